This is an optimization exercise on Yosys and OpenROAD, whose aim is small area, not a production implementation.
At most, simulation tests tie the RTL to the original design; equivalence was not proved.
Order is by start time. A run may have started before the one above it ended, and the first run may already hold edits.
Some runs may be left out. An edit can pass the tests and still lose a function that they never use.
No functional check of the RTL was part of runs 5 to 11.
In runs 12 to 18 the design's own scripts or RTL, not TritonCTS, make the clock network.
No driver is modelled on the clock port, so clock power and skew are understated where the tree is cut down; a real chip needs a root buffer or a tree.
Power figures rest on the tool's default switching activity, not on a simulated workload.

<file path="flow/constraint.sdc">
create_clock -name core_clock -period 20.0 [get_ports {clk}]
set_input_delay 4.0000 -clock core_clock [delete_from_list [all_inputs] [get_ports {clk}]]
set_output_delay 4.0000 -clock core_clock [all_outputs]
set_load 0.01 [all_outputs]
</file>
<file path="flow/design.v">
module mod_m_counter
  #(
    parameter N=4,  
              M=10  
    )
    (
     input wire clk, reset,
     output wire max_tick,
     output wire [N-1:0] q
    );
    reg [N-1:0] r_reg;
    wire [N-1:0] r_next;
    always@(posedge clk, posedge reset)
      if (reset)
        r_reg <= 0;
      else
        r_reg <= r_next;
    assign r_next = (r_reg==(M-1)) ? 0 : r_reg + 1;
    assign q = r_reg;
    assign max_tick = (r_reg==(M-1)) ? 1'b1 : 1'b0;
endmodule 
module visualizer
  (input wire clk,reset,
   input wire [7:0] d,
   output wire [7:0] leds
  );
reg [7:0] s_reg;
always@(posedge clk, posedge reset)
  if (reset)
    s_reg <= 0;
  else
    s_reg <= d;
assign leds[0] = (s_reg >= 8'h1f ) ? 1'b1 : 1'b0;
assign leds[1] = (s_reg >= 8'h3f ) ? 1'b1 : 1'b0;
assign leds[2] = (s_reg >= 8'h5f ) ? 1'b1 : 1'b0;
assign leds[3] = (s_reg >= 8'h7f ) ? 1'b1 : 1'b0;
assign leds[4] = (s_reg >= 8'h9f ) ? 1'b1 : 1'b0;
assign leds[5] = (s_reg >= 8'hbf ) ? 1'b1 : 1'b0;
assign leds[6] = (s_reg >= 8'hdf ) ? 1'b1 : 1'b0;
assign leds[7] = (s_reg >= 8'hff ) ? 1'b1 : 1'b0;
endmodule
module processing_unit
  #(
    parameter k=50,      
              k_th=3,    
              th_val=8'd75  
  )
  (
  input wire clk, reset,
  input wire sample_tick,  
  input wire [7:0] d,      
  output wire ctrl, wr
  );
  localparam [1:0]
    idle = 2'b00,
    read = 2'b01,
    compare = 2'b10;
  reg [1:0] state_reg, state_next;
  reg [5:0] cmp_succ_reg, cmp_succ_next;
  reg [5:0] n_reg, n_next;
  reg [7:0] s_reg;
  reg ctrl_reg, ctrl_next;
  reg wr_reg, wr_next;
  always@(posedge clk, posedge reset)
    if (reset)
      begin
        state_reg <= idle;
        cmp_succ_reg <= 0;
        n_reg <= 0;
        s_reg <= 8'b0;
        ctrl_reg <= 0;
        wr_reg <= 0;
      end
    else
      begin
        state_reg <= state_next;
        ctrl_reg <= ctrl_next;
		  s_reg <= d;
        wr_reg <= wr_next;
        cmp_succ_reg <= cmp_succ_next;
        n_reg <= n_next;
      end
  always@*
    begin
      state_next = state_reg;
      cmp_succ_next = cmp_succ_reg;
      n_next = n_reg;
      ctrl_next = ctrl_reg;
      wr_next = 0;
      case(state_reg)
        idle:
          begin
            cmp_succ_next = 0;
            n_next = 0;
            if(sample_tick)
              begin
                wr_next = 0;
                state_next = read;
              end
          end
        read:
          if(sample_tick)
            if(n_reg==k)
              state_next = compare;
            else 
              begin
                n_next = n_reg + 1;
                if(s_reg > th_val)
                  cmp_succ_next = cmp_succ_reg + 1;
              end
        compare:
          if(sample_tick)
            if(cmp_succ_reg >= k_th)
            begin
              ctrl_next = 1;
              wr_next = 1;
              state_next =idle;
            end
            else
            begin
              ctrl_next = 0;
              wr_next = 1;
              state_next =idle;
            end
      endcase
    end
  assign ctrl = ctrl_reg;
  assign wr = wr_reg;
endmodule 
module fifo
  #(
   parameter B=8,
             W=4
  )
  (
   input wire clk,reset,
   input wire rd, wr,
   input wire [B-1:0] w_data,
   output wire empty, full,
   output wire [B-1:0] r_data
  );
  reg [B-1:0] array_reg [2**W-1:0];  
  reg [W-1:0] w_ptr_reg, w_ptr_next ;
  reg [W-1:0] r_ptr_reg, r_ptr_next ;
  reg full_reg, empty_reg, full_next, empty_next;
  wire [W-1:0] w_ptr_succ, r_ptr_succ;
  wire wr_en;
  always@(posedge clk)
    if (wr_en)
        array_reg[w_ptr_reg] <= w_data ;
  assign r_data = array_reg[r_ptr_reg];
  assign wr_en = wr & ~full_reg;
always@(posedge clk, posedge reset)
  if (reset)
    begin 
      w_ptr_reg <= 0;
      r_ptr_reg <= 0;
      full_reg <= 1'b0;
      empty_reg <= 1'b1;
    end
  else
    begin
      w_ptr_reg <= w_ptr_next;
      r_ptr_reg <= r_ptr_next;
      full_reg <= full_next;
      empty_reg <= empty_next;
    end
  always@*
    begin
      w_ptr_next = w_ptr_reg;
      r_ptr_next = r_ptr_reg;
      full_next = full_reg;
      empty_next = empty_reg;
      case ({wr, rd})
        2'b01:  
          if(~empty_reg)
            begin
              r_ptr_next = r_ptr_succ;
              full_next = 1'b0;
              if (r_ptr_succ == w_ptr_reg)
                empty_next = 1'b1;
            end
        2'b10:  
          if (~full_reg)
            begin
              w_ptr_next = w_ptr_succ;
              empty_next = 1'b0;
              if (w_ptr_succ == r_ptr_reg)
                full_next = 1'b1;
            end
        2'b11:
          begin
            w_ptr_next = w_ptr_succ;
            r_ptr_next = r_ptr_succ;
          end
      endcase
    end
    assign w_ptr_succ = w_ptr_reg + 1;
    assign r_ptr_succ = r_ptr_reg + 1;
    assign full = full_reg;
    assign empty =empty_reg;
endmodule
module pwm_generator
	#(
		parameter period = 20'd1000000,		 
					 pbit = 20,			 
					 dbit = 20			 
	  )
  (
	input wire clk, reset,
	input wire en,	big_tick,					 
	input wire [dbit-1:0] duty,    
	output wire pwm_out            
   );
	localparam [1:0]
		start = 2'b00,
		idle = 2'b01,
		one  = 2'b10,
		zero = 2'b11;
	reg pwm_next, pwm_reg;
	reg [1:0] state_next, state_reg;
	reg [dbit-1:0] dut_next, dut_reg;
	reg [pbit-1:0] per_next, per_reg;
	always @(posedge clk, posedge reset)
		if (reset)
			begin
				state_reg <= start;
				dut_reg <= 0;
				per_reg <= 0;
				pwm_reg <= 0;
			end
		else
			begin
				state_reg <= state_next;
				dut_reg <= dut_next;
				per_reg <= per_next;
				pwm_reg <= pwm_next;
			end
	always @*
	begin
		state_next = state_reg;
		dut_next = dut_reg;
		per_next = per_reg;
		pwm_next = pwm_reg;
		case (state_reg)
			start:
				if (big_tick)
					state_next = idle;
			idle:
				if (en)
					begin
						state_next = one;
						dut_next = duty;
						per_next = period;
					end
			one:
				begin
					pwm_next = 1'b1;
					if (dut_reg == 0)
						state_next = zero;
					else
						begin
							dut_next = dut_reg - 1;
							per_next = per_reg - 1;
						end
				end
			zero:
				begin
					pwm_next = 1'b0;
					if (per_reg == 0)
						state_next = idle;
					else
						per_next = per_reg - 1;
				end
			default: state_next = idle;
		endcase
	end
	assign pwm_out = pwm_reg;
endmodule
module top_level
  #(
    parameter DVSR = 50,    
              DVSR_BIT = 8,
              DBIT = 1,
              FIFO_W = 2         
  )
  (input wire clk,reset,
   input wire [7:0] d,
   output wire servo, pwm,
	output wire [7:0] leds
  );
reg [19:0] duty;
reg en;
wire tick, big_tick, ctrl, wr, empty ;
wire r_data;
reg led_reg, led_next, rd;
mod_m_counter #(.M(24'd10000000), .N(24)) sample_tick_gen1
  (.clk(clk), .reset(reset), .q(), .max_tick(big_tick));
mod_m_counter #(.M(DVSR), .N(DVSR_BIT)) sample_tick_gen
  (.clk(clk), .reset(reset), .q(), .max_tick(tick));
visualizer visual_unit
  (.clk(clk), .reset(reset), .d(d), .leds(leds));
processing_unit proc_unit 
  (.clk(clk), .reset(reset), .d(d), .sample_tick(tick),
   .wr(wr), .ctrl(ctrl));
fifo #(.B(DBIT), .W(FIFO_W)) fifo_unit
  (.clk(clk), .reset(reset), .w_data(ctrl), .wr(wr), .full(), .rd(rd),
   .empty(empty) , .r_data(r_data));
pwm_generator pwm_gen_unit  
	(.clk(clk), .reset(reset), .en(en), .duty(duty), .pwm_out(pwm), .big_tick(big_tick));
always@(posedge clk, posedge reset)
  if(reset)
    led_reg <= 0;
  else
    led_reg <= led_next;
always@*
  begin
	 duty = 0;
	 en = 0;
    rd = 0;
    led_next = led_reg;
    if(~empty)
      begin
       rd = 1;
		 en = 1;
       led_next = r_data;		 
		 if (led_reg)
			duty = 20'd88000;                
		 else
			duty = 20'd60000;						 
     end
  end
assign servo = led_reg;
endmodule
</file>
<file path="flow/config.mk">
export PLATFORM = sky130hd
export DESIGN_NAME = top_level
export DESIGN_NICKNAME = top_level
export VERILOG_FILES = /design/flow/design.v
export SDC_FILE = /design/flow/constraint.sdc
export NUM_CORES = 4
export LEC_CHECK = 0
export CAP_MARGIN = 20
export CORE_MARGIN = 2
export CORE_UTILIZATION = 40
export SLEW_MARGIN = 20
</file>
<file path="flow/run.sh">
#!/bin/bash
# synth_recipe.tcl (not shown) runs the flow's synth.tcl, then flattens the netlist and writes it again
# the make line also repeats each setting of config.mk as NAME=value (left out here)
make -C /OpenROAD-flow-scripts/flow DESIGN_CONFIG=/design/flow/config.mk WORK_HOME=/design/flow/orfs CLKGATE_MAP_FILE= SYNTH_SCRIPT=/design/flow/synth_recipe.tcl finish
</file>
==> results.yml, run 1 <==
cts:
  ctsResizeCount: 0
  clock_path_buffers: 2
  hold_buffers: 0
  clock_latency_ns: 0.36
  htree_levels: 3
  cts_sinks: 110
  root_buffer: "clkbuf_16"
  cts.reportedPaths.clkPinSlew_ns: 0.07
  cts_made_buffers: 9
  tritoncts: "yes"
  cts_setup_buffers: 0
detailed_routing:
  wl_met1_mm: 5.95
  met3_length_um: 401
  wl_per_cell_um: 14.9
  first_iter_violations: 287
  vias_per_cell: 5.59
  antenna_left: 0
  routed_wl_mm: 12.2
  vias: 4547
  top_layer: "met4"
  dr.pass1.iters: 5
  wl_met2_mm: 5.67
  drc: 0
pwr:
  combPwrFrac_pct: 2.3
  swShare_pct: 23.5
  ir_drop_mv: 0.0474
  p_leak_nw: 2.93
  p_total_mw: 0.413
  power.density_nw_per_um2: 62.3
  p_int_mw: 0.316
  clkPwrFrac_pct: 43.3
  switchingPower_mw: 0.0969
  p_seq_share_pct: 54.4
sta:
  tightest_slew_ns: 1.04
  fmax_ghz: 0.172
  setup_viol: 0
  clock_skew_ns: 0.0157
  fin_tns_setup_ns: 0
  hold_ws_ns: 0.481
  slew_headroom_pct: 30.5
  layout_min_cycle_time_ns: 5.83
  maxSlewViolCount: 0
  min_period_over_period_pct: 29.1
  timing.final.hold_violations: 0
  rsz0062_at_grt: "no"
finish:
  final_nets: 661
  final-seq-area_sq_um: 2770
  synthToLayoutAreaGrowth_pct: 11.0
  diodes: 0
  instances_no_fill: 814
  drive_above_1_share_pct: 6.67
  num-fill-cells: 1335
  multi_input_area_sq_um: 3030
  largest_reg_flops: 24
  fin_area_sq_um: 6640
synth:
  synth_async_sr_flop_share_pct: 96.4
  synth_nets: 647
  synth-seq-cells: 110
  synth_area_leaders: "dfrtp_1 (44%), ha_1 (5.4%), nor2_1 (4.6%)"
  synth_top_cell_by_area: "dfrtp_1"
  syn-cell-area_sq_um: 5980
  syn_inst: 611
  yosysSeqAreaShare_pct: 46.4
  synthDominantCellAreaShare_pct: 44.0
  syn_area_per_cell_sq_um: 9.78
  synth.most_common_cell: "dfrtp_1"
  synth-edff-count: 4
  yosysUniqueCellTypes: 67
  yosysWarnings: 7
  ys_dominant_reg_cell: "dfrtp_1"
  synthTopCellsByCount: "dfrtp_1 (105), nor2_1 (74), nand2_1 (41)"
floorplan:
  die_h_um: 126
  start_util_pct: 41.0
  ios: 20
  coreArea_sq_um: 14600
  die_w_um: 126
  num_rows: 44
  fp.dieArea_sq_um: 15900
critical_path:
  path_max_fanout: 4
  rr_worst_depth: 5
  path_class: "reg2out"
  endpoint_kind: "primary output"
  critPathArrivalTime_ns: 1.83
  crit_required_ns: 16.00
  worstSetupStartpointType: "flip-flop"
hold_path:
  holdCritPathClass: "reg2reg"
  hold_path_depth: 1
status:
  status: "no timing/DRC/antenna violations"
place:
  io_buffer_count: 19
  dpl-instance-area_sq_um: 6330
  place_congestion: 0.807
  dp.cells: 798
  dpl.hpwl_mm: 8.46
grt:
  grt_pass1_wl_mm: 21.0
  grt_usage_pct: 15.9
  overflow: 0
  grt_max_degree: 87
  grt_pass1_vias: 4466
  antenna_found_initial: 0
job:
  cap_viol_max_count: 0
[path summary, 6_finish.rpt]
kind / from / endpoint / slack (ns)
max: proc_unit.s_reg[3] / leds[2] / 14.17
min: sample_tick_gen1.r_reg[0] / sample_tick_gen1.r_reg[0] / 0.48
max reg2reg: pwm_gen_unit.per_reg[9] / pwm_gen_unit.per_reg[3] / 17.01
min reg2reg: sample_tick_gen1.r_reg[0] / sample_tick_gen1.r_reg[0] / 0.48
max in group asynchronous: reset / pwm_gen_unit.dut_reg[10] / 15.01
min in group asynchronous: reset / proc_unit.s_reg[2] / 3.92
[per-stage QoR]
step / util [%] / setup slack (ns)
2_1_floorplan: - / 13.21
3_3_place_gp: 43.4 / 14.25
3_5_place_dp: 43.4 / 14.21
4_1_cts: 45.5 / 14.15
5_1_grt: 45.5 / 14.01
6_report: 45.5 / 14.17
[area by class of cell]
| cell class | count | area share, % |
|---|---|---|
| clock buffer | 9 | 3.39 |
| inverter | 23 | 1.34 |
| multi-input combinational | 459 | 45.6 |
| timing repair buffer | 22 | 3.26 |
| tap | 184 | 3.47 |
| clock inverter | 7 | 1.11 |
| sequential | 110 | 41.8 |
[critical path: stages, from the launching register on]
cell and delay (ns):
dfrtp_1 0.38, nand3_1 0.08, nor2_1 0.07, or2_2 0.29, a21o_1 0.18, clkdlybuf4s50_1 0.47
[kinds of logic (layout without fill, tap and decap cells)]
kind of cell | after synthesis | in the layout | synth area share (%)
multiplexers | 13 | 13 | 2.45
AO/OA/AOI/OAI | 111 | 111 | 12.8
XOR/XNOR | 40 | 40 | 5.86
flip-flops | 110 | 110 | 46.4
adder cells (fa/ha/maj) | 26 | 26 | 5.44
AND/OR/NAND/NOR | 269 | 269 | 24.1
buffers and inverters | 42 | 61 | 2.97
[cell usage in the layout (no fill, tap or decap), drive strengths merged, types with 9 or more instances in the layout]
cell type / count
dfrtp: 105
or3: 11
xnor2: 25
o31ai: 13
nand3: 24
o21ai: 28
ha: 26
and2: 10
xor2: 15
o22a: 14
nor4: 11
inv: 26
a31oi: 10
nand2: 41
clkbuf: 9
clkdlybuf4s50: 19
a21oi: 19
nand4: 22
mux2i: 9
nor3: 29
nor2: 74
[power groups by stage]
| stage | clock (mW) | sequential (mW) | combinational, mW |
|---|---|---|---|
| after floorplan | 0 | 0.229 | 0.00473 |
| after global placement | 0 | 0.229 | 0.00956 |
| after detailed placement | 0 | 0.229 | 0.00972 |
| after CTS | 0.185 | 0.225 | 0.00978 |
| after global routing | 0.193 | 0.225 | 0.0108 |
| final | 0.179 | 0.225 | 0.00935 |
[layer usage]
layer / up-vias / track usage [%]
met4: 0 / 4.85
met1: 2226 / 21.6
met2: 65 / 25.8
met5: - / 0
met3: 9 / 3.44
li1: 2247 / -
==> run 2: changes to the inputs <==
==> flow/design.v (replaced) <==
module top_level
  (input wire clk, reset,
   input wire [7:0] d,
   output wire servo, pwm,
   output wire [7:0] leds
  );
  reg [2:0] s_hi;
  reg       s_lo31;    
  reg       s_lo12;    
  always @(posedge clk, posedge reset)
    if (reset) begin
      s_hi   <= 3'd0;
      s_lo31 <= 1'b0;
      s_lo12 <= 1'b0;
    end else begin
      s_hi   <= d[7:5];
      s_lo31 <= &d[4:0];
      s_lo12 <= d[4] | (d[3] & d[2]);
    end
  genvar i;
  generate
    for (i = 0; i < 8; i = i + 1) begin : g_leds
      assign leds[i] = (s_hi > i) || ((s_hi == i) && s_lo31);
    end
  endgenerate
  wire hit = (s_hi > 3'd2) || ((s_hi == 3'd2) && s_lo12);
  reg [5:0]  c;
  reg [5:0]  p;
  reg [11:0] r;
  wire tick = (c == 6'd49);
  wire rt   = (p == 6'd0) && (c == 6'd1);    
  always @(posedge clk, posedge reset)
    if (reset)
      c <= 6'd0;
    else
      c <= tick ? 6'd0 : c + 6'd1;
  always @(posedge clk, posedge reset)
    if (reset)
      p <= 6'd0;
    else if (tick)
      p <= (p == 6'd52) ? 6'd0 : p + 6'd1;
  reg [1:0] succ;
  reg       servo_reg;
  always @(posedge clk, posedge reset)
    if (reset) begin
      succ      <= 2'd0;
      servo_reg <= 1'b0;
    end else if (rt) begin
      succ      <= 2'd0;
      servo_reg <= &succ;
    end else if (tick && (p != 6'd0) && (p < 6'd51) && hit && !(&succ))
      succ <= succ + 2'd1;
  assign servo = servo_reg;
  localparam [11:0] R_FIRE  = 12'd3774;           
  localparam [11:0] R_WRAP  = R_FIRE - 12'd377;   
  localparam [11:0] R_END1  = R_WRAP + 12'd33;    
  localparam [11:0] R_END0  = R_WRAP + 12'd22;    
  reg started;
  reg dsel;
  reg pwm_reg;
  wire fire = rt && (r == R_FIRE);
  always @(posedge clk, posedge reset)
    if (reset) begin
      r       <= 12'd0;
      started <= 1'b0;
    end else if (rt) begin
      if (r == R_FIRE) begin
        r       <= R_WRAP;
        started <= 1'b1;
      end else
        r <= r + 12'd1;
    end
  always @(posedge clk)
    if (fire)
      dsel <= servo_reg;
  wire pwm_on  = started && (r == R_WRAP) && (p == 6'd0) && (c == 6'd2);
  wire pwm_off = started && (c == 6'd3) &&
                 (dsel ? ((r == R_END1) && (p == 6'd11))
                       : ((r == R_END0) && (p == 6'd34)));
  always @(posedge clk, posedge reset)
    if (reset)
      pwm_reg <= 1'b0;
    else if (pwm_on)
      pwm_reg <= 1'b1;
    else if (pwm_off)
      pwm_reg <= 1'b0;
  assign pwm = pwm_reg;
endmodule
==> results.yml, run 2 <==
grt:
  grt_usage_pct: 16.0
  overflow: 0
  grt_max_degree: 35
  grt_pass1_wl_mm: 6.73
  antenna_found_initial: 0
  grt_pass1_vias: 1444
place:
  dpl-instance-area_sq_um: 2250
  io_buffer_count: 19
  dp.cells: 286
  place_congestion: 0.745
  pre_cts_ws_ns: 14.81
  dpl.hpwl_mm: 2.75
finish:
  diodes: 0
  instances_no_fill: 294
  largest_reg_flops: 12
  num-fill-cells: 446
  drive_above_1_share_pct: 9.69
  final_nets: 246
  fin_util_pct: 49.4
  synthToLayoutAreaGrowth_pct: 18.1
  layout.cells.most_common: "dfrtp_1"
  fin_area_sq_um: 2360
  final_cell_mix: "dfrtp_1 (34), nand2_1 (25), nor2_1 (19), clkdlybuf4s50_1 (19), nand3_1 (13)"
cts:
  cts.reportedPaths.clkPinSlew_ns: 0.07
  cts_made_buffers: 5
  hold_buffers: 0
  ctsResizeCount: 0
  clock_path_buffers: 2
  tritoncts: "yes"
  htree_levels: 2
  cts_setup_buffers: 0
  clock_latency_ns: 0.29
  root_buffer: "clkbuf_8"
  cts_sinks: 35
floorplan:
  num_rows: 25
  ios: 20
  die_h_um: 74.7
  start_util_pct: 41.8
  die_w_um: 74.7
  fp.dieArea_sq_um: 5590
  coreArea_sq_um: 4790
critical_path:
  path_max_fanout: 7
  path_cells: "o31a_1 > clkdlybuf4s50_1"
  cp_slowest_cell: "clkdlybuf4s50_1"
  critPathBufInv: 1
  rrSetupSlack_ns: 17.87
  endpoint_kind: "primary output"
  critPathMaxStageDelay_ns: 0.47
  worstSetupStartpointType: "flip-flop"
  path_class: "reg2out"
  crit_required_ns: 16.00
  path_delay_family: "buffers and inverters"
  critPathArrivalTime_ns: 1.51
synth:
  synth_top_cell_by_area: "dfrtp_1"
  syn_area_per_cell_sq_um: 9.72
  synth.most_common_cell: "dfrtp_1"
  syn-cell-area_sq_um: 2000
  syn_inst: 206
  synth-seq-cells: 35
  yosysUniqueCellTypes: 51
  yosysWarnings: 1
  synthDominantCellAreaShare_pct: 42.5
  synth_async_sr_flop_share_pct: 97.1
  synth-edff-count: 1
  yosysSeqAreaShare_pct: 44.0
  synth_nets: 226
  synth_area_leaders: "dfrtp_1 (43%), ha_1 (6.3%), nand2_1 (4.7%)"
  ys_dominant_reg_cell: "dfrtp_1"
  synthTopCellsByCount: "dfrtp_1 (34), nand2_1 (25), nor2_1 (19)"
sta:
  hold_ws_ns: 0.490
  min_period_over_period_pct: 27.5
  fmax_ghz: 0.182
  slew_headroom_pct: 71.7
  clock_skew_ns: 0.00591
  layout_min_cycle_time_ns: 5.51
  setup_viol: 0
  fin_tns_setup_ns: 0
  tightest_slew_ns: 0.425
  timing.final.hold_violations: 0
  maxSlewViolCount: 0
  rsz0062_at_grt: "no"
  worst_slack_ns: 14.49
job:
  cap_viol_max_count: 0
pwr:
  ir_drop_mv: 0.0439
  p_leak_nw: 1.02
  power.density_nw_per_um2: 61.4
  p_total_mw: 0.145
detailed_routing:
  vias: 1517
  dr.pass1.iters: 4
  first_iter_violations: 113
  drc: 0
  antenna_left: 0
  routed_wl_mm: 3.85
  vias_per_cell: 5.16
  wl_per_cell_um: 13.1
status:
  status: "no timing/DRC/antenna violations"
hold_path:
  holdCritPathClass: "reg2reg"
==> run 2: kinds of logic (layout without fill, tap and decap cells) <==
logic type | count (synthesis) | in the layout | synth area share (%)
DFF | 35 | 35 | 44.0
buffers and inverters | 16 | 37 | 3.75
adders and majority gates | 10 | 10 | 6.25
muxes | 7 | 7 | 3.69
and+or+nand+nor | 101 | 101 | 30.1
AOI/OAI and AO/OA | 33 | 33 | 10.5
xor gates and xnor gates | 4 | 4 | 1.75
==> run 2: path summary, 6_finish.rpt <==
check,start,to,depth (start not counted)
setup / recovery,s_hi[1],leds[4],2
hold / removal,servo_reg,dsel,0
setup reg to reg,p[0],dsel,6
hold reg to reg,servo_reg,dsel,0
max in group asynchronous,reset,c[0],3
min in group asynchronous,reset,r[4],3
==> run 2: routing by layer <==
layer | track usage (%) | part of all wire (%) | vias to the layer above
li1 | - | - | 777
met1 | 21.8 | 53 | 708
met2 | 23.4 | 41 | 25
met3 | 4.55 | 3.6 | 7
met4 | 7.74 | 2.0 | 0
met5 | 0 | 0 | -
==> run 2: report_power, final <==
part	total (mW)	internal, mW	switching (mW)	leakage (nW)
Clock	0.0667	0.0403	0.0264	0.0612
Sequential	0.0720	0.0714	0.000555	0.453
Combinational	0.00635	0.00360	0.00275	0.506
==> run 2: final cells by class <==
| cell class | count | area (sq um) | share of cell area (%) |
|---|---|---|---|
| clock buffers | 6 | 82.6 | 3.49 |
| repair buffers | 21 | 205 | 8.68 |
| inverters | 8 | 30.0 | 1.27 |
| clock inverters | 2 | 35.0 | 1.48 |
| well taps | 67 | 83.8 | 3.55 |
| flip-flops and latches | 35 | 881 | 37.3 |
| multi-input cells | 155 | 1050 | 44.3 |
==> run 2: worst reg2reg max path, delay by kind of cell, from the launching register on <==
family | cells | cell delay, ns
flip-flops | 1 | 0.41
AND/OR/NAND/NOR | 3 | 0.99
buffers and inverters | 2 | 0.24
adder cells (fa/ha/maj) | 1 | 0.20
==> run 3: changes to the inputs <==
==> flow/design.v (replaced) <==
module top_level
  (input wire clk, reset,
   input wire [7:0] d,
   output wire servo, pwm,
   output wire [7:0] leds
  );
  reg [2:0] s_hi;
  reg       s_lo31;
  always @(posedge clk, posedge reset)
    if (reset) begin
      s_hi   <= 3'd0;
      s_lo31 <= 1'b0;
    end else begin
      s_hi   <= d[7:5];
      s_lo31 <= &d[4:0];
    end
  genvar i;
  generate
    for (i = 0; i < 8; i = i + 1) begin : g_leds
      assign leds[i] = (s_hi > i) || ((s_hi == i) && s_lo31);
    end
  endgenerate
  reg [5:0] c;
  reg [5:0] q;
  reg [6:0] a;
  reg [4:0] b;
  wire [11:0] ab = {b, a};
  wire c1  = (~c[0] & c[2] & ~c[3] & c[5]);
  wire c2  = (c[0] & ~c[1] & c[3] & ~c[4]);
  wire c3  = (c[1] & ~c[2] & c[4] & ~c[5]);
  wire c48 = (~c[0] & ~c[1] & c[2] & ~c[4] & c[5]);
  wire q1  = (q[0] & ~q[1] & ~q[2] & ~q[4] & q[5]);
  wire q2  = (~q[0] & q[1] & ~q[2] & ~q[3] & ~q[5]);
  wire q7  = (~q[0] & q[2] & ~q[4] & ~q[5]);
  wire q23 = (~q[0] & ~q[1] & ~q[2] & q[3] & ~q[4]);
  wire qx  = (q[0] & ~q[1] & q[3] & ~q[4] & q[5]) | (q[0] & ~q[1] & q[2] & q[3] & q[4] & ~q[5]);
  wire rt   = c1 & q1;                         
  wire fire = rt & (ab[0] & ab[1] & ab[2] & ~ab[3] & ~ab[4] & ab[5] & ab[6] & ab[7] & ab[8] & ab[9] & ab[10] & ~ab[11]);   
  always @(posedge clk, posedge reset)
    if (reset)
      c <= 6'd51;
    else
      c <= {c[4:0], c[5] ^ c[0]} ^ {3'd0, c1, 2'd0};
  always @(posedge clk, posedge reset)
    if (reset)
      q <= 6'd52;
    else
      q <= {q[4:0], q[5] ^ q[0]} ^ {5'd0, q23};
  always @(posedge clk, posedge reset)
    if (reset) begin
      a <= 7'd105;
      b <= 5'd5;
    end else begin
      a <= {a[5], a[4], a[3], a[2], a[1], a[0], (~(a[6] ^ a[5]) & ~fire)};
      b <= {b[3], (b[2] & ~fire), b[1], b[0], ~(b[4] ^ b[2])};
    end
  reg [1:0] succ;
  reg       servo_reg;
  always @(posedge clk, posedge reset)
    if (reset) begin
      succ      <= 2'd0;
      servo_reg <= 1'b0;
    end else if (rt) begin
      succ      <= 2'd0;
      servo_reg <= &succ;
    end else if (c48 && !qx && (d > 8'd75) && !(&succ))
      succ <= succ + 2'd1;
  assign servo = servo_reg;
  reg dsel;         
  reg pwm_reg;      
  always @(posedge clk)
    if (fire)
      dsel <= servo_reg;
  wire off1 = c3 & q23 & (~ab[2] & ~ab[3] & ab[6]);
  wire off0 = c3 & q7 & (ab[1] & ~ab[5] & ab[10]);
  always @(posedge clk, posedge reset)
    if (reset)
      pwm_reg <= 1'b0;
    else if (fire)
      pwm_reg <= 1'b1;
    else if (dsel ? off1 : off0)
      pwm_reg <= 1'b0;
  wire first = c2 & q2 & (ab[2] & ~ab[5] & ab[8]);
  assign pwm = pwm_reg & ~first;
endmodule
==> results.yml, run 3 <==
critical_path:
  crit_required_ns: 16.00
  endpoint_kind: "primary output"
  path_cells: "or3_1 > nor3_1 > a21boi_0 > clkdlybuf4s50_1"
  critPathArrivalTime_ns: 1.94
  cp_slowest_cell: "clkdlybuf4s50_1"
  rrSetupSlack_ns: 18.27
  critPathMaxStageDelay_ns: 0.49
  path_delay_family: "simple AND/OR/NAND/NOR gates"
  worstSetupStartpointType: "flip-flop"
  path_max_fanout: 6
  path_class: "reg2out"
  critPathBufInv: 1
finish:
  largest_reg_flops: 7
  final_nets: 134
  diodes: 0
  final_cell_mix: "dfrtp_1 (19), clkdlybuf4s50_1 (19), dfstp_2 (13)"
  drive_above_1_share_pct: 20.2
  synthToLayoutAreaGrowth_pct: 24.1
  final-seq-area_sq_um: 847
  fin_area_sq_um: 1600
  num-fill-cells: 292
  multi_input_area_sq_um: 442
  fin_util_pct: 52.5
synth:
  synth_area_leaders: "dfrtp_1 (37%), dfstp_2 (26%), nand2_1 (2.9%)"
  syn-cell-area_sq_um: 1290
  yosysUniqueCellTypes: 33
  syn_area_per_cell_sq_um: 13.5
  synth_nets: 107
  synth_top_cell_by_area: "dfrtp_1"
  synthDominantCellAreaShare_pct: 36.8
  ys_dominant_reg_cell: "dfrtp_1"
  synth.most_common_cell: "dfrtp_1"
  yosysWarnings: 1
  synth-edff-count: 1
  synth_async_sr_flop_share_pct: 97.0
  syn_inst: 96
  synthTopCellsByCount: "dfrtp_1 (19), dfstp_2 (13), nand2_1 (10)"
  yosysSeqAreaShare_pct: 65.5
  synth-seq-cells: 33
sta:
  rsz0062_at_grt: "no"
  maxSlewViolCount: 0
  hold_ws_ns: 0.388
  timing.final.hold_violations: 0
  tightest_slew_ns: 0.383
  fin_tns_setup_ns: 0
  fmax_ghz: 0.168
  layout_min_cycle_time_ns: 5.94
  slew_headroom_pct: 74.5
  clock_skew_ns: 0.0129
  min_period_over_period_pct: 29.7
  setup_viol: 0
detailed_routing:
  drc: 0
  wl_per_cell_um: 13.4
  vias_per_cell: 4.85
  routed_wl_mm: 2.26
  dr.pass1.iters: 4
  vias: 815
  antenna_left: 0
  first_iter_violations: 29
grt:
  grt_pass1_vias: 802
  grt_max_degree: 33
  antenna_found_initial: 0
  grt_usage_pct: 15.0
  grt_pass1_wl_mm: 3.80
  overflow: 0
floorplan:
  start_util_pct: 42.3
  ios: 20
  fp.dieArea_sq_um: 3700
  die_w_um: 60.8
  num_rows: 20
  coreArea_sq_um: 3050
  die_h_um: 60.8
status:
  status: "no timing/DRC/antenna violations"
cts:
  cts_sinks: 33
  htree_levels: 2
  cts_made_buffers: 5
  clock_latency_ns: 0.33
  cts.reportedPaths.clkPinSlew_ns: 0.10
  ctsResizeCount: 0
  cts_setup_buffers: 0
  root_buffer: "clkbuf_4"
  clock_path_buffers: 2
  hold_buffers: 0
  tritoncts: "yes"
pwr:
  power.density_nw_per_um2: 70.0
  p_leak_nw: 0.692
  ir_drop_mv: 0.0461
  p_total_mw: 0.112
job:
  cap_viol_max_count: 0
place:
  place_congestion: 0.757
  dpl.hpwl_mm: 1.64
  io_buffer_count: 19
  dpl-instance-area_sq_um: 1550
hold_path:
  holdCritPathClass: "reg2reg"
run 3: layout make-up:
type / count / share of cell area [%]
timing repair buffer: 20 / 12.3
inverter: 1 / 0.234
sequential: 33 / 52.8
tap: 44 / 3.43
multi-input combinational: 62 / 27.5
clock buffer: 8 / 3.67
run 3: report_power, final:
group	switching, mW	leakage, nW	internal, mW
clock network	0.0207	0.0326	0.0173
logic	0.00272	0.288	0.00356
registers	0.000514	0.371	0.0674
total	0.0239	0.692	0.0883
run 3: final timing paths:
check | from | cells after the start | to
max in group asynchronous | reset | 3 | q[2]
min reg2reg | q[4] | 0 | q[5]
min | q[4] | 0 | q[5]
max | q[0] | 4 | pwm
max reg2reg | c[5] | 3 | dsel
min in group asynchronous | reset | 3 | a[1]
run 3: routing by layer:
| metal | track usage (%) | vias to the layer above | wire length (um) |
|---|---|---|---|
| met2 | 20.6 | 17 | 1040 |
| met3 | 7.04 | 5 | 112 |
| li1 | - | 396 | - |
| met1 | 20.1 | 397 | 1060 |
| met5 | 0 | - | 0 |
| met4 | 7.45 | 0 | 45 |
run 3: cells by family (layout without fill, tap and decap cells):
kind of cell | Yosys count | in the layout | synth area share (%)
flops | 33 | 33 | 65.5
fa+ha+maj | 1 | 1 | 0.968
compound gates | 11 | 11 | 6.20
mux | 4 | 4 | 3.19
buf+inv | 1 | 29 | 0.290
simple gates | 41 | 41 | 20.4
xor+xnor | 5 | 5 | 3.39
run 3: per-stage QoR:
stage	instances	setup slack (ns)
2_1_floorplan	96	14.92
3_3_place_gp	160	14.44
3_5_place_dp	160	14.41
4_1_cts	168	14.03
5_1_grt	168	13.93
6_report	168	14.06
run 3: worst reg2reg max path, stage by stage (launching register included):
cell,delay (ns)
dfstp_2,0.57
and4bb_2,0.29
nand4_4,0.17
nor4_4,0.40
==> run 4: changes to the inputs <==
--- a/flow/config.mk
+++ b/flow/config.mk
@@ -7,5 +7,6 @@
 export LEC_CHECK = 0
 export CAP_MARGIN = 20
 export CORE_MARGIN = 2
-export CORE_UTILIZATION = 40
+export CORE_UTILIZATION = 70
+export CTS_BUF_LIST = sky130_fd_sc_hd__clkbuf_4
 export SLEW_MARGIN = 20
==> results.yml, run 4 <==
sta:
  min_period_over_period_pct: 30.1
  tightest_slew_ns: 0.651
  fmax_ghz: 0.166
  rsz0062_at_grt: "no"
  maxSlewViolCount: 0
  layout_min_cycle_time_ns: 6.02
  slew_headroom_pct: 56.5
  fin_tns_setup_ns: 0
  timing.final.hold_violations: 0
  clock_skew_ns: 0.0143
  setup_viol: 0
grt:
  grt_pass1_vias: 931
  grt_pass1_wl_mm: 5.11
  antenna_found_initial: 0
  grt_usage_pct: 36.5
  overflow: 0
  grt_max_degree: 18
synth:
  synth.most_common_cell: "dfrtp_1"
  yosysSeqAreaShare_pct: 65.5
  synth_top_cell_by_area: "dfrtp_1"
  synth-edff-count: 1
  ys_dominant_reg_cell: "dfrtp_1"
  synth-seq-cells: 33
  synthDominantCellAreaShare_pct: 36.8
  syn_inst: 96
  synthTopCellsByCount: "dfrtp_1 (19), dfstp_2 (13), nand2_1 (10)"
  yosysUniqueCellTypes: 33
  synth_nets: 107
  syn_area_per_cell_sq_um: 13.5
  yosysWarnings: 1
  syn-cell-area_sq_um: 1290
  synth_area_leaders: "dfrtp_1 (37%), dfstp_2 (26%), nand2_1 (2.9%)"
  synth_async_sr_flop_share_pct: 97.0
floorplan:
  num_rows: 15
  die_w_um: 47.0
  ios: 20
  coreArea_sq_um: 1730
  start_util_pct: 74.9
  die_h_um: 47.0
  fp.dieArea_sq_um: 2210
critical_path:
  critPathBufInv: 1
  path_delay_family: "simple AND/OR/NAND/NOR gates"
  crit_required_ns: 16.00
  path_max_fanout: 6
  cp_slowest_cell: "clkdlybuf4s50_1"
  critPathArrivalTime_ns: 2.02
  path_cells: "or3_1 > nor3_1 > a21boi_0 > clkdlybuf4s50_1"
  endpoint_kind: "primary output"
  worstSetupStartpointType: "flip-flop"
  path_class: "reg2out"
  critPathMaxStageDelay_ns: 0.50
detailed_routing:
  first_iter_violations: 45
  vias_per_cell: 6.40
  antenna_left: 0
  routed_wl_mm: 3.24
  vias: 953
  dr.pass1.iters: 4
  wl_per_cell_um: 21.8
  drc: 0
place:
  place_congestion: 0.781
  dpl-instance-area_sq_um: 1530
  dpl.hpwl_mm: 2.25
  dp.cells: 141
  io_buffer_count: 19
cts:
  cts_made_buffers: 5
  hold_buffers: 0
  root_buffer: "clkbuf_4"
  clock_path_buffers: 2
  cts.reportedPaths.clkPinSlew_ns: 0.10
  ctsResizeCount: 0
  htree_levels: 2
  cts_sinks: 33
  clock_latency_ns: 0.34
  tritoncts: "yes"
  cts_setup_buffers: 0
job:
  cap_viol_max_count: 0
finish:
  largest_reg_flops: 7
  drive_above_1_share_pct: 21.0
  instances_no_fill: 149
  synthToLayoutAreaGrowth_pct: 22.7
  diodes: 0
  final_nets: 134
  final_cell_mix: "dfrtp_1 (19), clkdlybuf4s50_1 (19), dfstp_2 (13)"
  fin_area_sq_um: 1590
pwr:
  power.density_nw_per_um2: 70.5
  ir_drop_mv: 0.0591
  p_leak_nw: 0.695
status:
  status: "no timing/DRC/antenna violations"
hold_path:
  holdCritPathClass: "reg2reg"
run 4: cell type report:
cell class | instances | area, sq um
Sequential cell | 33 | 847
Multi-Input combinational cell | 62 | 442
Timing Repair Buffer | 20 | 205
Fill cell | 66 | 141
Clock buffer | 7 | 52.6
Tap cell | 25 | 31.3
Clock inverter | 1 | 3.75
Inverter | 1 | 3.75
run 4: path summary, 6_finish.rpt:
| path | from | end | slack (ns) | cells after the start |
|---|---|---|---|---|
| worst min register to register | a[5] | a[6] | 0.38 | 0 |
| worst max register to register | c[5] | dsel | 18.15 | 3 |
| worst min-delay path | a[5] | a[6] | 0.38 | 0 |
| min in group asynchronous | reset | succ[0] | 4.05 | 2 |
| worst max-delay path | q[0] | pwm | 13.98 | 4 |
| max in group asynchronous | reset | q[2] | 15.33 | 3 |
run 4: logic make-up (layout without fill, tap and decap cells):
family / Yosys count / after routing / synth area share [%]
simple gates: 41 / 41 / 20.4
buf+inv: 1 / 29 / 0.290
flops: 33 / 33 / 65.5
compound gates: 11 / 11 / 6.20
mux: 4 / 4 / 3.19
fa+ha+maj: 1 / 1 / 0.968
xor+xnor: 5 / 5 / 3.39
run 4: metal layers:
metal	GRT usage [%]	routed length (um)
met1	43.2	1170
met5	0	0
met3	12.7	257
met2	60.5	1650
met4	16.1	162
run 4: power breakdown:
| part | internal [mW] | switching [mW] | total [mW] |
|---|---|---|---|
| registers | 0.0674 | 0.000540 | 0.0679 |
| clock network | 0.0162 | 0.0208 | 0.0370 |
| logic | 0.00370 | 0.00305 | 0.00676 |
| total | 0.0873 | 0.0244 | 0.112 |
run 4: metrics by stage:
stage	power [mW]	setup WS [ns]	hold WS, ns	util [%]
after floorplan	0.0714	14.92	0.348	-
after global placement	0.0751	14.45	0.374	87.7
after detailed placement	0.0759	14.43	0.380	88.6
after CTS	0.111	14.05	0.386	91.8
after global routing	0.116	13.94	0.402	91.8
final	0.112	13.98	0.378	91.8
==> run 5: changes to the inputs <==
--- a/flow/design.v
+++ b/flow/design.v
@@ -40,12 +40,12 @@
     if (reset)
       c <= 6'd51;
     else
-      c <= {c[4:0], c[5] ^ c[0]} ^ {3'd0, c1, 2'd0};
+      c <= {c[4], c[3], c[2], (c[1] & ~c1), c[0], (c[5] ^ c[0])};
   always @(posedge clk, posedge reset)
     if (reset)
       q <= 6'd52;
     else
-      q <= {q[4:0], q[5] ^ q[0]} ^ {5'd0, q23};
+      q <= {q[4], q[3], q[2], q[1], q[0], ((q[5] ^ q[0]) & ~q23)};
   always @(posedge clk, posedge reset)
     if (reset) begin
       a <= 7'd105;
@@ -56,15 +56,16 @@
     end
   reg [1:0] succ;
   reg       servo_reg;
+  wire      hit = c48 & ~qx & (d > 8'd75);
   always @(posedge clk, posedge reset)
     if (reset) begin
       succ      <= 2'd0;
       servo_reg <= 1'b0;
     end else if (rt) begin
       succ      <= 2'd0;
-      servo_reg <= &succ;
-    end else if (c48 && !qx && (d > 8'd75) && !(&succ))
-      succ <= succ + 2'd1;
+      servo_reg <= succ[1] & ~succ[0];
+    end else if (hit)
+      succ <= {succ[1] | succ[0], ~succ[1]};
   assign servo = servo_reg;
   reg dsel;         
   reg pwm_reg;      
==> flow/config.mk (replaced) <==
export PLATFORM = sky130hd
export DESIGN_NAME = top_level
export DESIGN_NICKNAME = top_level
export VERILOG_FILES = /design/flow/design.v
export SDC_FILE = /design/flow/constraint.sdc
export NUM_CORES = 4
export LEC_CHECK = 0
export CAP_MARGIN = 0
export CORE_MARGIN = 2
export CORE_UTILIZATION = 70
export CTS_BUF_LIST = sky130_fd_sc_hd__clkbuf_8
export CTS_CLUSTER_DIAMETER = 100
export CTS_CLUSTER_SIZE = 40
export SLEW_MARGIN = 0
==> results.yml, run 5 <==
grt:
  grt_pass1_wl_mm: 4.00
  grt_max_degree: 33
  overflow: 0
  antenna_found_initial: 0
  grt_pass1_vias: 850
  grt_usage_pct: 28.1
critical_path:
  rrSetupSlack_ns: 18.15
  path_max_fanout: 7
  path_class: "reg2out"
  critPathArrivalTime_ns: 2.02
  crit_start: "q[0]"
  crit_required_ns: 16.00
  rr_startpoint: "c[5]"
  crit_end: "pwm"
  endpoint_kind: "primary output"
  timing.rr.end: "dsel"
  rr_worst_depth: 3
  worstSetupStartpointType: "flip-flop"
floorplan:
  start_util_pct: 74.3
  die_h_um: 46.6
  die_w_um: 46.6
  ios: 20
  fp.dieArea_sq_um: 2170
  coreArea_sq_um: 1710
  num_rows: 15
sta:
  min_period_over_period_pct: 30.1
  fin_tns_setup_ns: 0
  timing.final.hold_violations: 0
  fmax_ghz: 0.166
  rsz0062_at_grt: "no"
  slew_headroom_pct: 25.3
  clock_skew_ns: 0.00714
  tightest_slew_ns: 1.12
  maxSlewViolCount: 0
  layout_min_cycle_time_ns: 6.02
  hold_ws_ns: 0.384
  setup_viol: 0
pwr:
  ir_drop_mv: 0.0563
  combPwrFrac_pct: 5.1
  clkPwrFrac_pct: 39.6
  switchingPower_mw: 0.0253
  p_int_mw: 0.0979
  p_seq_share_pct: 55.2
  p_leak_nw: 0.652
  swShare_pct: 20.5
  power.density_nw_per_um2: 78.0
place:
  place_congestion: 0.841
  io_buffer_count: 19
  dpl.hpwl_mm: 1.71
  dpl-instance-area_sq_um: 1490
finish:
  final-seq-area_sq_um: 847
  diodes: 0
  multi_input_area_sq_um: 407
  num-fill-cells: 62
  drive_above_1_share_pct: 18.3
  synthToLayoutAreaGrowth_pct: 24.6
  largest_reg_flops: 7
  final_nets: 135
  fin_area_sq_um: 1580
  final_cell_mix: "dfrtp_1 (19), clkdlybuf4s50_1 (19), dfstp_2 (13)"
cts:
  ctsResizeCount: 0
  htree_levels: 2
  hold_buffers: 0
  cts_sinks: 33
  cts_made_buffers: 5
  cts.reportedPaths.clkPinSlew_ns: 0.07
  clock_latency_ns: 0.28
  root_buffer: "clkbuf_8"
  tritoncts: "yes"
  cts_setup_buffers: 0
  clock_path_buffers: 2
detailed_routing:
  wl_met2_mm: 1.34
  met3_length_um: 140
  antenna_left: 0
  dr.pass1.iters: 4
  routed_wl_mm: 2.64
  top_layer: "met4"
  vias_per_cell: 5.93
  wl_per_cell_um: 17.5
  first_iter_violations: 24
  wl_met1_mm: 1.11
  drc: 0
  vias: 895
synth:
  synth-edff-count: 1
  synth.most_common_cell: "dfrtp_1"
  synth-seq-cells: 33
  syn-cell-area_sq_um: 1270
  synthDominantCellAreaShare_pct: 37.5
  synth_area_leaders: "dfrtp_1 (37%), dfstp_2 (27%), nand2_1 (3.0%)"
  synth_async_sr_flop_share_pct: 97.0
  syn_area_per_cell_sq_um: 12.8
  yosysWarnings: 1
  synth_top_cell_by_area: "dfrtp_1"
  synthTopCellsByCount: "dfrtp_1 (19), dfstp_2 (13), nand2_1 (10)"
  synth_nets: 109
  syn_inst: 99
  ys_dominant_reg_cell: "dfrtp_1"
  yosysSeqAreaShare_pct: 66.8
  yosysUniqueCellTypes: 35
hold_path:
  hold_path_depth: 0
  holdCritPathClass: "reg2reg"
job:
  cap_viol_max_count: 0
status:
  status: "no timing/DRC/antenna violations"
==> run 5: cell count changes in the layout (fill, tap and decap cells not counted), moves of 3 or more <==
cell | previous run | this run
clkbuf_4 | 7 | 0
clkbuf_8 | 0 | 6
inv_1 | 1 | 6
nand2b_1 | 2 | 5
nand4b_1 | 4 | 0
nor3_1 | 4 | 0
nor4_1 | 0 | 4
==> run 5: power by group through the flow <==
stage,Combinational (mW),Clock (mW),Sequential [mW]
after floorplan,0.00250,0,0.0690
after global placement,0.00616,0,0.0690
after detailed placement,0.00636,0,0.0691
after CTS,0.00647,0.0491,0.0681
after global routing,0.00702,0.0522,0.0681
final,0.00634,0.0488,0.0681
==> run 5: critical path, cell delays in order, from the launching register on <==
cell	delay [ns]
dfrtp_1	0.44
or3_1	0.43
o41a_1	0.41
clkdlybuf4s50_1	0.48
==> run 5: metal layers <==
| layer | track usage, % | up-vias |
|---|---|---|
| li1 | - | 400 |
| met2 | 43.3 | 38 |
| met1 | 37.5 | 452 |
| met4 | 12.6 | 0 |
| met3 | 7.06 | 5 |
| met5 | 0 | - |
==> run 5: stage by stage <==
step           setup slack, ns  utilization (%)  total power, mW  cells
3_5_place_dp             14.29             87.3           0.0755    143
3_3_place_gp             14.29             87.3           0.0752    143
2_1_floorplan            14.75                -           0.0715     99
5_1_grt                  13.91             92.5            0.127    151
6_report                 13.98             92.5            0.123    151
4_1_cts                  13.97             92.5            0.124    151
==> run 5: cells by family after synthesis <==
logic type / Yosys count / share of synthesized area [%]
compound gates: 13 / 7.50
xor+xnor: 4 / 2.76
buf+inv: 4 / 1.18
flops: 33 / 66.8
mux: 1 / 0.789
simple gates: 44 / 21.0
==> run 5: how the worst min path moves through the flow <==
stage                end  from  slack [ns]
floorplan           b[4]  b[3]        0.35
global route        c[5]  c[4]        0.39
CTS                 a[2]  a[1]        0.39
detailed placement  b[4]  b[3]        0.37
finish              a[2]  a[1]        0.38
global placement    b[4]  b[3]        0.36
==> run 5: area by class of cell <==
cell class / count / area share, %
clock buffers: 6 / 5.23
well taps: 25 / 1.98
clock inverters: 2 / 0.475
inverters: 4 / 0.950
repair buffers: 19 / 12.0
flip-flops and latches: 33 / 53.6
multi-input cells: 62 / 25.7
==> run 6: changes to the inputs <==
==> flow/flow/run.sh (new file) <==
#!/bin/bash
# The standard layout, with one-size-smaller port buffers: every input and
# output port still gets its own buffer, of cell sky130_fd_sc_hd__buf_1.
set -euo pipefail
export BUFFER_PORTS_ARGS="-buffer_cell sky130_fd_sc_hd__buf_1"
bash standard.sh finish > standard_flow.log 2>&1
==> flow/standard.sh (new file) <==
#!/bin/bash
# synth_recipe.tcl (not shown) runs the flow's synth.tcl, then flattens the netlist and writes it again
# the make line also repeats each setting of config.mk as NAME=value (left out here)
make -C /OpenROAD-flow-scripts/flow DESIGN_CONFIG=/design/flow/config.mk WORK_HOME=/design/flow/orfs CLKGATE_MAP_FILE= SYNTH_SCRIPT=/design/flow/synth_recipe.tcl "${@:-finish}"
removed: flow/run.sh
==> results.yml, run 6 <==
hold_path:
  holdCritPathClass: "reg2reg"
finish:
  drive_above_1_share_pct: 20.5
  num-fill-cells: 79
  synthToLayoutAreaGrowth_pct: 16.7
  diodes: 0
  instances_no_fill: 152
  largest_reg_flops: 7
  final-seq-area_sq_um: 847
  fin_util_pct: 86.7
  multi_input_area_sq_um: 407
  final_cell_mix: "dfrtp_1 (19), buf_1 (19), dfstp_2 (13)"
  final_nets: 136
cts:
  cts_sinks: 33
  cts.reportedPaths.clkPinSlew_ns: 0.07
  hold_buffers: 0
  clock_latency_ns: 0.28
  htree_levels: 2
  clock_path_buffers: 2
  cts_made_buffers: 5
  root_buffer: "clkbuf_8"
  cts_setup_buffers: 0
  tritoncts: "yes"
  ctsResizeCount: 0
sta:
  layout_min_cycle_time_ns: 5.67
  setup_viol: 0
  tightest_slew_ns: 0.461
  clock_skew_ns: 0.00812
  hold_ws_ns: 0.385
  rsz0062_at_grt: "no"
  fin_tns_setup_ns: 0
  maxSlewViolCount: 0
  slew_headroom_pct: 69.2
  min_period_over_period_pct: 28.4
  timing.final.hold_violations: 0
  fmax_ghz: 0.176
place:
  dp.cells: 144
  io_buffer_count: 19
  dpl.hpwl_mm: 1.71
  place_congestion: 0.917
grt:
  grt_pass1_wl_mm: 3.91
  top_usage_layer: "met2"
  grt_use_met1_pct: 34.6
  antenna_found_initial: 0
  grt_max_degree: 21
  grt_util_met2_pct: 44.7
  grt_usage_pct: 28.5
  overflow: 0
  met3_usage_pct: 10.6
  grt_pass1_vias: 803
floorplan:
  fp.dieArea_sq_um: 2170
  coreArea_sq_um: 1710
  num_rows: 15
  start_util_pct: 74.3
  die_h_um: 46.6
  die_w_um: 46.6
  ios: 20
critical_path:
  critPathArrivalTime_ns: 1.67
  endpoint_kind: "primary output"
  crit_end: "pwm"
  crit_required_ns: 16.00
  worstSetupStartpointType: "flip-flop"
  timing.rr.end: "dsel"
  crit_start: "q[0]"
  path_max_fanout: 7
  path_class: "reg2out"
  rr_startpoint: "c[5]"
  rr_worst_depth: 3
  rrSetupSlack_ns: 18.15
synth:
  synthTopCellsByCount: "dfrtp_1 (19), dfstp_2 (13), nand2_1 (10)"
  ys_dominant_reg_cell: "dfrtp_1"
  syn_inst: 99
  synth.most_common_cell: "dfrtp_1"
  synth-edff-count: 1
  syn_area_per_cell_sq_um: 12.8
  synth_top_cell_by_area: "dfrtp_1"
  synth_async_sr_flop_share_pct: 97.0
  synth_nets: 109
  synth-seq-cells: 33
  synthDominantCellAreaShare_pct: 37.5
  synth_area_leaders: "dfrtp_1 (37%), dfstp_2 (27%), nand2_1 (3.0%)"
  yosysUniqueCellTypes: 35
  syn-cell-area_sq_um: 1270
  yosysWarnings: 1
  yosysSeqAreaShare_pct: 66.8
detailed_routing:
  routed_wl_mm: 2.52
  vias_per_cell: 5.72
  antenna_left: 0
  vias: 870
  first_iter_violations: 28
  dr.pass1.iters: 4
  drc: 0
  wl_per_cell_um: 16.6
pwr:
  p_leak_nw: 0.606
  ir_drop_mv: 0.0759
  power.density_nw_per_um2: 85.6
job:
  cap_viol_max_count: 0
status:
  status: "no timing/DRC/antenna violations"
==> run 6: cell counts after synthesis <==
Identical to the previous run, type by type.
==> run 6: metal layers <==
layer	vias to the layer above	routed length, um
met5	-	0
met3	2	103
met2	23	1340
li1	402	-
met1	443	1050
met4	0	27
==> run 6: cells by family after synthesis <==
group / Yosys count / share of synthesized area (%)
xor gates and xnor gates: 4 / 2.76
AOI/OAI and AO/OA: 13 / 7.50
buffers and inverters: 4 / 1.18
and+or+nand+nor: 44 / 21.0
DFF: 33 / 66.8
muxes: 1 / 0.789
==> run 6: through the flow <==
| stage | power, mW | setup slack, ns | instance area [sq um] |
|---|---|---|---|
| finish | 0.127 | 14.33 | 1480 |
| global placement | 0.0732 | 14.66 | 1380 |
| CTS | 0.127 | 14.32 | 1480 |
| global route | 0.131 | 14.29 | 1480 |
| detailed placement | 0.0735 | 14.63 | 1380 |
| floorplan | 0.0715 | 14.75 | 1270 |
==> run 6: critical path, cell delays in order (launching register included) <==
cell and delay (ns):
dfrtp_1 0.45, or3_1 0.41, o41a_1 0.40, buf_1 0.13
==> run 6: worst min path at each step <==
stage | from | end | cells after the start
floorplan | b[3] | b[4] | 0
global placement | b[3] | b[4] | 0
detailed placement | a[1] | a[2] | 0
CTS | b[3] | b[4] | 0
global route | b[3] | b[4] | 0
finish | a[1] | a[2] | 0
==> run 6: final cells by class <==
class | instances | share of cell area (%)
clock buffers | 7 | 6.51
repair buffers | 20 | 5.33
well taps | 25 | 2.11
inverters | 4 | 1.01
flip-flops and latches | 33 | 57.2
clock inverters | 1 | 0.338
multi-input cells | 62 | 27.5
==> run 6: power breakdown <==
part           internal (mW)  leakage (nW)  switching, mW
Combinational        0.00149         0.181        0.00285
Clock                 0.0311        0.0542         0.0233
Sequential            0.0675         0.371       0.000489
==> run 7: changes to the inputs <==
==> flow/flow/run.sh (replaced) <==
#!/bin/bash
# The standard layout with smaller port buffers and a flatter clock tree.
set -euo pipefail
export BUFFER_PORTS_ARGS="-buffer_cell sky130_fd_sc_hd__buf_1"
export CTS_ARGS="-sink_clustering_enable -sink_clustering_size 40 -sink_clustering_max_diameter 200 -buf_list sky130_fd_sc_hd__clkbuf_8 -root_buf sky130_fd_sc_hd__clkbuf_8 -dont_use_dummy_load -repair_clock_nets"
bash standard.sh finish > standard_flow.log 2>&1
--- a/flow/config.mk
+++ b/flow/config.mk
@@ -8,7 +8,4 @@
 export CAP_MARGIN = 0
 export CORE_MARGIN = 2
 export CORE_UTILIZATION = 70
-export CTS_BUF_LIST = sky130_fd_sc_hd__clkbuf_8
-export CTS_CLUSTER_DIAMETER = 100
-export CTS_CLUSTER_SIZE = 40
 export SLEW_MARGIN = 0
==> results.yml, run 7 <==
status:
  status: "no timing/DRC/antenna violations"
critical_path:
  crit_end: "pwm"
  rr_startpoint: "c[5]"
  rrSetupSlack_ns: 18.16
  crit_required_ns: 16.00
  worstSetupStartpointType: "flip-flop"
  endpoint_kind: "primary output"
  crit_start: "q[0]"
  critPathArrivalTime_ns: 1.67
  path_class: "reg2out"
  path_max_fanout: 7
  rr_worst_depth: 3
  timing.rr.end: "dsel"
cts:
  root_buffer: "clkbuf_8"
  ctsResizeCount: 0
  cts_setup_buffers: 0
  clock_latency_ns: 0.29
  cts_made_buffers: 5
  htree_levels: 2
  cts_sinks: 33
  tritoncts: "yes"
  clock_path_buffers: 2
  hold_buffers: 0
  cts.reportedPaths.clkPinSlew_ns: 0.06
sta:
  maxSlewViolCount: 0
  layout_min_cycle_time_ns: 5.67
  hold_ws_ns: 0.382
  fin_tns_setup_ns: 0
  fmax_ghz: 0.176
  clock_skew_ns: 0.0161
  setup_viol: 0
  min_period_over_period_pct: 28.3
  tightest_slew_ns: 0.461
  slew_headroom_pct: 69.2
  rsz0062_at_grt: "no"
  timing.final.hold_violations: 0
synth:
  syn_area_per_cell_sq_um: 12.8
  synth_top_cell_by_area: "dfrtp_1"
  synth_area_leaders: "dfrtp_1 (37%), dfstp_2 (27%), nand2_1 (3.0%)"
  synth.most_common_cell: "dfrtp_1"
  synth-seq-cells: 33
  syn-cell-area_sq_um: 1270
  syn_inst: 99
  synth_async_sr_flop_share_pct: 97.0
  yosysUniqueCellTypes: 35
  synthDominantCellAreaShare_pct: 37.5
  ys_dominant_reg_cell: "dfrtp_1"
  synth_nets: 109
  synth-edff-count: 1
  yosysSeqAreaShare_pct: 66.8
  yosysWarnings: 1
  synthTopCellsByCount: "dfrtp_1 (19), dfstp_2 (13), nand2_1 (10)"
finish:
  final_cell_mix: "dfrtp_1 (19), buf_1 (19), dfstp_2 (13)"
  final_nets: 136
  drive_above_1_share_pct: 18.5
  num-fill-cells: 86
  synthToLayoutAreaGrowth_pct: 14.1
  largest_reg_flops: 7
  fin_area_sq_um: 1450
  diodes: 0
place:
  io_buffer_count: 19
  dpl-instance-area_sq_um: 1380
  place_congestion: 0.917
  dpl.hpwl_mm: 1.71
detailed_routing:
  wl_per_cell_um: 16.1
  routed_wl_mm: 2.39
  drc: 0
  vias_per_cell: 5.75
  antenna_left: 0
  vias: 857
  dr.pass1.iters: 4
  first_iter_violations: 27
grt:
  grt_pass1_vias: 802
  overflow: 0
  antenna_found_initial: 0
  grt_max_degree: 21
  grt_pass1_wl_mm: 3.64
  grt_usage_pct: 26.3
pwr:
  p_leak_nw: 0.588
  power.density_nw_per_um2: 79.9
  ir_drop_mv: 0.0668
floorplan:
  num_rows: 15
  die_w_um: 46.6
  start_util_pct: 74.3
  fp.dieArea_sq_um: 2170
  coreArea_sq_um: 1710
  ios: 20
  die_h_um: 46.6
hold_path:
  min-delay-start: "a[1]"
  holdCritPathClass: "reg2reg"
job:
  cap_viol_max_count: 0
[run 7: cell types whose count changed in the layout (fill, tap and decap cells not counted), sizes merged]
cell | before | now
clkbuf | 7 | 5
clkinv | 1 | 0
[run 7: metal layers]
metal / track usage, % / routed length [um] / vias up
met1: 31.7 / 1050 / 422
met2: 38.6 / 1170 / 21
met3: 12.5 / 98 / 11
met5: 0 / 0 / -
met4: 14.9 / 77 / 0
li1: - / - / 403
[run 7: how the worst min path moves through the flow]
stage | cells after the start | endpoint | slack (ns)
3_5_place_dp | 0 | a[2] | 0.37
4_1_cts | 0 | b[4] | 0.38
2_1_floorplan | 0 | b[4] | 0.35
6_report | 0 | a[2] | 0.38
3_3_place_gp | 0 | b[4] | 0.36
5_1_grt | 0 | b[4] | 0.39
[run 7: area by class of cell]
cell class	instances	area [sq um]	share of cell area [%]
multi-input cells	62	407	28.1
clock buffers	5	68.8	4.75
inverters	4	15.0	1.04
flip-flops and latches	33	847	58.5
repair buffers	20	78.8	5.45
well taps	25	31.3	2.16
[run 7: cell families (layout without fill, tap and decap cells)]
| kind of cell | Yosys count | in the layout | synth area share [%] |
|---|---|---|---|
| AO/OA/AOI/OAI | 13 | 13 | 7.50 |
| XOR/XNOR | 4 | 4 | 2.76 |
| buffers and inverters | 4 | 29 | 1.18 |
| flip-flops | 33 | 33 | 66.8 |
| multiplexers | 1 | 1 | 0.789 |
| AND/OR/NAND/NOR | 44 | 44 | 21.0 |
[run 7: power by group]
group | internal, mW | leakage, nW | switching [mW] | total [mW]
sequential | 0.0675 | 0.371 | 0.000484 | 0.0680
combinational | 0.00149 | 0.181 | 0.00282 | 0.00432
clock | 0.0223 | 0.0359 | 0.0210 | 0.0433
[run 7: worst max-delay path, stage by stage (launching register included)]
cell,delay [ns]
dfrtp_1,0.45
or3_1,0.42
o41a_1,0.40
buf_1,0.13
[run 7: stage by stage]
stage	total power, mW	util, %	setup slack [ns]	cells
5_1_grt	0.120	84.8	14.28	149
6_report	0.116	84.8	14.33	149
2_1_floorplan	0.0715	-	14.75	99
3_5_place_dp	0.0735	80.7	14.63	144
3_3_place_gp	0.0732	80.7	14.66	144
4_1_cts	0.116	84.8	14.33	149
==> run 8: changes to the inputs <==
==> flow/flow/run.sh (replaced) <==
#!/bin/bash
# The standard layout with smaller port buffers and a flatter clock tree.
set -euo pipefail
export BUFFER_PORTS_ARGS="-buffer_cell sky130_fd_sc_hd__buf_1"
export CTS_ARGS="-sink_clustering_enable -sink_clustering_size 40 -sink_clustering_max_diameter 200 -buf_list sky130_fd_sc_hd__clkbuf_4 -root_buf sky130_fd_sc_hd__clkbuf_4 -dont_use_dummy_load -repair_clock_nets"
bash standard.sh finish > standard_flow.log 2>&1
==> results.yml, run 8 <==
critical_path:
  cp_slowest_cell: "dfrtp_1"
  endpoint_kind: "primary output"
  crit_required_ns: 16.00
  path_cells: "or3_1 > o41a_1 > buf_1"
  critPathArrivalTime_ns: 1.72
  worstSetupStartpointType: "flip-flop"
  critPathBufInv: 1
  critPathMaxStageDelay_ns: 0.45
  path_max_fanout: 7
  path_class: "reg2out"
  path_delay_family: "flip-flops"
grt:
  grt_pass1_wl_mm: 3.66
  overflow: 0
  grt_max_degree: 21
  antenna_found_initial: 0
  grt_usage_pct: 27.0
  grt_pass1_vias: 796
synth:
  synth-edff-count: 1
  synth_top_cell_by_area: "dfrtp_1"
  syn-cell-area_sq_um: 1270
  synth-seq-cells: 33
  synth.most_common_cell: "dfrtp_1"
  ys_dominant_reg_cell: "dfrtp_1"
  yosysWarnings: 1
  synth_async_sr_flop_share_pct: 97.0
  yosysSeqAreaShare_pct: 66.8
  synthTopCellsByCount: "dfrtp_1 (19), dfstp_2 (13), nand2_1 (10)"
  syn_inst: 99
  yosysUniqueCellTypes: 35
  syn_area_per_cell_sq_um: 12.8
  synth_nets: 109
  synth_area_leaders: "dfrtp_1 (37%), dfstp_2 (27%), nand2_1 (3.0%)"
  synthDominantCellAreaShare_pct: 37.5
sta:
  tightest_slew_ns: 0.459
  clock_skew_ns: 0.0262
  layout_min_cycle_time_ns: 5.72
  rsz0062_at_grt: "no"
  setup_viol: 0
  timing.final.hold_violations: 0
  fin_tns_setup_ns: 0
  slew_headroom_pct: 69.3
  maxSlewViolCount: 0
  fmax_ghz: 0.175
  min_period_over_period_pct: 28.6
detailed_routing:
  first_iter_violations: 33
  wl_per_cell_um: 15.9
  vias_per_cell: 5.87
  dr.pass1.iters: 4
  drc: 0
  antenna_left: 0
  vias: 875
  routed_wl_mm: 2.37
floorplan:
  ios: 20
  start_util_pct: 74.3
  coreArea_sq_um: 1710
  die_h_um: 46.6
  die_w_um: 46.6
  num_rows: 15
  fp.dieArea_sq_um: 2170
finish:
  final_nets: 136
  drive_above_1_share_pct: 18.5
  synthToLayoutAreaGrowth_pct: 11.6
  largest_reg_flops: 7
  diodes: 0
  instances_no_fill: 149
  final_cell_mix: "dfrtp_1 (19), buf_1 (19), dfstp_2 (13)"
  num-fill-cells: 93
cts:
  cts_made_buffers: 5
  hold_buffers: 0
  cts_setup_buffers: 0
  htree_levels: 2
  root_buffer: "clkbuf_4"
  ctsResizeCount: 0
  clock_path_buffers: 2
  clock_latency_ns: 0.34
  tritoncts: "yes"
  cts.reportedPaths.clkPinSlew_ns: 0.11
  cts_sinks: 33
place:
  io_buffer_count: 19
  dp.cells: 144
  place_congestion: 0.917
  dpl.hpwl_mm: 1.71
status:
  status: "no timing/DRC/antenna violations"
job:
  cap_viol_max_count: 0
hold_path:
  holdCritPathClass: "reg2reg"
pwr:
  ir_drop_mv: 0.0501
  p_leak_nw: 0.575
  power.density_nw_per_um2: 73.2
==> run 8: kinds of logic after synthesis <==
group	after synthesis	share of synthesized area, %
AO/OA/AOI/OAI	13	7.50
flip-flops	33	66.8
multiplexers	1	0.789
AND/OR/NAND/NOR	44	21.0
buffers and inverters	4	1.18
XOR/XNOR	4	2.76
==> run 8: worst register-to-register path: stages, from the launching register on <==
cell and delay, ns:
dfstp_2 0.57, nand4bb_1 0.19, nor4_4 0.45, and3_1 0.33
==> run 8: metrics by stage <==
step,total power [mW],util [%],instance area [sq um],hold WS (ns),setup WS (ns)
final,0.104,82.9,1420,0.384,14.28
after global routing,0.108,82.9,1420,0.390,14.23
after CTS,0.104,82.9,1420,0.389,14.28
after detailed placement,0.0735,80.7,1380,0.372,14.63
after global placement,0.0732,80.7,1380,0.365,14.66
after floorplan,0.0715,-,1270,0.354,14.75
==> run 8: report_power, final <==
part | leakage (nW) | switching, mW | total [mW] | internal (mW)
clock network | 0.0230 | 0.0198 | 0.0315 | 0.0117
registers | 0.371 | 0.000482 | 0.0679 | 0.0674
logic | 0.181 | 0.00281 | 0.00431 | 0.00149
total | 0.575 | 0.0231 | 0.104 | 0.0806
==> run 8: final timing paths <==
| path | from | endpoint | slack (ns) | cells past startpoint |
|---|---|---|---|---|
| max in group asynchronous | reset | c[0] | 15.68 | 3 |
| worst min-delay path | b[0] | b[1] | 0.38 | 0 |
| worst max-delay path | q[0] | pwm | 14.28 | 3 |
| worst max register to register | c[5] | dsel | 18.16 | 3 |
| min in group asynchronous | reset | a[4] | 3.64 | 2 |
| worst min register to register | b[0] | b[1] | 0.38 | 0 |
==> run 8: final cells by class <==
cell class | count | area (sq um) | area share, %
flip-flops and latches | 33 | 847 | 59.8
multi-input cells | 62 | 407 | 28.7
clock buffers | 5 | 37.5 | 2.65
well taps | 25 | 31.3 | 2.21
inverters | 4 | 15.0 | 1.06
repair buffers | 20 | 78.8 | 5.57
==> run 8: layer usage <==
layer  part of all wire, %  track usage, %  wire, um
met2                    50            36.7      1180
met4                   3.3            20.0        79
met3                   4.4            11.4       105
met1                    42            33.9       999
met5                     0               0         0
==> run 9: changes to the inputs <==
--- a/flow/design.v
+++ b/flow/design.v
@@ -35,7 +35,7 @@
   wire q23 = (~q[0] & ~q[1] & ~q[2] & q[3] & ~q[4]);
   wire qx  = (q[0] & ~q[1] & q[3] & ~q[4] & q[5]) | (q[0] & ~q[1] & q[2] & q[3] & q[4] & ~q[5]);
   wire rt   = c1 & q1;                         
-  wire fire = rt & (ab[0] & ab[1] & ab[2] & ~ab[3] & ~ab[4] & ab[5] & ab[6] & ab[7] & ab[8] & ab[9] & ab[10] & ~ab[11]);   
+  wire fire = c2 & q2 & (ab[0] & ab[1] & ab[2] & ~ab[3] & ~ab[4] & ab[5] & ab[6] & ab[7] & ab[8] & ab[9] & ab[10] & ~ab[11]);
   always @(posedge clk, posedge reset)
     if (reset)
       c <= 6'd51;
@@ -48,8 +48,8 @@
       q <= {q[4], q[3], q[2], q[1], q[0], ((q[5] ^ q[0]) & ~q23)};
   always @(posedge clk, posedge reset)
     if (reset) begin
-      a <= 7'd105;
-      b <= 5'd5;
+      a <= 7'd116;
+      b <= 5'd2;
     end else begin
       a <= {a[5], a[4], a[3], a[2], a[1], a[0], (~(a[6] ^ a[5]) & ~fire)};
       b <= {b[3], (b[2] & ~fire), b[1], b[0], ~(b[4] ^ b[2])};
@@ -68,12 +68,12 @@
       succ <= {succ[1] | succ[0], ~succ[1]};
   assign servo = servo_reg;
   reg dsel;         
-  reg pwm_reg;      
+  reg pwm_reg;
   always @(posedge clk)
-    if (fire)
+    if (rt & ~pwm_reg)
       dsel <= servo_reg;
-  wire off1 = c3 & q23 & (~ab[2] & ~ab[3] & ab[6]);
-  wire off0 = c3 & q7 & (ab[1] & ~ab[5] & ab[10]);
+  wire off1 = c3 & q23 & (~ab[1] & ~ab[2] & ab[5]);
+  wire off0 = c3 & q7 & (ab[0] & ~ab[4] & ab[9]);
   always @(posedge clk, posedge reset)
     if (reset)
       pwm_reg <= 1'b0;
@@ -81,6 +81,5 @@
       pwm_reg <= 1'b1;
     else if (dsel ? off1 : off0)
       pwm_reg <= 1'b0;
-  wire first = c2 & q2 & (ab[2] & ~ab[5] & ab[8]);
-  assign pwm = pwm_reg & ~first;
+  assign pwm = pwm_reg;
 endmodule
==> flow/flow/run.sh (replaced) <==
#!/bin/bash
# The standard layout, with two changes:
#  - each port's buffer is a sky130_fd_sc_hd__buf_1 (buffer_ports -buffer_cell)
#  - the clock tree is a single clock buffer between the clock port and all
#    registers (flow/cts_hook.tcl, sourced by ORFS before its CTS command)
set -euo pipefail
export BUFFER_PORTS_ARGS="-buffer_cell sky130_fd_sc_hd__buf_1"
export PRE_CTS_TCL="$PWD/flow/cts_hook.tcl"
bash standard.sh finish > standard_flow.log 2>&1
==> flow/flow/cts_hook.tcl (new file) <==
# Sourced by ORFS's cts.tcl just before it runs clock_tree_synthesis: the
# design has few registers, so one clock buffer, placed at the centre of
# the registers it drives, replaces the H-tree.
rename clock_tree_synthesis _orfs_clock_tree_synthesis
proc clock_tree_synthesis { args } {
  set block [ord::get_db_block]
  set n 0; set sx 0; set sy 0
  foreach inst [$block getInsts] {
    if { [[$inst getMaster] isSequential] } {
      set bb [$inst getBBox]
      set sx [expr { $sx + ([$bb xMin] + [$bb xMax]) / 2 }]
      set sy [expr { $sy + ([$bb yMin] + [$bb yMax]) / 2 }]
      incr n
    }
  }
  set dbu [$block getDbUnitsPerMicron]
  set x [expr { double($sx) / $n / $dbu }]
  set y [expr { double($sy) / $n / $dbu }]
  puts "cts_hook: one sky130_fd_sc_hd__clkbuf_16 for $n registers at ($x, $y)"
  insert_buffer -buffer_cell sky130_fd_sc_hd__clkbuf_16 -net clk -location [list $x $y] -buffer_name clkbuf_root -net_name clk_root
  set_propagated_clock [all_clocks]
}
--- a/flow/config.mk
+++ b/flow/config.mk
@@ -7,5 +7,5 @@
 export LEC_CHECK = 0
 export CAP_MARGIN = 0
 export CORE_MARGIN = 2
-export CORE_UTILIZATION = 70
+export CORE_UTILIZATION = 85
 export SLEW_MARGIN = 0
==> results.yml, run 9 <==
synth:
  synth.most_common_cell: "dfrtp_1"
  yosysSeqAreaShare_pct: 67.4
  synthDominantCellAreaShare_pct: 39.9
  synth_area_leaders: "dfrtp_1 (40%), dfstp_2 (25%), nand2_1 (3.3%)"
  yosysWarnings: 1
  synth_nets: 107
  synth_async_sr_flop_share_pct: 97.0
  ys_dominant_reg_cell: "dfrtp_1"
  yosysUniqueCellTypes: 30
  synth_top_cell_by_area: "dfrtp_1"
  synth-edff-count: 1
  syn-cell-area_sq_um: 1250
  syn_inst: 97
  syn_area_per_cell_sq_um: 12.9
  synth-seq-cells: 33
  synthTopCellsByCount: "dfrtp_1 (20), dfstp_2 (12), nand2_1 (11)"
status:
  failed_stage: "3_1_place_gp_skip_io"
  error_line: "[ERROR GPL-0301] Utilization 101.558 % exceeds 100%."
  status: "did not finish"
floorplan:
  die_w_um: 42.4
  start_util_pct: 94.1
  die_h_um: 42.4
  num_rows: 13
==> run 9: changes by cell type after synthesis, moves of 2 or more <==
| cell | before | now |
|---|---|---|
| and2_1 | 1 | 4 |
| nand4b_1 | 0 | 3 |
| nor4_1 | 4 | 2 |
| nand4bb_1 | 2 | 0 |
| inv_1 | 4 | 1 |
| nor2_1 | 7 | 9 |
| o21ai_1 | 2 | 0 |
==> run 9: cell families after synthesis <==
family	synth area share [%]
AO/OA/AOI/OAI	7.78
AND/OR/NAND/NOR	20.1
flip-flops	67.4
XOR/XNOR	2.79
buffers and inverters	0.299
multiplexers	1.60
==> run 10: changes to the inputs <==
--- a/flow/flow/cts_hook.tcl
+++ b/flow/flow/cts_hook.tcl
@@ -16,7 +16,7 @@
   set dbu [$block getDbUnitsPerMicron]
   set x [expr { double($sx) / $n / $dbu }]
   set y [expr { double($sy) / $n / $dbu }]
-  puts "cts_hook: one sky130_fd_sc_hd__clkbuf_16 for $n registers at ($x, $y)"
-  insert_buffer -buffer_cell sky130_fd_sc_hd__clkbuf_16 -net clk -location [list $x $y] -buffer_name clkbuf_root -net_name clk_root
+  puts "cts_hook: one sky130_fd_sc_hd__buf_12 for $n registers at ($x, $y)"
+  insert_buffer -buffer_cell sky130_fd_sc_hd__buf_12 -net clk -location [list $x $y] -buffer_name clkbuf_root -net_name clk_root
   set_propagated_clock [all_clocks]
 }
--- a/flow/config.mk
+++ b/flow/config.mk
@@ -6,6 +6,7 @@
 export NUM_CORES = 4
 export LEC_CHECK = 0
 export CAP_MARGIN = 0
+export CORE_ASPECT_RATIO = 0.4
 export CORE_MARGIN = 2
-export CORE_UTILIZATION = 85
+export CORE_UTILIZATION = 70
 export SLEW_MARGIN = 0
==> results.yml, run 10 <==
floorplan:
  num_rows: 9
  start_util_pct: 77.4
  die_w_um: 70.9
  die_h_um: 30.8
synth:
  synth-seq-cells: 33
  synth_top_cell_by_area: "dfrtp_1"
  synth.most_common_cell: "dfrtp_1"
  ys_dominant_reg_cell: "dfrtp_1"
  yosysSeqAreaShare_pct: 67.4
  synth-edff-count: 1
  yosysWarnings: 1
  yosysUniqueCellTypes: 30
  synth_async_sr_flop_share_pct: 97.0
  synthDominantCellAreaShare_pct: 39.9
  syn_inst: 97
  synth_area_leaders: "dfrtp_1 (40%), dfstp_2 (25%), nand2_1 (3.3%)"
  synth_nets: 107
  synthTopCellsByCount: "dfrtp_1 (20), dfstp_2 (12), nand2_1 (11)"
  syn_area_per_cell_sq_um: 12.9
  syn-cell-area_sq_um: 1250
status:
  status: "did not finish"
  error_line: "[ERROR PDN-0185] Insufficient width (24.48 um) to add straps on layer met5 in grid \"grid\" with total strap width 15.2 um and offset 13.6 um."
  failed_stage: "2_4_floorplan_pdn"
run 10: cell counts after synthesis:
No cell type changed its count.
run 10: logic make-up after synthesis:
family / synth area share (%)
xor gates and xnor gates: 2.79
DFF: 67.4
muxes: 1.60
AOI/OAI and AO/OA: 7.78
and+or+nand+nor: 20.1
buffers and inverters: 0.299
==> run 11: changes to the inputs <==
--- a/flow/config.mk
+++ b/flow/config.mk
@@ -6,7 +6,7 @@
 export NUM_CORES = 4
 export LEC_CHECK = 0
 export CAP_MARGIN = 0
-export CORE_ASPECT_RATIO = 0.4
+export CORE_ASPECT_RATIO = 2.5
 export CORE_MARGIN = 2
 export CORE_UTILIZATION = 70
 export SLEW_MARGIN = 0
==> results.yml, run 11 <==
synth:
  synth-edff-count: 1
  synthTopCellsByCount: "dfrtp_1 (20), dfstp_2 (12), nand2_1 (11)"
  syn_inst: 97
  syn_area_per_cell_sq_um: 12.9
  syn-cell-area_sq_um: 1250
  synth_async_sr_flop_share_pct: 97.0
  synth-seq-cells: 33
  synth_nets: 107
  yosysUniqueCellTypes: 30
  ys_dominant_reg_cell: "dfrtp_1"
  synth_area_leaders: "dfrtp_1 (40%), dfstp_2 (25%), nand2_1 (3.3%)"
  synth.most_common_cell: "dfrtp_1"
  yosysWarnings: 1
  yosysSeqAreaShare_pct: 67.4
  synth_top_cell_by_area: "dfrtp_1"
  synthDominantCellAreaShare_pct: 39.9
floorplan:
  num_rows: 24
  die_w_um: 30.8
  start_util_pct: 73.3
  die_h_um: 71.0
status:
  status: "did not finish"
  failed_stage: "2_4_floorplan_pdn"
  error_line: "[ERROR PDN-0185] Insufficient width (26.22 um) to add straps on layer met4 in grid \"grid\" with total strap width 15.2 um and offset 13.6 um."
-- run 11: cell counts after synthesis --
No cell type changed its count.
-- run 11: cells by family after synthesis --
group	Yosys count	share of synthesized area, %
flip-flops	33	67.4
multiplexers	2	1.60
buffers and inverters	1	0.299
AO/OA/AOI/OAI	12	7.78
AND/OR/NAND/NOR	45	20.1
XOR/XNOR	4	2.79
==> run 12: changes to the inputs <==
--- a/flow/design.v
+++ b/flow/design.v
@@ -29,13 +29,13 @@
   wire c2  = (c[0] & ~c[1] & c[3] & ~c[4]);
   wire c3  = (c[1] & ~c[2] & c[4] & ~c[5]);
   wire c48 = (~c[0] & ~c[1] & c[2] & ~c[4] & c[5]);
-  wire q1  = (q[0] & ~q[1] & ~q[2] & ~q[4] & q[5]);
-  wire q2  = (~q[0] & q[1] & ~q[2] & ~q[3] & ~q[5]);
-  wire q7  = (~q[0] & q[2] & ~q[4] & ~q[5]);
-  wire q23 = (~q[0] & ~q[1] & ~q[2] & q[3] & ~q[4]);
-  wire qx  = (q[0] & ~q[1] & q[3] & ~q[4] & q[5]) | (q[0] & ~q[1] & q[2] & q[3] & q[4] & ~q[5]);
-  wire rt   = c1 & q1;                         
-  wire fire = c2 & q2 & (ab[0] & ab[1] & ab[2] & ~ab[3] & ~ab[4] & ab[5] & ab[6] & ab[7] & ab[8] & ab[9] & ab[10] & ~ab[11]);
+  wire q1  = (~q[0] & ~q[1] & ~q[2] & ~q[3] & ~q[5]);
+  wire q2  = (q[0] & ~q[1] & ~q[2] & ~q[4] & q[5]);
+  wire q7  = (q[0] & ~q[1] & q[2] & q[3] & q[4] & q[5]);
+  wire q23 = (~q[0] & q[1] & q[2] & ~q[3] & ~q[5]);
+  wire qx  = (~q[0] & q[1] & ~q[2] & ~q[3] & ~q[4]) | (~q[0] & ~q[1] & ~q[2] & ~q[3] & q[4]);
+  wire rt   = c1 & q1;
+  wire fire = c2 & q2 & (~ab[0] & ~ab[1] & ~ab[2] & ab[3] & ~ab[4] & ~ab[5] & ab[6] & ab[7] & ~ab[8] & ~ab[9] & ab[10] & ab[11]);
   always @(posedge clk, posedge reset)
     if (reset)
       c <= 6'd51;
@@ -43,16 +43,16 @@
       c <= {c[4], c[3], c[2], (c[1] & ~c1), c[0], (c[5] ^ c[0])};
   always @(posedge clk, posedge reset)
     if (reset)
-      q <= 6'd52;
+      q <= 6'd8;
     else
-      q <= {q[4], q[3], q[2], q[1], q[0], ((q[5] ^ q[0]) & ~q23)};
+      q <= {q[4], q[3], (q[2] | q1), q[1], q[0], (q[5] ^ q[4])};
   always @(posedge clk, posedge reset)
     if (reset) begin
-      a <= 7'd116;
-      b <= 5'd2;
+      a <= 7'd8;
+      b <= 5'd16;
     end else begin
-      a <= {a[5], a[4], a[3], a[2], a[1], a[0], (~(a[6] ^ a[5]) & ~fire)};
-      b <= {b[3], (b[2] & ~fire), b[1], b[0], ~(b[4] ^ b[2])};
+      a <= {a[5], a[4], a[3], (a[2] | fire), a[1], a[0], ~(a[6] ^ a[3])};
+      b <= {b[3], b[2], (b[1] | fire), b[0], ~(b[4] ^ b[1])};
     end
   reg [1:0] succ;
   reg       servo_reg;
@@ -72,8 +72,8 @@
   always @(posedge clk)
     if (rt & ~pwm_reg)
       dsel <= servo_reg;
-  wire off1 = c3 & q23 & (~ab[1] & ~ab[2] & ab[5]);
-  wire off0 = c3 & q7 & (ab[0] & ~ab[4] & ab[9]);
+  wire off1 = c3 & q23 & (~ab[4] & ~ab[7] & ~ab[10]);
+  wire off0 = c3 & q7 & (~ab[1] & ab[3] & ab[4]);
   always @(posedge clk, posedge reset)
     if (reset)
       pwm_reg <= 1'b0;
--- a/flow/flow/cts_hook.tcl
+++ b/flow/flow/cts_hook.tcl
@@ -1,5 +1,5 @@
 # Sourced by ORFS's cts.tcl just before it runs clock_tree_synthesis: the
-# design has few registers, so one clock buffer, placed at the centre of
+# design has few registers, so one buffer (buf_12), placed at the centre of
 # the registers it drives, replaces the H-tree.
 rename clock_tree_synthesis _orfs_clock_tree_synthesis
 proc clock_tree_synthesis { args } {
@@ -16,7 +16,7 @@
   set dbu [$block getDbUnitsPerMicron]
   set x [expr { double($sx) / $n / $dbu }]
   set y [expr { double($sy) / $n / $dbu }]
-  puts "cts_hook: one sky130_fd_sc_hd__buf_12 for $n registers at ($x, $y)"
+  puts "cts_hook: one buf_12 for $n registers at ($x, $y)"
   insert_buffer -buffer_cell sky130_fd_sc_hd__buf_12 -net clk -location [list $x $y] -buffer_name clkbuf_root -net_name clk_root
   set_propagated_clock [all_clocks]
 }
--- a/flow/config.mk
+++ b/flow/config.mk
@@ -6,7 +6,7 @@
 export NUM_CORES = 4
 export LEC_CHECK = 0
 export CAP_MARGIN = 0
-export CORE_ASPECT_RATIO = 2.5
 export CORE_MARGIN = 2
-export CORE_UTILIZATION = 70
+export CORE_UTILIZATION = 40
+export PLACE_DENSITY = 0.85
 export SLEW_MARGIN = 0
==> results.yml, run 12 <==
critical_path:
  rr_worst_depth: 3
  crit_start: "s_hi[0]"
  critPathBufInv: 1
  critPathMaxStageDelay_ns: 0.46
  path_class: "reg2out"
  cp_slowest_cell: "dfrtp_1"
  endpoint_kind: "primary output"
  cp.depth: 2
  path_delay_family: "flip-flops"
  rr_startpoint: "q[5]"
  critPathArrivalTime_ns: 1.05
  crit_required_ns: 16.00
  path_cells: "o31a_1 > buf_1"
  worstSetupStartpointType: "flip-flop"
  path_max_fanout: 6
detailed_routing:
  wl_per_cell_um: 14.8
  vias: 795
  first_iter_violations: 18
  routed_wl_mm: 2.17
  drc: 0
  dr.pass1.iters: 4
  vias_per_cell: 5.45
  antenna_left: 0
status:
  status: "no timing/DRC/antenna violations"
job:
  cap_viol_max_count: 0
synth:
  synth-seq-cells: 33
  ys_dominant_reg_cell: "dfrtp_1"
  synth_async_sr_flop_share_pct: 97.0
  synth_nets: 104
  synthDominantCellAreaShare_pct: 51.2
  synth-edff-count: 1
  synth.most_common_cell: "dfrtp_1"
  synth_top_cell_by_area: "dfrtp_1"
  synth_area_leaders: "dfrtp_1 (51%), dfstp_2 (15%), edfxtp_1 (2.5%)"
  yosysWarnings: 1
  synthTopCellsByCount: "dfrtp_1 (25), nand2_1 (8), nor2_1 (8)"
  yosysUniqueCellTypes: 32
  yosysSeqAreaShare_pct: 68.8
  syn_area_per_cell_sq_um: 13.0
  syn-cell-area_sq_um: 1220
  syn_inst: 94
sta:
  timing.final.hold_violations: 0
  min_period_over_period_pct: 25.3
  maxSlewViolCount: 0
  slew_headroom_pct: 25.0
  rsz0062_at_grt: "no"
  clock_skew_ns: 0.00524
  tightest_slew_ns: 1.12
  setup_viol: 0
  fmax_ghz: 0.198
  fin_tns_setup_ns: 0
  layout_min_cycle_time_ns: 5.05
floorplan:
  start_util_pct: 41.0
  ios: 20
  num_rows: 20
  die_h_um: 59.3
  coreArea_sq_um: 2980
  fp.dieArea_sq_um: 3510
  die_w_um: 59.3
cts:
  clock_latency_ns: 0.15
  ctsResizeCount: 0
  cts.reportedPaths.clkPinSlew_ns: 0.12
  cts_setup_buffers: 0
  hold_buffers: 0
finish:
  drive_above_1_share_pct: 12.4
  final_nets: 125
  layout.cells.most_common: "dfrtp_1"
  num-fill-cells: 267
  final_cell_mix: "dfrtp_1 (25), buf_1 (19), nor2_1 (8), nand2_1 (8), dfstp_2 (7)"
  synthToLayoutAreaGrowth_pct: 10.5
  final-seq-area_sq_um: 840
  largest_reg_flops: 7
  multi_input_area_sq_um: 373
  instances_no_fill: 146
  diodes: 0
hold_path:
  holdCritPathClass: "reg2reg"
  min-delay-start: "b[2]"
  hold_path_depth: 0
place:
  io_buffer_count: 19
  dp.cells: 145
  dpl.hpwl_mm: 1.63
  place_congestion: 0.830
grt:
  overflow: 0
  grt_usage_pct: 12.1
  grt_max_degree: 34
  grt_pass1_vias: 801
  antenna_found_initial: 0
  grt_pass1_wl_mm: 3.44
pwr:
  p_leak_nw: 0.567
  p_int_mw: 0.0769
  swShare_pct: 19.8
  power.density_nw_per_um2: 71.1
  switchingPower_mw: 0.0190
  combPwrFrac_pct: 4.2
  ir_drop_mv: 0.0443
  p_seq_share_pct: 70.8
  clkPwrFrac_pct: 25.0
## run 12: layer usage
layer | up-vias | track usage (%) | routed length, um
li1 | 377 | - | -
met1 | 400 | 16.1 | 1020
met2 | 18 | 23.2 | 1100
met3 | 0 | 0 | 50
met4 | 0 | 0.649 | 0
met5 | - | 0 | 0
## run 12: cell families (layout without fill, tap and decap cells)
kind of cell | count (synthesis) | count (layout) | synth area share, %
AND/OR/NAND/NOR | 42 | 42 | 20.1
AO/OA/AOI/OAI | 11 | 11 | 6.05
XOR/XNOR | 5 | 5 | 3.59
flip-flops | 33 | 33 | 68.8
buffers and inverters | 2 | 21 | 0.717
multiplexers | 1 | 1 | 0.820
## run 12: worst paths after layout
check	slack (ns)	to
setup / recovery	14.95	leds[4]
hold / removal	0.39	b[3]
setup reg to reg	18.06	dsel
hold reg to reg	0.39	b[3]
max in group asynchronous	15.23	a[5]
min in group asynchronous	4.10	servo_reg
## run 12: cell type report, without the clock buffers
class	instances	share of cell area [%]
inverters	1	0.278
repair buffers	19	5.29
flip-flops and latches	33	62.2
well taps	33	3.06
multi-input cells	59	27.6
## run 12: power groups by stage
stage          Combinational [mW]  Sequential [mW]  Clock, mW
2_1_floorplan             0.00245           0.0690          0
3_3_place_gp              0.00398           0.0690          0
3_5_place_dp              0.00423           0.0692          0
4_1_cts                   0.00424           0.0679     0.0248
5_1_grt                   0.00472           0.0679     0.0264
6_report                  0.00407           0.0679     0.0239
## run 12: stage by stage
| step | setup slack (ns) | total power [mW] | util [%] | hold WS (ns) | instance area [sq um] |
|---|---|---|---|---|---|
| after floorplan | 14.97 | 0.0714 | - | 0.345 | 1220 |
| after global placement | 14.84 | 0.0730 | 44.6 | 0.357 | 1330 |
| after detailed placement | 14.79 | 0.0734 | 44.6 | 0.356 | 1330 |
| after CTS | 14.94 | 0.0969 | 45.3 | 0.392 | 1350 |
| after global routing | 14.91 | 0.0990 | 45.3 | 0.395 | 1350 |
| final | 14.95 | 0.0959 | 45.3 | 0.388 | 1350 |
## run 12: worst register-to-register path: cells and delay by family, from the launching register on
kind	cells	cell delay [ns]
AND/OR/NAND/NOR	3	1.23
flip-flops	1	0.44
==> run 13: changes to the inputs <==
--- a/flow/config.mk
+++ b/flow/config.mk
@@ -8,5 +8,4 @@
 export CAP_MARGIN = 0
 export CORE_MARGIN = 2
 export CORE_UTILIZATION = 40
-export PLACE_DENSITY = 0.85
 export SLEW_MARGIN = 0
==> results.yml, run 13 <==
grt:
  grt_use_met1_pct: 18.0
  antenna_found_initial: 0
  top_usage_layer: "met2"
  grt_pass1_vias: 754
  grt_max_degree: 34
  grt_pass1_wl_mm: 3.48
  grt_usage_pct: 12.6
  grt_util_met2_pct: 22.1
  overflow: 0
  met3_usage_pct: 0.655
finish:
  num-fill-cells: 276
  final_nets: 125
  final_cell_mix: "dfrtp_1 (25), buf_1 (19), nor2_1 (8), nand2_1 (8), dfstp_2 (7)"
  fin_util_pct: 45.3
  synthToLayoutAreaGrowth_pct: 10.5
  layout.cells.most_common: "dfrtp_1"
  largest_reg_flops: 7
  diodes: 0
  drive_above_1_share_pct: 12.4
sta:
  fin_tns_setup_ns: 0
  slew_headroom_pct: 24.6
  min_period_over_period_pct: 25.1
  layout_min_cycle_time_ns: 5.03
  timing.final.hold_violations: 0
  fmax_ghz: 0.199
  clock_skew_ns: 0.00430
  setup_viol: 0
  rsz0062_at_grt: "no"
  tightest_slew_ns: 1.13
  maxSlewViolCount: 0
synth:
  synth-seq-cells: 33
  yosys-mux-area-fraction_pct: 0.820
  synthSimpleGateAreaFrac_pct: 20.1
  syn_inst: 94
  synth.most_common_cell: "dfrtp_1"
  synth_nets: 104
  synth-xor-area-share_pct: 3.59
  syn_area_per_cell_sq_um: 13.0
  synth-edff-count: 1
  yosysUniqueCellTypes: 32
  yosysWarnings: 1
  synth_compound_area_share_pct: 6.05
  synth_area_leaders: "dfrtp_1 (51%), dfstp_2 (15%), edfxtp_1 (2.5%)"
  ys_dominant_reg_cell: "dfrtp_1"
  synthTopCellsByCount: "dfrtp_1 (25), nand2_1 (8), nor2_1 (8)"
  synthAdderAreaFrac_pct: 0
  syn-cell-area_sq_um: 1220
  synth_top_cell_by_area: "dfrtp_1"
  synth_async_sr_flop_share_pct: 97.0
  synth_top_family_by_area: "simple AND/OR/NAND/NOR gates"
  yosysSeqAreaShare_pct: 68.8
  synthDominantCellAreaShare_pct: 51.2
hold_path:
  holdCritPathClass: "reg2reg"
  min-delay-start: "a[5]"
cts:
  cts_setup_buffers: 0
  clock_latency_ns: 0.15
  cts.reportedPaths.clkPinSlew_ns: 0.12
  hold_buffers: 0
  ctsResizeCount: 0
place:
  io_buffer_count: 19
  place_congestion: 0.715
  dpl.hpwl_mm: 1.49
detailed_routing:
  vias_per_cell: 5.19
  routed_wl_mm: 1.96
  drc: 0
  vias: 758
  antenna_left: 0
  dr.pass1.iters: 2
  first_iter_violations: 42
  wl_per_cell_um: 13.5
critical_path:
  crit_required_ns: 16.00
  rr_startpoint: "q[5]"
  crit_start: "s_hi[0]"
  critPathArrivalTime_ns: 1.03
  worstSetupStartpointType: "flip-flop"
  path_max_fanout: 6
  path_class: "reg2out"
  endpoint_kind: "primary output"
pwr:
  p_leak_nw: 0.567
  ir_drop_mv: 0.0292
  power.density_nw_per_um2: 70.7
  p_total_mw: 0.0953
floorplan:
  coreArea_sq_um: 2980
  die_h_um: 59.3
  start_util_pct: 41.0
  fp.dieArea_sq_um: 3510
  die_w_um: 59.3
  num_rows: 20
  ios: 20
status:
  status: "no timing/DRC/antenna violations"
job:
  cap_viol_max_count: 0
==> run 13: cell counts in the layout (fill, tap and decap cells not counted) <==
No cell type changed its count.
==> run 13: final cells by class, without the clock buffers <==
cell class / count / area (sq um) / area share [%]
Timing Repair Buffer: 19 / 71.3 / 5.29
Tap cell: 33 / 41.3 / 3.06
Inverter: 1 / 3.75 / 0.278
Sequential cell: 33 / 840 / 62.2
Multi-Input combinational cell: 59 / 373 / 27.6
==> run 13: power by group <==
part | switching, mW | total [mW] | internal (mW)
clock network | 0.0153 | 0.0235 | 0.00819
registers | 0.000481 | 0.0678 | 0.0673
logic | 0.00263 | 0.00396 | 0.00133
total | 0.0184 | 0.0953 | 0.0769
==> run 13: through the flow <==
stage	hold slack, ns	cells	area (sq um)	setup slack [ns]
finish	0.385	146	1350	14.97
global route	0.396	146	1350	14.90
CTS	0.390	146	1350	14.96
detailed placement	0.358	145	1330	14.83
global placement	0.359	145	1330	14.84
floorplan	0.345	94	1220	14.97
==> run 13: worst paths after layout <==
kind | end | slack, ns | cells past startpoint
worst min-delay path | a[6] | 0.38 | 0
worst max-delay path | leds[4] | 14.97 | 2
worst max register to register | dsel | 18.07 | 3
min in group asynchronous | succ[1] | 4.10 | 2
max in group asynchronous | a[5] | 15.23 | 2
worst min register to register | a[6] | 0.38 | 0
==> run 13: cells by family (layout without fill, tap and decap cells) <==
group	after synthesis	after routing
simple gates	42	42
xor+xnor	5	5
compound gates	11	11
mux	1	1
buf+inv	2	21
flops	33	33
==> run 13: layer usage <==
metal  share of wire (%)  wire length, um
met5                   0                0
met4                0.81               16
met3                 3.1               61
met2                  49              955
met1                  47              930
==> run 13: worst max-delay path, cell delays in order, from the launching register on <==
cell and delay [ns]:
dfrtp_1 0.45, o31a_1 0.31, buf_1 0.13
==> run 14: changes to the inputs <==
--- a/flow/design.v
+++ b/flow/design.v
@@ -25,22 +25,22 @@
   reg [6:0] a;
   reg [4:0] b;
   wire [11:0] ab = {b, a};
-  wire c1  = (~c[0] & c[2] & ~c[3] & c[5]);
-  wire c2  = (c[0] & ~c[1] & c[3] & ~c[4]);
-  wire c3  = (c[1] & ~c[2] & c[4] & ~c[5]);
-  wire c48 = (~c[0] & ~c[1] & c[2] & ~c[4] & c[5]);
+  wire c1  = (~c[0] & c[1] & ~c[3] & c[4]);
+  wire c2  = (~c[1] & c[2] & ~c[4] & c[5]);
+  wire c3  = (c[0] & ~c[2] & c[3] & ~c[5]);
+  wire c48 = (~c[0] & c[1] & c[2] & c[3] & ~c[4]);
   wire q1  = (~q[0] & ~q[1] & ~q[2] & ~q[3] & ~q[5]);
   wire q2  = (q[0] & ~q[1] & ~q[2] & ~q[4] & q[5]);
   wire q7  = (q[0] & ~q[1] & q[2] & q[3] & q[4] & q[5]);
   wire q23 = (~q[0] & q[1] & q[2] & ~q[3] & ~q[5]);
   wire qx  = (~q[0] & q[1] & ~q[2] & ~q[3] & ~q[4]) | (~q[0] & ~q[1] & ~q[2] & ~q[3] & q[4]);
   wire rt   = c1 & q1;
-  wire fire = c2 & q2 & (~ab[0] & ~ab[1] & ~ab[2] & ab[3] & ~ab[4] & ~ab[5] & ab[6] & ab[7] & ~ab[8] & ~ab[9] & ab[10] & ab[11]);
+  wire fire = c2 & q2 & (ab[0] & ab[1] & ab[2] & ab[3] & ab[4] & ~ab[5] & ~ab[6] & ~ab[7] & ab[8] & ab[9] & ~ab[10] & ab[11]);
   always @(posedge clk, posedge reset)
     if (reset)
-      c <= 6'd51;
+      c <= 6'd59;
     else
-      c <= {c[4], c[3], c[2], (c[1] & ~c1), c[0], (c[5] ^ c[0])};
+      c <= {c[4], c[3], c[2], c[1], c[0], ((c[5] ^ c[4]) | c48)};
   always @(posedge clk, posedge reset)
     if (reset)
       q <= 6'd8;
@@ -48,11 +48,11 @@
       q <= {q[4], q[3], (q[2] | q1), q[1], q[0], (q[5] ^ q[4])};
   always @(posedge clk, posedge reset)
     if (reset) begin
-      a <= 7'd8;
-      b <= 5'd16;
+      a <= 7'd102;
+      b <= 5'd6;
     end else begin
-      a <= {a[5], a[4], a[3], (a[2] | fire), a[1], a[0], ~(a[6] ^ a[3])};
-      b <= {b[3], b[2], (b[1] | fire), b[0], ~(b[4] ^ b[1])};
+      a <= {a[5], a[4], a[3], a[2], (a[1] & ~fire), a[0], ~(a[6] ^ a[2])};
+      b <= {b[3], b[2], b[1], (b[0] | fire), ~(b[4] ^ b[1])};
     end
   reg [1:0] succ;
   reg       servo_reg;
@@ -72,8 +72,8 @@
   always @(posedge clk)
     if (rt & ~pwm_reg)
       dsel <= servo_reg;
-  wire off1 = c3 & q23 & (~ab[4] & ~ab[7] & ~ab[10]);
-  wire off0 = c3 & q7 & (~ab[1] & ab[3] & ab[4]);
+  wire off1 = c3 & q23 & (~ab[4] & ~ab[5] & ~ab[8]);
+  wire off0 = c3 & q7 & (ab[0] & ~ab[1] & ~ab[4]);
   always @(posedge clk, posedge reset)
     if (reset)
       pwm_reg <= 1'b0;
==> results.yml, run 14 <==
sta:
  fin_tns_setup_ns: 0
  maxSlewViolCount: 0
  min_period_over_period_pct: 25.0
  timing.final.hold_violations: 0
  setup_viol: 0
  tightest_slew_ns: 0.462
  clock_skew_ns: 0.00712
  fmax_ghz: 0.200
  rsz0062_at_grt: "no"
  worst_slack_ns: 14.99
  slew_headroom_pct: 68.9
  layout_min_cycle_time_ns: 5.01
synth:
  yosysWarnings: 1
  synthDominantCellAreaShare_pct: 40.9
  yosysSeqAreaShare_pct: 69.1
  yosysUniqueCellTypes: 31
  synth_nets: 102
  synth_async_sr_flop_share_pct: 97.0
  syn_inst: 92
  syn_area_per_cell_sq_um: 13.3
  ys_dominant_reg_cell: "dfrtp_1"
  synth-edff-count: 1
  synthTopCellsByCount: "dfrtp_1 (20), dfstp_2 (12), nand2_1 (10)"
  syn-cell-area_sq_um: 1220
  synth-seq-cells: 33
  synth.most_common_cell: "dfrtp_1"
  synth_top_cell_by_area: "dfrtp_1"
  synth_area_leaders: "dfrtp_1 (41%), dfstp_2 (26%), nand2_1 (3.1%)"
critical_path:
  endpoint_kind: "primary output"
  path_class: "reg2out"
  path_max_fanout: 6
  worstSetupStartpointType: "flip-flop"
  critPathArrivalTime_ns: 1.01
  crit_required_ns: 16.00
  rrSetupSlack_ns: 18.47
finish:
  fin_area_sq_um: 1360
  diodes: 0
  num-fill-cells: 276
  largest_reg_flops: 7
  final_cell_mix: "dfrtp_1 (20), buf_1 (19), dfstp_2 (12)"
  layout.cells.most_common: "dfrtp_1"
  drive_above_1_share_pct: 15.9
  final_nets: 125
  synthToLayoutAreaGrowth_pct: 11.5
cts:
  cts.reportedPaths.clkPinSlew_ns: 0.11
  hold_buffers: 0
  clock_latency_ns: 0.14
  ctsResizeCount: 0
  cts_setup_buffers: 0
pwr:
  ir_drop_mv: 0.0360
  p_total_mw: 0.0949
  p_leak_nw: 0.541
  power.density_nw_per_um2: 69.6
place:
  pre_cts_ws_ns: 15.09
  dpl.hpwl_mm: 1.46
  place_congestion: 0.756
  io_buffer_count: 19
  dpl-instance-area_sq_um: 1340
detailed_routing:
  dr.pass1.iters: 4
  first_iter_violations: 31
  antenna_left: 0
  vias: 749
  vias_per_cell: 5.13
  drc: 0
  wl_per_cell_um: 13.2
  routed_wl_mm: 1.92
status:
  status: "no timing/DRC/antenna violations"
hold_path:
  holdCritPathClass: "reg2reg"
floorplan:
  die_h_um: 59.3
  num_rows: 20
  die_w_um: 59.3
  fp.dieArea_sq_um: 3520
  ios: 20
  coreArea_sq_um: 2980
  start_util_pct: 41.1
grt:
  grt_usage_pct: 12.2
  grt_max_degree: 34
  grt_pass1_vias: 733
  grt_pass1_wl_mm: 3.36
  overflow: 0
  antenna_found_initial: 0
job:
  cap_viol_max_count: 0
## run 14: cell count changes in the layout (fill, tap and decap cells not counted), sizes merged, moves of 3 or more
| cell | previous run | this run |
|---|---|---|
| dfrtp | 25 | 20 |
| dfstp | 7 | 12 |
| nor2b | 1 | 4 |
| nor4b | 0 | 3 |
## run 14: metrics by stage
stage               hold slack (ns)  std cells  utilization (%)
floorplan                     0.347         92                -
global placement              0.352        145             45.1
detailed placement            0.358        145             45.1
CTS                           0.384        146             45.8
global route                  0.387        146             45.8
finish                        0.381        146             45.8
## run 14: layout make-up, without the clock buffers
type / count / area (sq um) / area share (%)
Inverter: 1 / 3.75 / 0.275
Multi-Input combinational cell: 58 / 374 / 27.4
Sequential cell: 33 / 846 / 62.0
Tap cell: 33 / 41.3 / 3.03
Timing Repair Buffer: 20 / 78.8 / 5.78
## run 14: final timing paths
kind | start | endpoint | depth (start not counted)
max | s_hi[0] | leds[4] | 2
min | c[0] | c[1] | 0
max reg2reg | a[2] | b[1] | 4
min reg2reg | c[0] | c[1] | 0
max in group asynchronous | reset | c[5] | 3
min in group asynchronous | reset | a[0] | 3
## run 14: cell families after synthesis
logic type	Yosys count	share of synthesized area, %
buffers and inverters	1	0.306
and+or+nand+nor	41	19.7
AOI/OAI and AO/OA	11	6.44
DFF	33	69.1
xor gates and xnor gates	5	3.58
muxes	1	0.818
## run 14: critical path: stages (launching register included)
cell and delay [ns]:
dfrtp_1 0.44, o31a_1 0.30, buf_1 0.12
## run 14: per-layer routing
| layer | vias up | part of all wire [%] | track usage [%] |
|---|---|---|---|
| met1 | 369 | 49 | 17.9 |
| met2 | 8 | 47 | 20.4 |
| met3 | 2 | 2.0 | 0.873 |
| li1 | 370 | - | - |
| met4 | 0 | 1.2 | 1.30 |
| met5 | - | 0 | 0 |
## run 14: power breakdown
part	switching (mW)	total, mW	internal [mW]
logic	0.00273	0.00420	0.00147
registers	0.000459	0.0679	0.0674
clock network	0.0147	0.0229	0.00818
==> run 15: changes to the inputs <==
--- a/flow/config.mk
+++ b/flow/config.mk
@@ -8,4 +8,5 @@
 export CAP_MARGIN = 0
 export CORE_MARGIN = 2
 export CORE_UTILIZATION = 40
+export PLACE_DENSITY = 0.9
 export SLEW_MARGIN = 0
==> results.yml, run 15 <==
hold_path:
  holdCritPathClass: "reg2reg"
  min-delay-start: "c[0]"
detailed_routing:
  wl_met1_um: 956
  vias_per_cell: 5.37
  routed_wl_mm: 1.99
  first_iter_violations: 24
  wl_met2_um: 940
  top_layer: "met3"
  dr.pass1.iters: 4
  met3_length_um: 88
  vias: 779
  antenna_left: 0
  drc: 0
  wl_per_cell_um: 13.7
synth:
  yosysWarnings: 1
  synth_async_sr_flop_share_pct: 97.0
  synthTopCellsByCount: "dfrtp_1 (20), dfstp_2 (12), nand2_1 (10)"
  syn_inst: 92
  synth-edff-count: 1
  ys_dominant_reg_cell: "dfrtp_1"
  yosysUniqueCellTypes: 31
  synth_area_leaders: "dfrtp_1 (41%), dfstp_2 (26%), nand2_1 (3.1%)"
  syn_area_per_cell_sq_um: 13.3
  synth.most_common_cell: "dfrtp_1"
  synth-seq-cells: 33
  syn-cell-area_sq_um: 1220
  yosysSeqAreaShare_pct: 69.1
  synth_top_cell_by_area: "dfrtp_1"
  synth_nets: 102
  synthDominantCellAreaShare_pct: 40.9
floorplan:
  die_h_um: 59.3
  die_w_um: 59.3
  coreArea_sq_um: 2980
  ios: 20
  fp.dieArea_sq_um: 3520
  start_util_pct: 41.1
  num_rows: 20
sta:
  rsz0062_at_grt: "no"
  setup_viol: 0
  hold_ws_ns: 0.383
  fmax_ghz: 0.199
  clock_skew_ns: 0.00250
  timing.final.hold_violations: 0
  min_period_over_period_pct: 25.1
  tightest_slew_ns: 1.11
  maxSlewViolCount: 0
  layout_min_cycle_time_ns: 5.03
  fin_tns_setup_ns: 0
  slew_headroom_pct: 25.7
critical_path:
  crit_required_ns: 16.00
  path_max_fanout: 6
  worstSetupStartpointType: "flip-flop"
  critPathArrivalTime_ns: 1.03
  endpoint_kind: "primary output"
  critPathMaxStageDelay_ns: 0.44
  cp_slowest_cell: "dfrtp_1"
  path_cells: "o31a_1 > buf_1"
  path_class: "reg2out"
  crit_start: "s_hi[0]"
  rr_startpoint: "c[1]"
pwr:
  ir_drop_mv: 0.0430
  swShare_pct: 19.3
  clkPwrFrac_pct: 24.5
  combPwrFrac_pct: 4.3
  power.density_nw_per_um2: 70.2
  p_leak_nw: 0.536
  p_int_mw: 0.0769
  switchingPower_mw: 0.0183
  p_seq_share_pct: 71.3
cts:
  hold_buffers: 0
  clock_latency_ns: 0.14
  cts_setup_buffers: 0
  cts.reportedPaths.clkPinSlew_ns: 0.11
  ctsResizeCount: 0
place:
  place_congestion: 0.788
  io_buffer_count: 19
  dpl.hpwl_mm: 1.49
grt:
  grt_pass1_vias: 742
  grt_max_degree: 34
  antenna_found_initial: 0
  grt_pass1_wl_mm: 3.26
  grt_usage_pct: 11.8
  overflow: 0
finish:
  synthToLayoutAreaGrowth_pct: 10.8
  drive_above_1_share_pct: 15.2
  final_nets: 124
  final_cell_mix: "dfrtp_1 (20), buf_1 (19), dfstp_2 (12)"
  layout.cells.most_common: "dfrtp_1"
  largest_reg_flops: 7
  diodes: 0
  num-fill-cells: 297
job:
  cap_viol_max_count: 0
status:
  status: "no timing/DRC/antenna violations"
-- run 15: path summary, 6_finish.rpt --
path / end / depth (start not counted) / slack, ns
setup / recovery: leds[4] / 2 / 14.97
hold / removal: c[1] / 0 / 0.38
setup reg to reg: succ[0] / 4 / 18.49
hold reg to reg: c[1] / 0 / 0.38
max in group asynchronous: c[2] / 2 / 15.25
min in group asynchronous: s_lo31 / 2 / 4.10
-- run 15: area by class of cell, without the clock buffers --
cell class	instances	area (sq um)	area share [%]
Sequential cell	33	846	62.4
Multi-Input combinational cell	58	374	27.6
Inverter	1	3.75	0.277
Timing Repair Buffer	19	71.3	5.26
Tap cell	33	41.3	3.04
-- run 15: power by group through the flow --
stage / combinational [mW] / sequential (mW) / clock (mW)
after floorplan: 0.00245 / 0.0690 / 0
after global placement: 0.00392 / 0.0690 / 0
after detailed placement: 0.00416 / 0.0691 / 0
after CTS: 0.00418 / 0.0679 / 0.0242
after global routing: 0.00459 / 0.0680 / 0.0262
final: 0.00406 / 0.0679 / 0.0233
-- run 15: kinds of logic after synthesis --
group                     count (synthesis)  synth area share [%]
AOI/OAI and AO/OA                        11                  6.44
xor gates and xnor gates                  5                  3.58
buffers and inverters                     1                 0.306
DFF                                      33                  69.1
muxes                                     1                 0.818
and+or+nand+nor                          41                  19.7
-- run 15: stage by stage --
step / instance area [sq um] / setup slack (ns) / power [mW] / utilization, % / instances
after floorplan: 1220 / 15.24 / 0.0714 / - / 92
after global placement: 1340 / 15.07 / 0.0730 / 44.9 / 144
after detailed placement: 1340 / 14.97 / 0.0732 / 44.9 / 144
after CTS: 1360 / 14.97 / 0.0963 / 45.5 / 145
after global routing: 1360 / 14.93 / 0.0988 / 45.5 / 145
final: 1360 / 14.97 / 0.0953 / 45.5 / 145
-- run 15: metal layers --
metal	vias up	global-route usage, %
li1	367	-
met3	0	0.655
met2	24	21.4
met5	-	0
met4	0	0.325
met1	388	16.4
-- run 15: worst max-delay path: cells and delay by family, from the launching register on --
family	cells	cell delay, ns
flops	1	0.44
buf+inv	1	0.13
compound gates	1	0.31
==> run 16: changes to the inputs <==
--- a/flow/config.mk
+++ b/flow/config.mk
@@ -8,5 +8,5 @@
 export CAP_MARGIN = 0
 export CORE_MARGIN = 2
 export CORE_UTILIZATION = 40
-export PLACE_DENSITY = 0.9
+export PLACE_DENSITY = 0.7
 export SLEW_MARGIN = 0
==> results.yml, run 16 <==
critical_path:
  critPathArrivalTime_ns: 1.04
  path_max_fanout: 6
  endpoint_kind: "primary output"
  crit_required_ns: 16.00
  worstSetupStartpointType: "flip-flop"
  path_cells: "o31a_1 > buf_1"
  path_class: "reg2out"
  critPathMaxStageDelay_ns: 0.46
  cp_slowest_cell: "dfrtp_1"
synth:
  synth.most_common_cell: "dfrtp_1"
  synth_top_cell_by_area: "dfrtp_1"
  synth_async_sr_flop_share_pct: 97.0
  yosysWarnings: 1
  syn_area_per_cell_sq_um: 13.3
  synth_area_leaders: "dfrtp_1 (41%), dfstp_2 (26%), nand2_1 (3.1%)"
  synth-seq-cells: 33
  syn-cell-area_sq_um: 1220
  syn_inst: 92
  synthDominantCellAreaShare_pct: 40.9
  yosysSeqAreaShare_pct: 69.1
  synth-edff-count: 1
  synthTopCellsByCount: "dfrtp_1 (20), dfstp_2 (12), nand2_1 (10)"
  ys_dominant_reg_cell: "dfrtp_1"
  synth_nets: 102
  yosysUniqueCellTypes: 31
floorplan:
  num_rows: 20
  die_h_um: 59.3
  coreArea_sq_um: 2980
  ios: 20
  fp.dieArea_sq_um: 3520
  start_util_pct: 41.1
  die_w_um: 59.3
pwr:
  p_leak_nw: 0.541
  p_total_mw: 0.0960
  clkPwrFrac_pct: 24.9
  p_seq_share_pct: 70.8
  power.density_nw_per_um2: 70.4
  combPwrFrac_pct: 4.4
  p_int_mw: 0.0771
  switchingPower_mw: 0.0189
  swShare_pct: 19.7
  ir_drop_mv: 0.0432
detailed_routing:
  wl_per_cell_um: 14.3
  drc: 0
  antenna_left: 0
  routed_wl_mm: 2.08
  vias: 780
  vias_per_cell: 5.34
  first_iter_violations: 10
  dr.pass1.iters: 4
sta:
  clock_skew_ns: 0.00648
  rsz0062_at_grt: "no"
  tightest_slew_ns: 0.414
  worst_slack_ns: 14.96
  setup_viol: 0
  layout_min_cycle_time_ns: 5.04
  maxSlewViolCount: 0
  timing.final.hold_violations: 0
  fin_tns_setup_ns: 0
  min_period_over_period_pct: 25.2
  slew_headroom_pct: 72.2
  fmax_ghz: 0.198
cts:
  cts.reportedPaths.clkPinSlew_ns: 0.12
  clock_latency_ns: 0.15
  ctsResizeCount: 0
  hold_buffers: 0
  cts_setup_buffers: 0
finish:
  num-fill-cells: 283
  final_cell_mix: "dfrtp_1 (20), buf_1 (19), dfstp_2 (12)"
  fin_area_sq_um: 1360
  fin_util_pct: 45.8
  diodes: 0
  largest_reg_flops: 7
  layout.cells.most_common: "dfrtp_1"
  synthToLayoutAreaGrowth_pct: 11.5
  final_nets: 125
  drive_above_1_share_pct: 15.9
grt:
  grt_pass1_vias: 783
  grt_usage_pct: 12.5
  grt_max_degree: 34
  antenna_found_initial: 0
  overflow: 0
  grt_pass1_wl_mm: 3.47
place:
  pre_cts_ws_ns: 15.07
  place_congestion: 0.699
  dpl.hpwl_mm: 1.59
  dpl-instance-area_sq_um: 1340
  io_buffer_count: 19
status:
  status: "no timing/DRC/antenna violations"
job:
  cap_viol_max_count: 0
hold_path:
  holdCritPathClass: "reg2reg"
## run 16: final cells by class, without the clock buffers
| cell class | instances | area (sq um) | share of cell area (%) |
|---|---|---|---|
| repair buffers | 20 | 78.8 | 5.78 |
| flip-flops and latches | 33 | 846 | 62.0 |
| well taps | 33 | 41.3 | 3.03 |
| multi-input cells | 58 | 374 | 27.4 |
| inverters | 1 | 3.75 | 0.275 |
## run 16: metal layers
metal | global-route usage (%) | vias up | part of all wire, %
met5 | 0 | - | 0
met4 | 0.325 | 0 | 0
met3 | 0.655 | 0 | 3.9
met2 | 23.9 | 17 | 53
met1 | 16.4 | 395 | 43
li1 | - | 368 | -
## run 16: logic make-up after synthesis
kind of cell    count (synthesis)  share of synthesized area [%]
compound gates                 11                           6.44
xor+xnor                        5                           3.58
buf+inv                         1                          0.306
flops                          33                           69.1
mux                             1                          0.818
simple gates                   41                           19.7
## run 16: critical path: cells and delay by family (launching register included)
family                 cells  cell delay [ns]
AO/OA/AOI/OAI              1             0.31
buffers and inverters      1             0.12
flip-flops                 1             0.46
## run 16: path summary, 6_finish.rpt
path | startpoint | cells past startpoint | slack (ns) | to
max in group asynchronous | reset | 3 | 15.81 | c[0]
min in group asynchronous | reset | 3 | 3.88 | b[3]
worst min-delay path | c[0] | 0 | 0.39 | c[1]
worst max register to register | q[5] | 3 | 18.47 | dsel
worst min register to register | c[0] | 0 | 0.39 | c[1]
worst max-delay path | s_hi[0] | 2 | 14.96 | leds[4]
## run 16: stage by stage
step / hold slack, ns / instances
2_1_floorplan: 0.347 / 92
3_3_place_gp: 0.356 / 145
3_5_place_dp: 0.360 / 145
4_1_cts: 0.389 / 146
5_1_grt: 0.398 / 146
6_report: 0.389 / 146
## run 16: power groups by stage
stage / clock (mW) / combinational, mW / sequential [mW]
3_3_place_gp: 0 / 0.00419 / 0.0690
6_report: 0.0238 / 0.00419 / 0.0679
4_1_cts: 0.0245 / 0.00433 / 0.0679
5_1_grt: 0.0274 / 0.00483 / 0.0680
2_1_floorplan: 0 / 0.00245 / 0.0690
3_5_place_dp: 0 / 0.00432 / 0.0691
==> run 17: changes to the inputs <==
--- a/flow/design.v
+++ b/flow/design.v
@@ -30,12 +30,12 @@
   wire c3  = (c[0] & ~c[2] & c[3] & ~c[5]);
   wire c48 = (~c[0] & c[1] & c[2] & c[3] & ~c[4]);
   wire q1  = (~q[0] & ~q[1] & ~q[2] & ~q[3] & ~q[5]);
-  wire q2  = (q[0] & ~q[1] & ~q[2] & ~q[4] & q[5]);
+  wire q2  = (q[0] & ~q[1] & ~q[2] & ~q[3] & q[5]);
   wire q7  = (q[0] & ~q[1] & q[2] & q[3] & q[4] & q[5]);
   wire q23 = (~q[0] & q[1] & q[2] & ~q[3] & ~q[5]);
   wire qx  = (~q[0] & q[1] & ~q[2] & ~q[3] & ~q[4]) | (~q[0] & ~q[1] & ~q[2] & ~q[3] & q[4]);
   wire rt   = c1 & q1;
-  wire fire = c2 & q2 & (ab[0] & ab[1] & ab[2] & ab[3] & ab[4] & ~ab[5] & ~ab[6] & ~ab[7] & ab[8] & ab[9] & ~ab[10] & ab[11]);
+  wire fire = c2 & q2 & (ab[0] & ~ab[1] & ab[2] & ~ab[3] & ab[4] & ab[5] & ab[6] & ~ab[7] & ab[8] & ~ab[9] & ~ab[10] & ab[11]);
   always @(posedge clk, posedge reset)
     if (reset)
       c <= 6'd59;
@@ -45,14 +45,14 @@
     if (reset)
       q <= 6'd8;
     else
-      q <= {q[4], q[3], (q[2] | q1), q[1], q[0], (q[5] ^ q[4])};
+      q <= {q[4], (q[3] | q2), q[2], q[1], q[0], (q[5] ^ q[4])};
   always @(posedge clk, posedge reset)
     if (reset) begin
-      a <= 7'd102;
-      b <= 5'd6;
+      a <= 7'd24;
+      b <= 5'd0;
     end else begin
-      a <= {a[5], a[4], a[3], a[2], (a[1] & ~fire), a[0], ~(a[6] ^ a[2])};
-      b <= {b[3], b[2], b[1], (b[0] | fire), ~(b[4] ^ b[1])};
+      a <= {a[5], (a[4] & ~fire), a[3], a[2], a[1], a[0], ~(a[6] ^ a[5])};
+      b <= {b[3], (b[2] | fire), b[1], b[0], ~(b[4] ^ b[1])};
     end
   reg [1:0] succ;
   reg       servo_reg;
@@ -72,8 +72,8 @@
   always @(posedge clk)
     if (rt & ~pwm_reg)
       dsel <= servo_reg;
-  wire off1 = c3 & q23 & (~ab[4] & ~ab[5] & ~ab[8]);
-  wire off0 = c3 & q7 & (ab[0] & ~ab[1] & ~ab[4]);
+  wire off1 = c3 & q23 & (~ab[2] & ~ab[6] & ~ab[11]);
+  wire off0 = c3 & q7 & (~ab[3] & ab[5] & ~ab[9]);
   always @(posedge clk, posedge reset)
     if (reset)
       pwm_reg <= 1'b0;
--- a/flow/config.mk
+++ b/flow/config.mk
@@ -8,5 +8,5 @@
 export CAP_MARGIN = 0
 export CORE_MARGIN = 2
 export CORE_UTILIZATION = 40
-export PLACE_DENSITY = 0.7
+export PLACE_DENSITY = 0.9
 export SLEW_MARGIN = 0
==> results.yml, run 17 <==
finish:
  num-fill-cells: 271
  final_nets: 125
  largest_reg_flops: 7
  final-seq-area_sq_um: 841
  diodes: 0
  final_cell_mix: "dfrtp_1 (24), buf_1 (19), nand2_1 (11)"
  synthToLayoutAreaGrowth_pct: 10.9
  layout.cells.most_common: "dfrtp_1"
  multi_input_area_sq_um: 377
  drive_above_1_share_pct: 9.73
grt:
  antenna_found_initial: 0
  grt_pass1_vias: 834
  grt_usage_pct: 13.6
  grt_max_degree: 34
  grt_pass1_wl_mm: 3.79
  overflow: 0
place:
  io_buffer_count: 19
  place_congestion: 0.903
  dpl.hpwl_mm: 1.66
synth:
  yosysUniqueCellTypes: 30
  yosysWarnings: 1
  synth-seq-cells: 33
  synth.most_common_cell: "dfrtp_1"
  syn-cell-area_sq_um: 1220
  synth_top_cell_by_area: "dfrtp_1"
  synth_nets: 103
  synth_area_leaders: "dfrtp_1 (49%), dfstp_2 (17%), nand2_1 (3.4%)"
  ys_dominant_reg_cell: "dfrtp_1"
  syn_area_per_cell_sq_um: 13.1
  synth_async_sr_flop_share_pct: 97.0
  syn_inst: 93
  synth-edff-count: 1
  synthTopCellsByCount: "dfrtp_1 (24), nand2_1 (11), dfstp_2 (8), nor2_1 (8), xnor2_1 (4)"
  synthDominantCellAreaShare_pct: 49.2
  yosysSeqAreaShare_pct: 68.9
hold_path:
  min-delay-start: "a[3]"
  hold_path_depth: 0
  holdCritPathClass: "reg2reg"
  min_to: "a[4]"
detailed_routing:
  dr.pass1.iters: 4
  routed_wl_mm: 2.14
  drc: 0
  vias: 801
  vias_per_cell: 5.49
  wl_per_cell_um: 14.6
  first_iter_violations: 13
  antenna_left: 0
pwr:
  ir_drop_mv: 0.0413
  p_total_mw: 0.0946
  power.density_nw_per_um2: 69.9
  p_leak_nw: 0.552
sta:
  maxSlewViolCount: 0
  fmax_ghz: 0.199
  setup_viol: 0
  min_period_over_period_pct: 25.1
  clock_skew_ns: 0.00471
  slew_headroom_pct: 25.8
  layout_min_cycle_time_ns: 5.03
  tightest_slew_ns: 1.11
  fin_tns_setup_ns: 0
  rsz0062_at_grt: "no"
  timing.final.hold_violations: 0
critical_path:
  path_class: "reg2out"
  path_cells: "o31a_1 > buf_1"
  crit_required_ns: 16.00
  worstSetupStartpointType: "flip-flop"
  rrSetupSlack_ns: 18.08
  endpoint_kind: "primary output"
  critPathArrivalTime_ns: 1.03
  critPathMaxStageDelay_ns: 0.45
  path_delay_family: "flip-flops"
  rr_worst_depth: 4
  cp_slowest_cell: "dfrtp_1"
  path_max_fanout: 6
  timing.rr.end: "a[5]"
  rr_startpoint: "q[1]"
  critPathBufInv: 1
cts:
  hold_buffers: 0
  ctsResizeCount: 0
  cts.reportedPaths.clkPinSlew_ns: 0.11
  clock_latency_ns: 0.14
  cts_setup_buffers: 0
floorplan:
  die_h_um: 59.3
  ios: 20
  coreArea_sq_um: 2980
  fp.dieArea_sq_um: 3510
  die_w_um: 59.3
  num_rows: 20
  start_util_pct: 41.0
job:
  cap_viol_max_count: 0
status:
  status: "no timing/DRC/antenna violations"
==> run 17: cell count changes after synthesis, sizes merged, moves of 2 or more <==
cell / change
nand3: -2
dfrtp: +4
nand4bb: -2
nor2b: -3
nand4b: +3
dfstp: -4
nor4bb: +2
==> run 17: area by class of cell, without the clock buffers <==
type,instances,share of cell area [%]
Sequential cell,33,62.1
Multi-Input combinational cell,59,27.8
Tap cell,33,3.05
Timing Repair Buffer,19,5.27
Inverter,1,0.277
==> run 17: cell families after synthesis <==
logic type,after synthesis,synth area share (%)
muxes,1,0.820
and+or+nand+nor,42,19.8
DFF,33,68.9
buffers and inverters,1,0.307
AOI/OAI and AO/OA,11,6.66
xor gates and xnor gates,5,3.59
==> run 17: stage by stage <==
step	setup slack (ns)	hold WS (ns)	instance area (sq um)	utilization, %	std cells
detailed placement	14.98	0.362	1330	44.8	145
floorplan	15.19	0.345	1220	-	93
global placement	15.07	0.352	1330	44.8	145
finish	14.97	0.378	1350	45.5	146
CTS	14.97	0.379	1350	45.5	146
global route	14.93	0.384	1350	45.5	146
==> run 17: metal layers <==
metal	GRT usage, %	share of wire [%]	vias to the layer above
met3	0.437	2.9	5
met5	0	0	-
met4	2.60	2.6	0
li1	-	-	375
met2	24.8	51	26
met1	18.3	44	395
==> run 17: report_power, final <==
group	switching [mW]	leakage (nW)	internal (mW)	total [mW]
registers	0.000493	0.392	0.0673	0.0678
logic	0.00274	0.151	0.00133	0.00407
clock network	0.0145	0.00940	0.00818	0.0227
==> run 17: worst max-delay path by stage <==
stage | from | end | slack [ns] | depth (start not counted)
finish | s_hi[0] | leds[4] | 14.97 | 2
global route | s_hi[0] | leds[4] | 14.93 | 2
floorplan | d[3] | succ[1] | 15.19 | 4
CTS | s_hi[0] | leds[4] | 14.97 | 2
detailed placement | reset | b[2] | 14.98 | 2
global placement | reset | a[1] | 15.07 | 2
==> run 18: changes to the inputs <==
--- a/flow/design.v
+++ b/flow/design.v
@@ -30,12 +30,12 @@
   wire c3  = (c[0] & ~c[2] & c[3] & ~c[5]);
   wire c48 = (~c[0] & c[1] & c[2] & c[3] & ~c[4]);
   wire q1  = (~q[0] & ~q[1] & ~q[2] & ~q[3] & ~q[5]);
-  wire q2  = (q[0] & ~q[1] & ~q[2] & ~q[3] & q[5]);
+  wire q2  = (q[0] & ~q[1] & ~q[2] & ~q[4] & q[5]);
   wire q7  = (q[0] & ~q[1] & q[2] & q[3] & q[4] & q[5]);
   wire q23 = (~q[0] & q[1] & q[2] & ~q[3] & ~q[5]);
   wire qx  = (~q[0] & q[1] & ~q[2] & ~q[3] & ~q[4]) | (~q[0] & ~q[1] & ~q[2] & ~q[3] & q[4]);
   wire rt   = c1 & q1;
-  wire fire = c2 & q2 & (ab[0] & ~ab[1] & ab[2] & ~ab[3] & ab[4] & ab[5] & ab[6] & ~ab[7] & ab[8] & ~ab[9] & ~ab[10] & ab[11]);
+  wire fire = c2 & q2 & (ab[0] & ~ab[1] & ~ab[2] & ab[3] & ab[4] & ab[5] & ~ab[6] & ab[7] & ab[8] & ~ab[9] & ab[10] & ~ab[11]);
   always @(posedge clk, posedge reset)
     if (reset)
       c <= 6'd59;
@@ -45,14 +45,14 @@
     if (reset)
       q <= 6'd8;
     else
-      q <= {q[4], (q[3] | q2), q[2], q[1], q[0], (q[5] ^ q[4])};
+      q <= {q[4], q[3], (q[2] | q1), q[1], q[0], (q[5] ^ q[4])};
   always @(posedge clk, posedge reset)
     if (reset) begin
-      a <= 7'd24;
-      b <= 5'd0;
+      a <= 7'd54;
+      b <= 5'd3;
     end else begin
-      a <= {a[5], (a[4] & ~fire), a[3], a[2], a[1], a[0], ~(a[6] ^ a[5])};
-      b <= {b[3], (b[2] | fire), b[1], b[0], ~(b[4] ^ b[1])};
+      a <= {a[5], a[4], a[3], a[2], a[1], a[0], (~(a[6] ^ a[0]) | fire)};
+      b <= {b[3], b[2], b[1], b[0], (~(b[4] ^ b[1]) | fire)};
     end
   reg [1:0] succ;
   reg       servo_reg;
@@ -72,8 +72,8 @@
   always @(posedge clk)
     if (rt & ~pwm_reg)
       dsel <= servo_reg;
-  wire off1 = c3 & q23 & (~ab[2] & ~ab[6] & ~ab[11]);
-  wire off0 = c3 & q7 & (~ab[3] & ab[5] & ~ab[9]);
+  wire off1 = c3 & q23 & (ab[0] & ~ab[3] & ~ab[4]);
+  wire off0 = c3 & q7 & (ab[1] & ~ab[3] & ab[6]);
   always @(posedge clk, posedge reset)
     if (reset)
       pwm_reg <= 1'b0;
--- a/flow/config.mk
+++ b/flow/config.mk
@@ -6,7 +6,7 @@
 export NUM_CORES = 4
 export LEC_CHECK = 0
 export CAP_MARGIN = 0
-export CORE_MARGIN = 2
-export CORE_UTILIZATION = 40
+export CORE_AREA = 2.5 2.5 63.5 63.5
+export DIE_AREA = 0 0 66 66
 export PLACE_DENSITY = 0.9
 export SLEW_MARGIN = 0
==> results.yml, run 18 <==
finish:
  largest_reg_flops: 7
  diodes: 0
  drive_above_1_share_pct: 14.2
  final_cell_mix: "dfrtp_1 (20), buf_1 (19), nand2_1 (12), dfstp_2 (12), nor2_1 (7)"
  final_nets: 125
  num-fill-cells: 339
  synthToLayoutAreaGrowth_pct: 13.2
  fin_util_pct: 37.6
  layout.cells.most_common: "dfrtp_1"
detailed_routing:
  antenna_left: 0
  dr.pass1.iters: 6
  vias_per_cell: 4.76
  drc: 0
  routed_wl_mm: 1.89
  vias: 766
  wl_per_cell_um: 11.7
  first_iter_violations: 54
critical_path:
  worstSetupStartpointType: "flip-flop"
  path_max_fanout: 6
  timing.rr.end: "a[0]"
  rrSetupSlack_ns: 18.37
  rr_worst_depth: 4
  crit_start: "s_hi[0]"
  endpoint_kind: "primary output"
  crit_required_ns: 16.00
  critPathArrivalTime_ns: 1.03
  crit_end: "leds[4]"
  rr_startpoint: "q[2]"
  path_class: "reg2out"
pwr:
  clkPwrFrac_pct: 24.0
  p_leak_nw: 0.540
  p_seq_share_pct: 71.7
  swShare_pct: 18.6
  power.density_nw_per_um2: 69.4
  combPwrFrac_pct: 4.3
  switchingPower_mw: 0.0177
  ir_drop_mv: 0.0371
  p_int_mw: 0.0770
sta:
  tightest_slew_ns: 0.367
  fmax_ghz: 0.199
  fin_tns_setup_ns: 0
  timing.final.hold_violations: 0
  layout_min_cycle_time_ns: 5.03
  rsz0062_at_grt: "no"
  min_period_over_period_pct: 25.2
  maxSlewViolCount: 0
  slew_headroom_pct: 75.6
  worst_slack_ns: 14.97
  setup_viol: 0
  clock_skew_ns: 0.00899
synth:
  yosysWarnings: 1
  synthTopCellsByCount: "dfrtp_1 (20), dfstp_2 (12), nand2_1 (12)"
  syn_area_per_cell_sq_um: 13.1
  ys_dominant_reg_cell: "dfrtp_1"
  synth.most_common_cell: "dfrtp_1"
  yosysSeqAreaShare_pct: 70.1
  synth-seq-cells: 33
  synth_top_cell_by_area: "dfrtp_1"
  synthDominantCellAreaShare_pct: 41.5
  syn_inst: 92
  synth_async_sr_flop_share_pct: 97.0
  synth-edff-count: 1
  synth_nets: 102
  yosysUniqueCellTypes: 29
  synth_area_leaders: "dfrtp_1 (41%), dfstp_2 (26%), nand2_1 (3.7%)"
  syn-cell-area_sq_um: 1210
floorplan:
  fp.dieArea_sq_um: 4360
  num_rows: 22
  start_util_pct: 33.2
  die_h_um: 66
  ios: 20
  die_w_um: 66
  coreArea_sq_um: 3630
cts:
  cts.reportedPaths.clkPinSlew_ns: 0.11
  hold_buffers: 0
  clock_latency_ns: 0.14
  ctsResizeCount: 0
  cts_setup_buffers: 0
status:
  status: "no timing/DRC/antenna violations"
grt:
  grt_max_degree: 34
  grt_usage_pct: 9.05
  grt_pass1_vias: 718
  overflow: 0
  antenna_found_initial: 0
  grt_pass1_wl_mm: 3.24
place:
  io_buffer_count: 19
  pre_cts_ws_ns: 15.11
  dpl.hpwl_mm: 1.40
  place_congestion: 0.776
job:
  cap_viol_max_count: 0
hold_path:
  holdCritPathClass: "reg2reg"
  hold_path_depth: 0
-- run 18: final cells by class, without the clock buffers --
type                            count  area [sq um]  area share [%]
Sequential cell                    33           846            62.0
Inverter                            1          3.75           0.275
Multi-Input combinational cell     58           357            26.1
Timing Repair Buffer               20          78.8            5.77
Tap cell                           48          60.1            4.40
-- run 18: how the worst min path moves through the flow --
stage / start / endpoint / slack, ns
after floorplan: b[3] / b[4] / 0.35
after global placement: b[0] / b[1] / 0.36
after detailed placement: b[0] / b[1] / 0.36
after CTS: b[0] / b[1] / 0.38
after global routing: b[0] / b[1] / 0.38
final: b[0] / b[1] / 0.38
-- run 18: through the flow --
| step | instance area (sq um) | power (mW) | std cells | hold WS [ns] |
|---|---|---|---|---|
| floorplan | 1210 | 0.0714 | 92 | 0.346 |
| global placement | 1350 | 0.0732 | 160 | 0.359 |
| detailed placement | 1350 | 0.0733 | 160 | 0.362 |
| CTS | 1370 | 0.0956 | 161 | 0.379 |
| global route | 1370 | 0.0990 | 161 | 0.382 |
| finish | 1370 | 0.0947 | 161 | 0.379 |
-- run 18: power groups by stage --
stage                     Sequential [mW]  Clock, mW  Combinational, mW
after floorplan                    0.0690          0            0.00245
after global placement             0.0691          0            0.00413
after detailed placement           0.0691          0            0.00421
after CTS                          0.0679     0.0236            0.00421
after global routing               0.0680     0.0263            0.00472
final                              0.0679     0.0227            0.00411
-- run 18: logic make-up (layout without fill, tap and decap cells) --
family,after synthesis,count (layout),share of synthesized area (%)
AOI/OAI and AO/OA,9,9,5.29
buffers and inverters,1,22,0.311
xor gates and xnor gates,5,5,3.63
and+or+nand+nor,43,43,19.8
DFF,33,33,70.1
muxes,1,1,0.830
-- run 18: critical path: stages, from the launching register on --
cell     delay [ns]
dfrtp_1        0.45
o31a_1         0.31
buf_1          0.13
-- run 18: metal layers --
layer | part of all wire, % | global-route usage [%] | up-vias
met5 | 0 | 0 | -
met4 | 0.69 | 0.765 | 0
met3 | 5.0 | 0.852 | 2
met2 | 48 | 16.7 | 19
met1 | 46 | 12.0 | 378
li1 | - | - | 367

-- static timing again, ports no longer ideal --
How much do the figures lean on ideal ports? The routed layouts below were timed once more, with nothing changed but the port constraints.
Step 1 assumes that a clkbuf_16 drives the clock port and a buf_2 every other input.
Step 2, shift: input delay + t, output delay - t, t = (earliest + latest rising clock arrival at the registers) / 2. This alone moves slack from input paths to output paths.
Slacks: ideal / step 1 / step 2; pairs: ideal / step 1.
run | t (ns) | setup WS [ns] | worst setup path after step 2 | clock arrival spread, ns | cell pins on the clock port's net
run 1 | 0.399 | 14.175 / 14.133 / 14.531 | register to output | 0.015 / 0.015 | 1
run 2 | 0.319 | 14.493 / 14.463 / 14.782 | register to output | 0.006 / 0.006 | 1
run 3 | 0.347 | 14.055 / 14.034 / 14.380 | register to output | 0.013 / 0.013 | 1
run 4 | 0.351 | 13.980 / 13.956 / 14.307 | register to output | 0.014 / 0.014 | 1
run 5 | 0.294 | 13.976 / 13.954 / 14.248 | register to output | 0.007 / 0.007 | 1
run 6 | 0.305 | 14.327 / 14.299 / 14.604 | register to output | 0.008 / 0.008 | 1
run 7 | 0.301 | 14.334 / 14.310 / 14.611 | register to output | 0.016 / 0.016 | 1
run 8 | 0.351 | 14.276 / 14.256 / 14.607 | register to output | 0.026 / 0.026 | 1
run 12 | 0.171 | 14.947 / 14.922 / 14.807 | input to register | 0.006 / 0.006 | 1
run 13 | 0.173 | 14.973 / 14.943 / 14.829 | input to register | 0.004 / 0.005 | 1
run 14 | 0.174 | 14.995 / 14.961 / 15.091 | input to register | 0.007 / 0.007 | 1
run 15 | 0.170 | 14.974 / 14.946 / 15.062 | input to register | 0.003 / 0.003 | 1
run 16 | 0.173 | 14.960 / 14.932 / 15.082 | input to register | 0.007 / 0.007 | 1
run 17 | 0.171 | 14.970 / 14.938 / 15.039 | input to register | 0.005 / 0.006 | 1
run 18 | 0.172 | 14.968 / 14.936 / 15.109 | register to output | 0.009 / 0.009 | 1
After both steps every run listed still meets setup and hold. The setup slack of run 13, which loses most, moves by -0.030 ns with the drivers and by -0.144 ns with both steps.
